Source: an optimization exercise on an open RTL-to-GDS flow (aim: small area, a short achievable clock period and few clock cycles). Production flows keep margins and buffers that such runs may drop.
RTL that was checked went through simulation tests only; none was proved equivalent to the original.
The runs stand in the order in which they began. Some may have run side by side, so a run need not build on the results above it, and the first need not be the original design.
Some runs may be left out. An edit can pass the tests and still lose a function that they never use.
Only the layout flow was run in run 2; the RTL was not checked for function there.

--- design/flow/run.sh ---
#!/bin/bash
# synth_recipe.tcl (not shown) runs the flow's synth.tcl, then flattens the netlist and writes it again
# the make line also repeats each setting of config.mk as NAME=value (left out here)
make -C /OpenROAD-flow-scripts/flow DESIGN_CONFIG=/design/flow/config.mk WORK_HOME=/design/flow/orfs CLKGATE_MAP_FILE= SYNTH_SCRIPT=/design/flow/synth_recipe.tcl finish
--- design/flow/config.mk ---
export PLATFORM = sky130hd
export DESIGN_NAME = brainfuck
export DESIGN_NICKNAME = brainfuck
export VERILOG_FILES = /design/flow/design.v
export SDC_FILE = /design/flow/constraint.sdc
export NUM_CORES = 4
export LEC_CHECK = 0
export CAP_MARGIN = 20
export CORE_MARGIN = 2
export CORE_UTILIZATION = 45
export PLACE_DENSITY = 0.6
export SLEW_MARGIN = 20
--- design/flow/constraint.sdc ---
create_clock -name core_clock -period 10.0 [get_ports {clk}]
set_input_delay 2.0000 -clock core_clock [delete_from_list [all_inputs] [get_ports {clk}]]
set_output_delay 2.0000 -clock core_clock [all_outputs]
set_load 0.01 [all_outputs]
--- design/flow/design.v ---
module brainfuck(
  input clk,
  input rst,
  output [10:0] code_addr,
  input  [7:0]  code_data,
  output        out_valid,
  output [7:0]  out_data,
  input         out_ready,
  input         in_valid,
  input  [7:0]  in_data,
  output        in_ready,
  output        halted
);
wire [7:0] i, d;
reg [10:0] ptr;
reg [10:0] pc;
reg [3:0] state;
reg [3:0] depth;
wire print_program = 0;
wire print_code = 0;
assign halted = state == HALTED;
reg [7:0] reg_dat_di;
reg reg_dat_we;
wire reg_dat_wait = reg_dat_we && !out_ready;
assign out_valid = reg_dat_we;
assign out_data = reg_dat_di;
localparam WELCOME=0, PRINT_PROGRAM=1, STARTING = 2,
           EXECUTING = 3, SKIPPING_FORWARDS=4,
           SKIPPING_BACKWARDS = 5, WAITING_FOR_INPUT = 6,
           WAITING_FOR_OUTPUT = 7, HALTED = 8;
assign in_ready = state == WAITING_FOR_INPUT;
wire in_take = in_ready && in_valid;
wire [10:0] new_ptr = (state == EXECUTING && (i == "<")) ? ptr-11'd1 :
                     (state == EXECUTING && (i == ">")) ? ptr+11'd1 :
                     ptr;
wire [7:0] new_d = (state == WAITING_FOR_INPUT) ? in_data :
                   (state == EXECUTING && i == "+") ? d+8'd1 :
                   (state == EXECUTING && i == "-") ? d-8'd1 :
                   d;
wire [10:0] new_pc = (state == PRINT_PROGRAM || state == STARTING) ? pc :
                    (state == SKIPPING_BACKWARDS && (i != "[" || depth > 0)) ? pc-11'd1 :
                    (state == EXECUTING && i == "]" && d > 0) ? pc-1 :
                    pc+11'd1;
reg wait_for_send;
always @(posedge clk) begin
  if (rst) begin
    ptr <= 0;
    pc <= 0;
    state <= WELCOME;
    depth <= 0;
    reg_dat_we <= 0;
    wait_for_send <= 0;
  end else begin
  if (state == WELCOME) begin
    state <= PRINT_PROGRAM;
  end
  if (state == PRINT_PROGRAM) begin
    if (print_program) begin
      if (!wait_for_send) begin
        if (i == 8'hff) begin  
          pc <= 0;
          ptr <= 0;
          state <= STARTING;
        end else begin
          reg_dat_we <= 1;
          reg_dat_di <= i;
          wait_for_send <= 1;
          pc <= pc + 1;
        end
      end else if (!reg_dat_wait) begin
        reg_dat_we <= 0;
        wait_for_send <= 0;
      end
    end else begin
      state <= STARTING;
    end
  end
  if (state == STARTING) begin
    state  <= EXECUTING;
    if (print_code) begin
      reg_dat_we <= 1;
      reg_dat_di <= i;
      wait_for_send <= 1;
    end
  end
  if (state == HALTED && !reg_dat_wait) begin
    reg_dat_we <= 0;
    wait_for_send <= 0;
  end
  if ( state >= EXECUTING && state < HALTED) begin
    if (!wait_for_send) begin
      if (i != 8'hff && print_code) begin
        reg_dat_we <= 1;
        reg_dat_di <= i;
        wait_for_send <= 1;
      end
      if (state <= SKIPPING_BACKWARDS) begin
        pc <= new_pc;
        ptr <= new_ptr;
      end
      case (state)
      SKIPPING_FORWARDS:
        begin
          if (i == "[") depth <= depth + 1;
          else if (i == "]") begin
            if (depth == 0) state <= EXECUTING;
            else depth <= depth - 1;
          end
        end
      SKIPPING_BACKWARDS:
        begin
          if (i == "]") depth <= depth + 1;
          else if (i == "[") begin
            if (depth == 0) state <= EXECUTING;
            else depth <= depth -1;
          end
        end
      EXECUTING:
        begin
          if (i == 8'hff) begin
            state <= HALTED;
            ptr <= 0;
            pc <= 0;
          end else if (i == "[" && d == 0) begin
            depth <= 0;
            state <= SKIPPING_FORWARDS;
          end else if (i == "]" && d > 0) begin
            depth <= 0;
            state <= SKIPPING_BACKWARDS;
          end else if (i == ".") begin
            state <= WAITING_FOR_OUTPUT;
            reg_dat_we <= 1;
            reg_dat_di <= d;
            wait_for_send <= 1;
          end else if (i == ",") begin
            state <= WAITING_FOR_INPUT;
          end
        end
      WAITING_FOR_OUTPUT:
        if (!reg_dat_wait) begin
          state <= EXECUTING;
          reg_dat_we <= 0;
          wait_for_send <= 0;
        end
      WAITING_FOR_INPUT:
        if (in_valid) state <= EXECUTING;
      endcase
    end else if (!reg_dat_wait) begin
      reg_dat_we <= 0;
      wait_for_send <= 0;
    end
  end
  end
end
assign code_addr = new_pc;
rom code (.clk(clk), .code_data(code_data),
          .en(state >= PRINT_PROGRAM && state <= SKIPPING_BACKWARDS), .i(i));
ram data (.clk(clk), .rst(rst), .p_in(ptr), .d_in(new_d),
          .en((state >= STARTING && state <= SKIPPING_BACKWARDS) || in_take),
          .we((state >= EXECUTING && state <= SKIPPING_BACKWARDS) || in_take),
          .p_out(new_ptr), .d_out(d));
endmodule
module rom(
  input clk,
  input [7:0] code_data,
  input en,
  output reg [7:0] i
);
always @(posedge clk) if (en) begin
  i <= code_data;
end
endmodule
module ram #(
  parameter AW = 8
) (
  input clk,
  input rst,
  input [10:0] p_in,
  input [10:0] p_out,
  input en,
  input we,
  input [7:0] d_in,
  output reg [7:0] d_out
);
reg [8*(1<<AW)-1:0] mem;
genvar n;
generate for (n = 0; n < (1<<AW); n = n + 1) begin : tape_cell
  always @(posedge clk) begin
    if (rst) mem[8*n +: 8] <= 8'd0;
    else if (en && we && p_in[AW-1:0] == n) mem[8*n +: 8] <= d_in;
  end
end endgenerate
always @(posedge clk) if (en) begin
  d_out <= (we && p_in[AW-1:0] == p_out[AW-1:0]) ? d_in : mem[8*p_out[AW-1:0] +: 8];
end
endmodule
==> impl_metrics.ini, run 1 <==
[final_layout]
num-nets-final = 11069
syn2layout_area_growth_pct = 10.4
final_layout_size_suffix_gt1_frac = 0.0745
multiInputGateArea_um2 = 45500
mostFrequentLayoutCell = nor2_1
sequential_cell_area_um2 = 42300
final_cell_mix = nor2_1 (2,337), nand2_1 (2,078), dfxtp_1 (2,076), a211oi_1 (1,583), a21oi_1 (713)
n_fill_cell = 19188
post_layout_nonfiller_instances = 13901

[sta]
setup_repair_after_global_routing_missed_its_margin = false
timing.max_slew.rel_slack = 0.0898
maxClockFrequency_ghz = 0.141
finalHoldViolCount = 0
finalCriticalPeriod_ns = 7.07
post-route-period-util = 0.707
tightestPinTransition_ns = 1.37
slew_violations = 0
worst_clock_skew_ns = 0.0322
finalSetupViolations = 0
fin_tns_setup_ns = 0
fin_hold_ws_ns = 0.455

[place]
hpwl_um = 227000
finalWeightedCongestion = 0.975
dp.cells = 13484
placement.io_buffers = 41

[job]
timing.max_cap.violations = 0

[min_path]
hold_path.class = flop to flop

[critical_path]
crit_end_element = primary output
crit_start = data.d_out[4]$_DFFE_PN_
reg2reg_depth = 14
critical_path_class = flop to primary output
startpoint_type = flop
peak_fanout_along_the_critical_path = 8
cp.required_ns = 8.00
startpoint_of_the_worst_register_to_register_path = ptr[1]$_SDFFE_PP0P_
critPathCapture = code_addr[8]
crit-reg2reg-capture = data.d_out[7]$_DFFE_PN_
worst_ep_arrival_ns = 5.07
reg_to_reg_slack_setup_ns = 2.99

[detailed_routing]
avgViaCountPerCell = 6.28
detail_route.drc_violations = 0
drt_iter0_drc = 11754
wl_um = 376000
wl_per_cell_um = 27.0
dr.pass1.iters = 7
drt.antenna.violating_nets = 0
detailroute.via_count = 87349

[logic_synthesis]
postSynthAreaPerCell_um2 = 7.88
synth_nets = 11697
synth_enable_flop_cells = 24
netlist_instances = 11666
yosys_warnings = 3
synthArstFlopShare = 0
synth_seq_area_share = 0.460
ys_seq_elements = 2101
synthFlopType = dfxtp_1
post_synth_num_cell_types = 84
synth.cell_area_um2 = 91900

[clock_network]
cts_made_buffers = 220
clock_sinks = 2101
cts_root_buffer_type = clkbuf_16
clkLatencyLatePin_ns = 0.90
path_clk_slew_ns = 0.07
number_of_cells_upsized_or_downsized_after_cts = 0
cts-hold-fix-buffers = 0
tritoncts = yes
cts_max_level = 4
cts_setup_buffers = 0
cts.path.max_buffers = 3

[global_route]
maximum_number_of_pins_on_one_net_before_global_route_repair = 230
grt_pass1_wl_um = 545000
number_of_global_route_vias_before_repair = 79839
grt_overflow = 0
grt_use_total = 0.347
antenna_violations_before_repair = 22

[floorplan]
floorplan.initialDensity = 0.454
dieWidth_um = 456
die_h_um = 456
core.rowCount = 165
io-pin-count = 42
die_area_um2 = 208000
fp.coreArea_um2 = 203000

[outcome]
run_status = finished clean
==> how the worst min path moves through the flow <==
stage                     cells after the start                         from                           to
after floorplan                               0      data.d_out[2]$_DFFE_PN_      reg_dat_di[2]$_DFFE_PP_
after global placement                        2   data.mem[848]$_SDFFE_PP0P_   data.mem[848]$_SDFFE_PP0P_
after detailed placement                      2   data.mem[704]$_SDFFE_PP0P_   data.mem[704]$_SDFFE_PP0P_
after CTS                                     2  data.mem[1056]$_SDFFE_PP0P_  data.mem[1056]$_SDFFE_PP0P_
after global routing                          2  data.mem[1336]$_SDFFE_PP0P_  data.mem[1336]$_SDFFE_PP0P_
final                                         2    data.mem[72]$_SDFFE_PP0P_    data.mem[72]$_SDFFE_PP0P_
==> flip-flops by register name, indices dropped and copies added, names as in the netlist <==
name,count
data.mem,2048
pc,11
code.i,8
data.d_out,8
ptr,8
reg_dat_di,8
depth,4
state,4
reg_dat_we,1
wait_for_send,1
==> synth_stat cells (14+ instances only) <==
| master | count | area share |
|---|---|---|
| o22ai_1 | 63 | 0.0043 |
| nor4_1 | 37 | 0.0025 |
| buf_4 | 32 | 0.0026 |
| buf_2 | 180 | 0.0098 |
| nor2_1 | 2430 | 0.099 |
| a211oi_1 | 1583 | 0.13 |
| o221ai_1 | 28 | 0.0027 |
| a21oi_1 | 717 | 0.039 |
| buf_1 | 42 | 0.0017 |
| nand4_1 | 91 | 0.0062 |
| mux2i_1 | 223 | 0.024 |
| a221oi_1 | 15 | 0.0014 |
| o21ai_0 | 51 | 0.0028 |
| nand2_1 | 2081 | 0.085 |
| nand3_1 | 333 | 0.018 |
| mux4_2 | 63 | 0.015 |
| xor2_1 | 15 | 0.0014 |
| a311oi_1 | 56 | 0.0053 |
| clkbuf_1 | 885 | 0.036 |
| dfxtp_1 | 2077 | 0.45 |
| a31oi_1 | 141 | 0.0096 |
| xnor2_1 | 18 | 0.0017 |
| a22oi_1 | 51 | 0.0042 |
| nor3_1 | 41 | 0.0022 |
| edfxtp_1 | 24 | 0.0078 |
| and3_1 | 77 | 0.0052 |
| o211ai_1 | 14 | 0.0011 |
| a32oi_1 | 100 | 0.0095 |
==> metal layers <==
| layer | part of all wire | wire, um | track usage |
|---|---|---|---|
| met1 | 0.40 | 149000 | 0.456 |
| met2 | 0.42 | 159000 | 0.516 |
| met3 | 0.11 | 42000 | 0.0859 |
| met4 | 0.067 | 25100 | 0.202 |
| met5 | 0.00060 | 226 | 0 |
==> per-stage QoR <==
stage / area (um2) / util / setup slack (ns)
5_1_grt: 101000 / 0.501 / 2.71
6_report: 101000 / 0.501 / 2.93
2_1_floorplan: 91900 / - / 4.95
4_1_cts: 101000 / 0.500 / 3.01
3_5_place_dp: 93900 / 0.464 / 3.34
3_3_place_gp: 93700 / 0.463 / 2.82
==> cell families after synthesis <==
group / share of synthesized area
simple gates: 0.224
compound gates: 0.219
flops: 0.460
buf+inv: 0.0520
mux: 0.0402
xor+xnor: 0.00315
fa+ha+maj: 0.00150
==> worst max-delay path: stages, from the launching register on <==
cell	delay [ns]
edfxtp_1	0.71
or4_1	0.64
or4b_1	0.60
a31oi_2	0.53
and4_1	0.34
nand4_1	0.14
mux2_2	0.29
nor2_1	0.18
xor2_1	0.18
clkdlybuf4s50_1	0.55
==> area by class of cell <==
| cell class | instances | share of cell area |
|---|---|---|
| Antenna cell | 6 | 0.000148 |
| Clock buffer | 331 | 0.0644 |
| Clock inverter | 76 | 0.00858 |
| Inverter | 14 | 0.000518 |
| Multi-Input combinational cell | 8403 | 0.449 |
| Sequential cell | 2101 | 0.417 |
| Tap cell | 2672 | 0.0330 |
| Timing Repair Buffer | 298 | 0.0275 |
Testbench counts, summed over its fixed seeds: cycles 2,184,851.
Power of run 1 is not shown: the default activity estimate is doubtful for this run.
==> inputs of run 2 (changes only) <==
==> design/flow/design.v (replaced) <==
module brainfuck(
  input clk,
  input rst,
  output [10:0] code_addr,
  input  [7:0]  code_data,
  output        out_valid,
  output [7:0]  out_data,
  input         out_ready,
  input         in_valid,
  input  [7:0]  in_data,
  output        in_ready,
  output        halted
);
localparam W = 4;    
localparam [3:0] OFF_MAX = W;
localparam [3:0] OFF_MIN = -W;
reg [10:0] pc;         
reg [10:0] pc_e;       
reg        v_e;        
reg        e_plus, e_minus, e_left, e_right, e_dot, e_comma, e_open, e_close, e_end;
reg        pred_e;     
reg        skip;       
reg [3:0]  depth;      
reg        f1;         
reg        clrp;       
reg        halt_r;
reg        ov;
reg [7:0]  od;
reg        rst_q;      
reg        rec_ok;
reg [3:0]  roff;                
reg [3:0]  dl [0:2*W];          
reg        rep;                 
reg [10:0] stk_n [0:15];
reg [9:0]  ctag [0:1];
reg [10:0] ctgt [0:1];
reg        cval [0:1];
reg        sidx;
reg [7:0]  c0;
reg [7:0]  tn [1:255];
wire d_plus  = code_data == 8'h2B;
wire d_minus = code_data == 8'h2D;
wire d_right = code_data == 8'h3E;
wire d_left  = code_data == 8'h3C;
wire d_dot   = code_data == 8'h2E;
wire d_comma = code_data == 8'h2C;
wire d_open  = code_data == 8'h5B;
wire d_close = code_data == 8'h5D;
wire d_end   = code_data == 8'hFF;
wire nz = |c0;
wire ex = v_e & ~skip & ~halt_r;
wire sk = v_e & skip;
wire [10:0] stk0 = ~stk_n[0];
wire [10:0] stk1 = ~stk_n[1];
wire hit = cval[pc_e[0]] && ctag[pc_e[0]] == pc_e[10:1];
wire out_busy  = ov & ~out_ready;
wire stall     = ex & ((e_dot & out_busy) | (e_comma & ~in_valid) | (e_end & out_busy));
wire halt_now  = ex & e_end & ~out_busy;
wire simple     = rec_ok & roff == 4'd0;
wire push       = ex & e_open & nz;
wire enter_skip = ex & e_open & ~nz & ~hit;
wire hit_jump   = ex & e_open & ~nz & hit;
wire c_clr      = ex & e_close & clrp;
wire c_fall     = ex & e_close & ~clrp & ~nz;
wire c_rep      = ex & e_close & ~clrp & nz & simple;
wire c_taken    = ex & e_close & ~clrp & nz & ~simple;
wire pop        = c_clr | c_fall | c_rep;
wire redir_top  = c_taken & ~pred_e;
wire redir_seq  = ((c_clr | c_fall) & pred_e) | c_rep;
wire redirect   = hit_jump | redir_top | redir_seq;
wire [10:0] rtarget = hit_jump ? ctgt[pc_e[0]] : redir_top ? stk0 : pc_e + 11'd1;
wire apply   = rep & nz;
wire dot_go  = ex & e_dot & ~out_busy;
wire in_take = ex & e_comma & in_valid;
wire mv_r    = ex & e_right;
wire mv_l    = ex & e_left;
reg [3:0] dl_here;
integer m;
always @* begin
  dl_here = 4'd0;
  for (m = 0; m <= 2*W; m = m + 1)
    if (roff == OFF_MIN + m) dl_here = dl[m];
end
wire pred_ok   = ~skip & ~enter_skip & ~(ex & (e_plus | e_minus) & f1);
wire pred      = d_close & pred_ok;
wire [10:0] top_after = push ? pc : pop ? stk1 : stk0;
wire frozen    = halt_r | halt_now;
wire adv       = ~stall & ~redirect & ~frozen & ~apply;
always @(posedge clk) begin
  rst_q <= rst;
  if (rst) begin
    pc <= 11'd0;
    v_e <= 1'b0;
    pred_e <= 1'b0;
    skip <= 1'b0;
    depth <= 4'd0;
    f1 <= 1'b0;
    clrp <= 1'b0;
    halt_r <= 1'b0;
    ov <= 1'b0;
    rep <= 1'b0;
    rec_ok <= 1'b0;
    cval[0] <= 1'b0;
    cval[1] <= 1'b0;
  end else begin
    if (redirect) begin
      pc <= rtarget;
      v_e <= 1'b0;
    end else if (adv) begin
      pc <= pred ? top_after : pc + 11'd1;
      pc_e <= pc;
      v_e <= 1'b1;
      pred_e <= pred;
      e_plus <= d_plus;   e_minus <= d_minus;
      e_left <= d_left;   e_right <= d_right;
      e_dot <= d_dot;     e_comma <= d_comma;
      e_open <= d_open;   e_close <= d_close;
      e_end <= d_end;
    end
    if (ex & ~stall) begin
      f1 <= push;
      clrp <= (e_plus | e_minus) & f1;
    end
    if (push) begin
      rec_ok <= 1'b1;
      roff <= 4'd0;
    end else if (ex & rec_ok) begin
      if (e_dot | e_comma | e_open | e_close) rec_ok <= 1'b0;
      if (e_right) begin
        if (roff == OFF_MAX) rec_ok <= 1'b0;
        else roff <= roff + 4'd1;
      end
      if (e_left) begin
        if (roff == OFF_MIN) rec_ok <= 1'b0;
        else roff <= roff - 4'd1;
      end
      if (e_plus & dl_here == 4'd7) rec_ok <= 1'b0;
      if (e_minus & dl_here == 4'd8) rec_ok <= 1'b0;
    end
    if (c_rep) rep <= 1'b1;
    else if (rep & ~nz) rep <= 1'b0;
    if (enter_skip) begin
      skip <= 1'b1;
      depth <= 4'd0;
      sidx <= pc_e[0];
      ctag[pc_e[0]] <= pc_e[10:1];
      cval[pc_e[0]] <= 1'b0;
    end else if (sk) begin
      if (e_open) depth <= depth + 4'd1;
      else if (e_close) begin
        if (depth == 4'd0) begin
          skip <= 1'b0;
          ctgt[sidx] <= pc;
          cval[sidx] <= 1'b1;
        end else depth <= depth - 4'd1;
      end
    end
    if (halt_now) halt_r <= 1'b1;
    if (dot_go) begin
      ov <= 1'b1;
      od <= c0;
    end else if (out_ready) ov <= 1'b0;
  end
end
genvar j;
generate for (j = 0; j <= 2*W; j = j + 1) begin : rd
  localparam [3:0] OFF = j - W;
  wire here = roff == OFF;
  always @(posedge clk) begin
    if (push) dl[j] <= 4'd0;
    else if (ex & rec_ok & here & e_plus) dl[j] <= dl[j] + 4'd1;
    else if (ex & rec_ok & here & e_minus) dl[j] <= dl[j] - 4'd1;
  end
end endgenerate
wire s_push = push;
wire s_pop  = pop;
wire s_hold = ~push & ~pop;
always @(posedge clk) begin
  stk_n[0] <= ~(({11{s_hold}} & ~stk_n[0]) | ({11{s_push}} & pc) | ({11{s_pop}} & ~stk_n[1]));
end
genvar q;
generate for (q = 1; q < 16; q = q + 1) begin : sk_e
  wire [10:0] below;
  if (q == 15) begin : b0
    assign below = 11'd0;
  end else begin : bk
    assign below = ~stk_n[q + 1];
  end
  always @(posedge clk)
    stk_n[q] <= ~(({11{s_hold}} & ~stk_n[q]) | ({11{s_push}} & ~stk_n[q - 1]) | ({11{s_pop}} & below));
end endgenerate
wire [7:0] c0_add = (ex & e_plus) ? 8'd1 :
                    (ex & e_minus) ? 8'hFF :
                    {{4{dl[W][3]}}, dl[W]};
wire [7:0] c0_sum = c0 + c0_add;
always @(posedge clk) begin
  if (rst_q) c0 <= 8'd0;
  else if (mv_r) c0 <= ~tn[1];
  else if (mv_l) c0 <= ~tn[255];
  else if ((ex & (e_plus | e_minus)) | apply) c0 <= c0_sum;
  else if (in_take) c0 <= in_data;
  else if (c_clr) c0 <= 8'd0;
end
wire [7:0] t_r = {8{~rst_q & mv_r}};
wire [7:0] t_l = {8{~rst_q & mv_l}};
wire [7:0] t_h = {8{~rst_q & ~mv_r & ~mv_l}};
wire [7:0] t_hw = {8{~rst_q & ~mv_r & ~mv_l & ~apply}};
wire [7:0] t_a = {8{~rst_q & apply}};
genvar n;
generate for (n = 1; n < 256; n = n + 1) begin : tc
  wire [7:0] v = ~tn[n];
  wire [7:0] rn, ln;
  if (n == 255) begin : r0
    assign rn = c0;
  end else begin : rk
    assign rn = ~tn[n + 1];
  end
  if (n == 1) begin : l0
    assign ln = c0;
  end else begin : lk
    assign ln = ~tn[n - 1];
  end
  if (n <= W || n >= 256 - W) begin : win
    localparam integer IDX = (n <= W) ? W + n : W + n - 256;
    wire [7:0] vs = v + {{4{dl[IDX][3]}}, dl[IDX]};
    always @(posedge clk)
      tn[n] <= ~((t_hw & v) | (t_r & rn) | (t_l & ln) | (t_a & vs));
  end else begin : far
    always @(posedge clk)
      tn[n] <= ~((t_h & v) | (t_r & rn) | (t_l & ln));
  end
end endgenerate
assign code_addr = pc;
assign out_valid = ov;
assign out_data  = od;
assign in_ready  = ex & e_comma;
assign halted    = halt_r;
endmodule
--- a/design/flow/config.mk
+++ b/design/flow/config.mk
@@ -5,8 +5,11 @@
 export SDC_FILE = /design/flow/constraint.sdc
 export NUM_CORES = 4
 export LEC_CHECK = 0
+export ABC_AREA = 1
+export ABC_CLOCK_PERIOD_IN_PS = 3000
 export CAP_MARGIN = 20
 export CORE_MARGIN = 2
 export CORE_UTILIZATION = 45
 export PLACE_DENSITY = 0.6
-export SLEW_MARGIN = 20
+export SETUP_SLACK_MARGIN = 5
+export SLEW_MARGIN = 60
==> impl_metrics.ini, run 2 <==
[clock_network]
cts.path.max_buffers = 3
cts_made_buffers = 232
cts_max_level = 4
path_clk_slew_ns = 0.06
cts_setup_buffers = 0
tritoncts = yes
cts-hold-fix-buffers = 0
clock_sinks = 2363
number_of_cells_upsized_or_downsized_after_cts = 0
clkLatencyLatePin_ns = 0.87
cts_root_buffer_type = clkbuf_16

[logic_synthesis]
synth_seq_area_share = 0.541
synth_top_cell_area_share = 0.515
synth_most_common_cell = dfxtp_1
synth.cell_area_um2 = 88800
postSynthAreaPerCell_um2 = 8.55
ys_seq_elements = 2363
synthArstFlopShare = 0
post_synth_main_area_contributors = dfxtp_1 (52%), o22ai_1 (15%), nor2_1 (7.2%)
synth_nets = 10511
yosys_warnings = 4
synth_top_cells_by_count = dfxtp_1 (2,286), o22ai_1 (2,192), nor2_1 (1,713)
post_synth_num_cell_types = 47
synth_enable_flop_cells = 77
synthFlopType = dfxtp_1
netlist_instances = 10386
library_cell_occupying_the_most_area_in_the_post_synthesis_netlist = dfxtp_1

[global_route]
grt_overflow = 0
grt_use_total = 0.197
antenna_violations_before_repair = 1
grt_pass1_wl_um = 344000
number_of_global_route_vias_before_repair = 70462
maximum_number_of_pins_on_one_net_before_global_route_repair = 146

[floorplan]
dieWidth_um = 448
io-pin-count = 42
fp.coreArea_um2 = 197000
floorplan.initialDensity = 0.451
die_area_um2 = 201000
core.rowCount = 163
die_h_um = 448

[job]
timing.max_cap.violations = 0

[sta]
tightestPinTransition_ns = 0.587
finalHoldViolCount = 0
setup_repair_after_global_routing_missed_its_margin = false
post-route-period-util = 0.459
fin_hold_ws_ns = 0.453
maxClockFrequency_ghz = 0.218
timing.max_slew.rel_slack = 0.609
worst_clock_skew_ns = 0.0370
fin_tns_setup_ns = 0
finalSetupViolations = 0
finalCriticalPeriod_ns = 4.59
slew_violations = 0

[detailed_routing]
wl_um = 204000
dr.pass1.iters = 5
drt_iter0_drc = 5433
detailroute.via_count = 73519
wl_per_cell_um = 16.0
detail_route.drc_violations = 0
avgViaCountPerCell = 5.74
drt.antenna.violating_nets = 0

[critical_path]
worst_path_max_delay_cell = clkdlybuf4s50_1
startpoint_type = flop
worstPathBufferInverterCount = 3
cp.required_ns = 8.00
cpMostUsedCell = inv_2
crit_end_element = primary output
timing.critical_path.max_delay_family = buffers and inverters
peak_fanout_along_the_critical_path = 9
worst_ep_arrival_ns = 2.59
critPathMaxStageDelay_ns = 0.57
critical_path_class = flop to primary output
critical_path.cell_chain = inv_2 > nor3_4 > inv_2 > nor2_1 > clkdlybuf4s50_1

[final_layout]
final_cell_mix = dfxtp_1 (2,284), o22ai_1 (2,192), nor2_1 (1,704), a21oi_1 (946), inv_1 (917)
largest_register_ff_count = 2040
regMostFlops = tn
final_layout_size_suffix_gt1_frac = 0.0544
num-nets-final = 10094
post_layout_nonfiller_instances = 12803
final_core_utilization = 0.506
syn2layout_area_growth_pct = 12.1
mostFrequentLayoutCell = dfxtp_1
regs_by_ff_count = tn x2040, stk_n x176, dl x36

[place]
dp.cells = 12367
finalWeightedCongestion = 0.837
placement.io_buffers = 41
hpwl_um = 114000

[outcome]
run_status = finished clean

[min_path]
hold_path.class = flop to flop
==> run 2: cell type report <==
type | count | area, um2
timing repair buffer | 168 | 2900
inverter | 934 | 3560
fill | 18131 | 97200
clock buffer | 359 | 6980
clock inverter | 68 | 792
tap | 2640 | 3300
sequential | 2363 | 48100
antenna | 1 | 2.50
multi-input combinational | 6270 | 33900
==> run 2: logic make-up after synthesis <==
family | count (synthesis) | synth area share
AO/OA/AOI/OAI | 3910 | 0.263
XOR/XNOR | 57 | 0.00562
AND/OR/NAND/NOR | 2198 | 0.0964
flip-flops | 2363 | 0.541
buffers and inverters | 1753 | 0.0778
adder cells (fa/ha/maj) | 105 | 0.0164
==> run 2: stage by stage <==
step	setup WS, ns	cell area, um2
after floorplan	5.93	88800
after global placement	5.33	89900
after detailed placement	5.55	91500
after CTS	5.39	99300
after global routing	5.29	99600
final	5.41	99600
==> run 2: path summary, 6_finish.rpt <==
check | from | end | slack [ns] | cells after the start
setup reg to reg | halt_r$_SDFFE_PP0P_ | tn[202][6]$_DFF_P_ | 5.74 | 13
hold reg to reg | stk_n[15][6]$_DFF_P_ | stk_n[14][6]$_DFF_P_ | 0.45 | 2
setup / recovery | v_e$_SDFFE_PP0P_ | in_ready | 5.41 | 5
hold / removal | stk_n[15][6]$_DFF_P_ | stk_n[14][6]$_DFF_P_ | 0.45 | 2
==> run 2: worst min-delay path: stages, from the launching register on <==
cell     delay, ns
dfxtp_1       0.29
inv_1         0.06
a21oi_1       0.05
==> run 2: metal layers <==
| metal | up-vias | share of wire | wire (um) | track usage |
|---|---|---|---|---|
| met5 | - | 0 | 0 | 0 |
| met4 | 0 | 0.018 | 3630 | 0.0496 |
| met3 | 260 | 0.037 | 7510 | 0.0265 |
| met2 | 1185 | 0.47 | 96800 | 0.337 |
| met1 | 35658 | 0.47 | 96400 | 0.262 |
| li1 | 36416 | - | - | - |
Power of run 2 is not shown: the default activity estimate is doubtful for this run.
==> inputs of run 3 (changes only) <==
==> design/flow/design.v (replaced) <==
module brainfuck(
  input clk,
  input rst,
  output [10:0] code_addr,
  input  [7:0]  code_data,
  output        out_valid,
  output [7:0]  out_data,
  input         out_ready,
  input         in_valid,
  input  [7:0]  in_data,
  output        in_ready,
  output        halted
);
localparam W = 4;    
localparam [3:0] OFF_MAX = W;
localparam [3:0] OFF_MIN = -W;
reg [10:0] pc;         
reg [10:0] pc_e;       
reg        v_e;        
reg        e_plus, e_minus, e_left, e_right, e_dot, e_comma, e_open, e_close, e_end;
reg        pred_e;     
reg        e_fsk;      
reg        skip;       
reg [3:0]  depth;      
reg        f1;         
reg        clrp;       
reg        halt_r;
reg        ov;
reg [7:0]  od;
reg        rst_q;      
reg        inr;        
reg        sel_r, sel_l, sel_a;
reg        rec_ok;
reg [3:0]  roff;                
reg [7:0]  dl [0:2*W];          
reg        rep;                 
reg [7:0]  nrem;                
localparam SD = 8;
reg [10:0] stk_n [0:SD-1];
reg [3:0]  vcnt;       
reg        bscan;      
localparam CB = 2, CN = 1 << CB;
reg [10-CB:0] ctag [0:CN-1];
reg [10:0]    ctgt [0:CN-1];
reg [CN-1:0]  cval;
reg [CB-1:0]  sidx;
localparam RM = 256 - 2*W - 1;
reg [7:0]  c0;
reg [7:0]  cr [1:W];
reg [7:0]  cl [1:W];
reg [7:0]  rg [0:RM-1];
reg        rq;         
reg        par;        
reg        shl, shr;   
wire d_plus  = code_data == 8'h2B;
wire d_minus = code_data == 8'h2D;
wire d_right = code_data == 8'h3E;
wire d_left  = code_data == 8'h3C;
wire d_dot   = code_data == 8'h2E;
wire d_comma = code_data == 8'h2C;
wire d_open  = code_data == 8'h5B;
wire d_close = code_data == 8'h5D;
wire d_end   = code_data == 8'hFF;
wire nz = |c0;
wire ex = v_e & ~skip & ~bscan & ~halt_r;
wire bs = v_e & bscan;
wire v0 = vcnt != 4'd0;
wire v1 = vcnt[3:1] != 3'd0;
wire sk = v_e & skip;
wire [10:0] stk0 = ~stk_n[0];
wire [10:0] stk1 = ~stk_n[1];
wire hit = cval[pc_e[CB-1:0]] && ctag[pc_e[CB-1:0]] == pc_e[10:CB];
wire out_busy  = ov & ~out_ready;
wire stall     = ex & ((e_dot & out_busy) | (e_comma & ~in_valid) | (e_end & out_busy));
wire halt_now  = ex & e_end & ~out_busy;
wire unit_up    = dl[W] == 8'd1;
wire unit_dn    = dl[W] == 8'hFF;
wire simple     = rec_ok & roff == 4'd0 & (unit_up | unit_dn);
wire push       = ex & e_open & ~e_fsk & nz;
wire enter_skip = ex & e_open & ~e_fsk & ~nz & ~hit;
wire hit_jump   = ex & e_open & ~e_fsk & ~nz & hit;
wire c_clr      = ex & e_close & clrp;
wire c_fall     = ex & e_close & ~clrp & ~nz;
wire c_rep      = ex & e_close & ~clrp & nz & simple;
wire c_taken    = ex & e_close & ~clrp & nz & ~simple;
wire pop        = c_clr | c_fall | c_rep;
wire redir_top  = c_taken & ~pred_e & v0;
wire bs_start   = c_taken & ~pred_e & ~v0;
wire bs_found   = bs & e_open & depth == 4'd0;
wire redir_seq  = ((c_clr | c_fall) & pred_e) | c_rep;
wire redirect   = hit_jump | redir_top | redir_seq | bs_start | bs_found;
wire [10:0] pc_e1 = pc_e + 11'd1;
wire [10:0] rtarget = hit_jump ? ctgt[pc_e[CB-1:0]] : redir_top ? stk0 :
                      bs_start ? pc_e - 11'd1 : pc_e1;
wire apply   = sel_a;
wire rep_end = rep & nrem[7:1] == 7'd0;
wire dot_go  = ex & e_dot & ~out_busy;
wire in_take = inr & in_valid;
wire mv_r    = sel_r;
wire mv_l    = sel_l;
wire pred_ok   = ~skip & ~enter_skip & ~rep & ~bscan & ~(ex & (e_plus | e_minus) & f1);
wire [7:0] c0_add = (ex & e_plus) ? 8'd1 :
                    (ex & e_minus) ? 8'hFF :
                    dl[W];
wire [7:0] c0_sum = c0 + c0_add;
wire nz_next   = rst_q ? 1'b0 :
                 mv_r ? |cr[1] :
                 mv_l ? |cl[1] :
                 (ex & e_plus) ? ~&c0 :
                 (ex & e_minus) ? c0 != 8'd1 :
                 in_take ? |in_data :
                 c_clr ? 1'b0 : nz;
wire hit_f     = cval[pc[CB-1:0]] && ctag[pc[CB-1:0]] == pc[10:CB];
wire top_ok    = push | (pop ? v1 : v0);
wire pred      = d_close & pred_ok & nz_next & top_ok;
wire fjump     = d_open & pred_ok & hit_f & ~nz_next;
wire [10:0] top_after = push ? pc : pop ? stk1 : stk0;
wire frozen    = halt_r | halt_now;
wire adv       = ~stall & ~redirect & ~frozen & (~rep | rep_end);
wire skip_exit  = sk & e_close & depth == 4'd0;
wire skip_next  = enter_skip | (skip & ~skip_exit);
wire noex_next  = skip_next | bs_start | (bscan & ~bs_found);
wire mvr_next   = adv & d_right & ~noex_next;
wire mvl_next   = adv & d_left & ~noex_next;
wire apply_next = c_rep ? c0[0] : (rep & ~rep_end & nrem[1]);
wire q_new = rst ? 1'b0 : ((shl | shr) & ~mv_r & ~mv_l) ? ~rq : rq;
always @(posedge clk) begin
  rq  <= q_new;
  par <= (shl | shr) ? ~par : 1'b1;
  shl <= ~rst & (mvr_next | (~mvl_next & q_new));
  shr <= ~rst & (mvl_next | (~mvr_next & ~q_new));
  sel_r  <= ~rst & mvr_next;
  sel_l  <= ~rst & mvl_next;
  sel_a  <= ~rst & apply_next;
  if (rst | redirect) inr <= 1'b0;
  else if (adv) inr <= d_comma & ~noex_next;
end
always @(posedge clk) begin
  rst_q <= rst;
  if (rst) begin
    pc <= 11'd0;
    v_e <= 1'b0;
    pred_e <= 1'b0;
    skip <= 1'b0;
    depth <= 4'd0;
    f1 <= 1'b0;
    clrp <= 1'b0;
    halt_r <= 1'b0;
    ov <= 1'b0;
    rep <= 1'b0;
    rec_ok <= 1'b0;
    cval <= {CN{1'b0}};
    vcnt <= 4'd0;
    bscan <= 1'b0;
  end else begin
    if (redirect) begin
      pc <= rtarget;
      v_e <= 1'b0;
    end else if (adv) begin
      pc <= pred ? top_after : fjump ? ctgt[pc[CB-1:0]] : bscan ? pc - 11'd1 : pc + 11'd1;
      e_fsk <= fjump;
      pc_e <= pc;
      v_e <= 1'b1;
      pred_e <= pred;
      e_plus <= d_plus;   e_minus <= d_minus;
      e_left <= d_left;   e_right <= d_right;
      e_dot <= d_dot;     e_comma <= d_comma;
      e_open <= d_open;   e_close <= d_close;
      e_end <= d_end;
    end
    if (ex & ~stall) begin
      f1 <= push;
      clrp <= (e_plus | e_minus) & f1;
    end
    if (push) begin
      rec_ok <= 1'b1;
      roff <= 4'd0;
    end else if (ex & rec_ok) begin
      if (e_dot | e_comma | e_open | e_close) rec_ok <= 1'b0;
      if (e_right) begin
        if (roff == OFF_MAX) rec_ok <= 1'b0;
        else roff <= roff + 4'd1;
      end
      if (e_left) begin
        if (roff == OFF_MIN) rec_ok <= 1'b0;
        else roff <= roff - 4'd1;
      end
    end
    if (c_rep) begin
      rep <= 1'b1;
      nrem <= unit_dn ? c0 : 8'd0 - c0;
    end else if (rep) begin
      nrem <= nrem >> 1;
      if (rep_end) rep <= 1'b0;
    end
    if (enter_skip) begin
      skip <= 1'b1;
      depth <= 4'd0;
      sidx <= pc_e[CB-1:0];
      ctag[pc_e[CB-1:0]] <= pc_e[10:CB];
      cval[pc_e[CB-1:0]] <= 1'b0;
    end else if (sk) begin
      if (e_open) depth <= depth + 4'd1;
      else if (e_close) begin
        if (depth == 4'd0) begin
          skip <= 1'b0;
          ctgt[sidx] <= pc;
          cval[sidx] <= 1'b1;
        end else depth <= depth - 4'd1;
      end
    end
    if (bs_start) begin
      bscan <= 1'b1;
      depth <= 4'd0;
    end else if (bs) begin
      if (e_close) depth <= depth + 4'd1;
      else if (e_open) begin
        if (depth == 4'd0) bscan <= 1'b0;
        else depth <= depth - 4'd1;
      end
    end
    if (s_push) begin
      if (vcnt != SD) vcnt <= vcnt + 4'd1;
    end else if (s_pop) begin
      if (v0) vcnt <= vcnt - 4'd1;
    end
    if (halt_now) halt_r <= 1'b1;
    if (dot_go) begin
      ov <= 1'b1;
      od <= c0;
    end else if (out_ready) ov <= 1'b0;
  end
end
genvar j;
generate for (j = 0; j <= 2*W; j = j + 1) begin : rd
  localparam [3:0] OFF = j - W;
  wire here = roff == OFF;
  always @(posedge clk) begin
    if (push) dl[j] <= 8'd0;
    else if (rep) dl[j] <= dl[j] << 1;
    else if (ex & rec_ok & here & e_plus) dl[j] <= dl[j] + 8'd1;
    else if (ex & rec_ok & here & e_minus) dl[j] <= dl[j] - 8'd1;
  end
end endgenerate
wire s_push = push | bs_found;
wire s_pop  = pop;
wire s_hold = ~s_push & ~s_pop;
wire [10:0] push_val = bscan ? pc_e1 : pc;
always @(posedge clk) begin
  stk_n[0] <= ~(({11{s_hold}} & ~stk_n[0]) | ({11{s_push}} & push_val) | ({11{s_pop}} & ~stk_n[1]));
end
genvar q;
generate for (q = 1; q < SD; q = q + 1) begin : sk_e
  wire [10:0] below;
  if (q == SD - 1) begin : b0
    assign below = 11'd0;
  end else begin : bk
    assign below = ~stk_n[q + 1];
  end
  always @(posedge clk)
    stk_n[q] <= ~(({11{s_hold}} & ~stk_n[q]) | ({11{s_push}} & ~stk_n[q - 1]) | ({11{s_pop}} & below));
end endgenerate
wire [7:0] pm  = {8{par}};
wire [7:0] p5  = (rq ? rg[2] : rg[1]) ^ pm;    
wire [7:0] m5  = (rq ? rg[1] : rg[0]) ^ pm;    
always @(posedge clk) begin
  if (rst_q) c0 <= 8'd0;
  else if (mv_r) c0 <= cr[1];
  else if (mv_l) c0 <= cl[1];
  else if ((ex & (e_plus | e_minus)) | apply) c0 <= c0_sum;
  else if (in_take) c0 <= in_data;
  else if (c_clr) c0 <= 8'd0;
end
genvar n;
generate for (n = 1; n <= W; n = n + 1) begin : win
  wire [7:0] r_in = (n == W) ? p5 : cr[(n == W) ? n : n + 1];
  wire [7:0] r_lf = (n == 1) ? c0 : cr[(n == 1) ? n : n - 1];
  wire [7:0] l_in = (n == W) ? m5 : cl[(n == W) ? n : n + 1];
  wire [7:0] l_rt = (n == 1) ? c0 : cl[(n == 1) ? n : n - 1];
  always @(posedge clk) begin
    if (rst_q) begin
      cr[n] <= 8'd0;
      cl[n] <= 8'd0;
    end else if (mv_r) begin
      cr[n] <= r_in;
      cl[n] <= l_rt;
    end else if (mv_l) begin
      cr[n] <= r_lf;
      cl[n] <= l_in;
    end else if (apply) begin
      cr[n] <= cr[n] + dl[W + n];
      cl[n] <= cl[n] + dl[W - n];
    end
  end
end endgenerate
wire [7:0] r_l = {8{shl}};
wire [7:0] r_r = {8{shr}};
wire [7:0] to_m5 = cl[W] ^ ~pm;
wire [7:0] to_p5 = cr[W] ^ ~pm;
generate for (n = 0; n < RM; n = n + 1) begin : ring
  wire [7:0] nr = rg[(n + 1) % RM];
  wire [7:0] nl = rg[(n + RM - 1) % RM];
  if (n == 0) begin : j0
    always @(posedge clk)
      if (mv_r & ~rq) rg[n] <= to_m5;
      else rg[n] <= ~((r_l & nr) | (r_r & nl));
  end else if (n == 1) begin : j1
    always @(posedge clk)
      if (mv_r & rq) rg[n] <= to_m5;
      else if (mv_l & ~rq) rg[n] <= to_p5;
      else rg[n] <= ~((r_l & nr) | (r_r & nl));
  end else if (n == 2) begin : j2
    always @(posedge clk)
      if (mv_l & rq) rg[n] <= to_p5;
      else rg[n] <= ~((r_l & nr) | (r_r & nl));
  end else begin : jn
    always @(posedge clk)
      rg[n] <= ~((r_l & nr) | (r_r & nl));
  end
end endgenerate
assign code_addr = pc;
assign out_valid = ov;
assign out_data  = od;
assign in_ready  = inr;
assign halted    = halt_r;
endmodule
==> design/flow/flow/run.sh (new file) <==
#!/bin/bash
set -euo pipefail
bash standard.sh \
  "BUFFER_PORTS_ARGS=-buffer_cell sky130_fd_sc_hd__buf_4" \
  "SETUP_SLACK_MARGIN=6.4" \
  finish > standard_flow.log 2>&1
==> design/flow/standard.sh (new file) <==
#!/bin/bash
# synth_recipe.tcl (not shown) runs the flow's synth.tcl, then flattens the netlist and writes it again
# the make line also repeats each setting of config.mk as NAME=value (left out here)
make -C /OpenROAD-flow-scripts/flow DESIGN_CONFIG=/design/flow/config.mk WORK_HOME=/design/flow/orfs CLKGATE_MAP_FILE= SYNTH_SCRIPT=/design/flow/synth_recipe.tcl "${@:-finish}"
==> design/flow/config.mk (replaced) <==
export PLATFORM = sky130hd
export DESIGN_NAME = brainfuck
export DESIGN_NICKNAME = brainfuck
export VERILOG_FILES = /design/flow/design.v
export SDC_FILE = /design/flow/constraint.sdc
export NUM_CORES = 4
export LEC_CHECK = 0
export CAP_MARGIN = 20
export CELL_PAD_IN_SITES_DETAIL_PLACEMENT = 1
export CORE_MARGIN = 2
export CORE_UTILIZATION = 40
export PLACE_DENSITY = 0.5
export SLEW_MARGIN = 40
removed: design/flow/run.sh
==> impl_metrics.ini, run 3 <==
[logic_synthesis]
synth_top_cells_by_count = dfxtp_1 (2,254), a22oi_1 (1,986), clkbuf_1 (555)
synth_seq_area_share = 0.600
post_synth_main_area_contributors = dfxtp_1 (55%), a22oi_1 (18%), edfxtp_1 (4.5%)
netlist_instances = 7314
yosys_warnings = 6
ys_seq_elements = 2376
synth.cell_area_um2 = 81400
synthFlopType = dfxtp_1
library_cell_occupying_the_most_area_in_the_post_synthesis_netlist = dfxtp_1
postSynthAreaPerCell_um2 = 11.1
synth_top_cell_area_share = 0.555
synth_most_common_cell = dfxtp_1
synth_nets = 7492
synth_enable_flop_cells = 122
post_synth_num_cell_types = 91
synthArstFlopShare = 0

[clock_network]
clock_sinks = 2376
cts_made_buffers = 240
cts.path.max_buffers = 3
cts_root_buffer_type = clkbuf_16
path_clk_slew_ns = 0.07
tritoncts = yes
cts_max_level = 4
clkLatencyLatePin_ns = 0.88

[floorplan]
floorplan.initialDensity = 0.403
io-pin-count = 42
dieWidth_um = 455
fp.coreArea_um2 = 202000
die_area_um2 = 207000
die_h_um = 455
core.rowCount = 165

[critical_path]
reg_to_reg_slack_setup_ns = 6.50
crit-reg2reg-capture = pc[3]$_SDFFE_PP0P_
timing.critical_path.depth = 11
peak_fanout_along_the_critical_path = 4
startpoint_type = input pin
reg2reg_depth = 9
cp.required_ns = 10.75
startpoint_of_the_worst_register_to_register_path = dl[4][2]$_SDFFE_PP0P_
worst_path_max_delay_cell = or4_4
timing.critical_path.max_delay_family = simple AND/OR/NAND/NOR gates
worst_ep_arrival_ns = 4.38
critical_path.cell_chain = buf_4 > or4_4 > o21ai_4 > o311ai_4 > o211ai_1 > buf_4 > o41ai_4 > buf_6 > or4_4 > a21o_1 > o2111ai_1
critPathMaxStageDelay_ns = 0.52
critical_path_class = input pin to flop
crit_end_element = flop
worstPathBufferInverterCount = 3

[sta]
fin_tns_setup_ns = 0
finalSetupViolations = 0
fin_hold_ws_ns = 0.404
final_critical_path_setup_slack_ns = 6.37
slew_violations = 0
timing.max_slew.rel_slack = 0.451
finalHoldViolCount = 0
maxClockFrequency_ghz = 0.275
setup_repair_after_global_routing_missed_its_margin = false
post-route-period-util = 0.363
finalCriticalPeriod_ns = 3.63
tightestPinTransition_ns = 0.821
worst_clock_skew_ns = 0.0552

[global_route]
grt_overflow = 0
grt_use_total = 0.170
number_of_global_route_vias_before_repair = 57201
grt_pass1_wl_um = 298000
antenna_violations_before_repair = 2
maximum_number_of_pins_on_one_net_before_global_route_repair = 238

[place]
hpwl_um = 109000
finalWeightedCongestion = 0.853
dpl-instance-area_um2 = 83700
placement.io_buffers = 41
place_ws_ns = 5.03

[detailed_routing]
dr.pass1.iters = 6
detail_route.drc_violations = 0
wl_um = 181000
detailroute.via_count = 55930
avgViaCountPerCell = 5.61
drt.antenna.violating_nets = 0
drt_iter0_drc = 3796
wl_per_cell_um = 18.2

[min_path]
timing.hold.worst_endpoint = rg[15][6]$_DFF_P_
min_path_cells = 1
hold_path_startpoint = rg[14][6]$_DFF_P_
hold_path.class = flop to flop

[job]
timing.max_cap.violations = 0

[final_layout]
largest_register_ff_count = 1976
syn2layout_area_growth_pct = 14.3
regs_by_ff_count = rg x1976, stk_n x88, dl x72
final_cell_mix = dfxtp_1 (2,233), a22oi_1 (1,986), nor2_1 (441), a21oi_1 (258), clkbuf_16 (242)
mostFrequentLayoutCell = dfxtp_1
postLayoutCellArea_um2 = 93000
regMostFlops = rg
final_layout_size_suffix_gt1_frac = 0.0987
num-nets-final = 7258

[outcome]
run_status = finished clean
==> run 3: cell type report <==
type	count	area, um2
diodes	1	2.50
clock buffers	363	7130
well taps	2672	3340
inverters	98	373
clock inverters	87	1190
flip-flops and latches	2376	48900
fillers	20995	109000
multi-input cells	4212	30300
repair buffers	152	1810
==> run 3: worst reg2reg max path, cell delays in order, from the launching register on <==
cell and delay, ns:
dfxtp_1 0.51, and4_1 0.33, and4_1 0.31, o2111ai_2 0.32, and3_1 0.33, o31ai_4 0.56
nand2b_4 0.38, nor2_1 0.19, a32oi_1 0.29, o211ai_1 0.11
==> run 3: stage by stage <==
step	utilization	instances
after floorplan	-	7314
after global placement	0.412	9458
after detailed placement	0.414	9471
after CTS	0.457	9932
after global routing	0.460	9961
final	0.460	9961
==> run 3: worst max path at each step <==
stage / start / to / slack [ns]
finish: in_data[1] / pc[2]$_SDFFE_PP0P_ / 6.37
global route: bscan$_SDFFE_PP0P_ / dl[5][7]$_SDFFE_PP0P_ / 6.36
CTS: bscan$_SDFFE_PP0P_ / dl[3][7]$_SDFFE_PP0P_ / 6.30
detailed placement: in_data[0] / pc[8]$_SDFFE_PP0P_ / 5.03
global placement: in_valid / pc[10]$_SDFFE_PP0P_ / 5.07
floorplan: code_data[7] / pc[6]$_SDFFE_PP0P_ / 5.90
==> run 3: what timing repair did <==
action,CTS,global route
pin swaps,6,25
gates resized for setup,79,61
hold buffers,0,0
endpoints found under the setup margin,173,194
cloned,1,2
setup buffers,10,22
endpoints found under the hold margin,0,0
==> run 3: cells by family after synthesis <==
kind of cell	synth area share
compound gates	0.245
xor+xnor	0.0219
fa+ha+maj	0.0261
buf+inv	0.0343
flops	0.600
mux	0.0219
simple gates	0.0512
==> run 3: per-layer routing <==
metal	vias to the layer above	track usage	part of all wire
met5	-	0	0
met4	0	0.0539	0.026
met3	317	0.0288	0.032
met2	640	0.275	0.46
li1	27070	-	-
met1	27903	0.231	0.48
Testbench counts for the RTL of run 3, summed over its fixed seeds: cycles 316,232.
Power of run 3 is not shown: the default activity estimate is doubtful for this run.
==> inputs of run 4 (changes only) <==
--- a/design/flow/design.v
+++ b/design/flow/design.v
@@ -231,15 +231,24 @@
     end else if (out_ready) ov <= 1'b0;
   end
 end
+wire [2*W:0] here;
+reg  [7:0]   dl_cur;
+integer m;
+always @* begin
+  dl_cur = 8'd0;
+  for (m = 0; m <= 2*W; m = m + 1)
+    dl_cur = dl_cur | ({8{here[m]}} & dl[m]);
+end
+wire [7:0] dl_upd = dl_cur + {{7{e_minus}}, 1'b1};
+wire       rec_w  = ex & rec_ok & (e_plus | e_minus);
 genvar j;
 generate for (j = 0; j <= 2*W; j = j + 1) begin : rd
   localparam [3:0] OFF = j - W;
-  wire here = roff == OFF;
+  assign here[j] = roff == OFF;
   always @(posedge clk) begin
     if (push) dl[j] <= 8'd0;
     else if (rep) dl[j] <= dl[j] << 1;
-    else if (ex & rec_ok & here & e_plus) dl[j] <= dl[j] + 8'd1;
-    else if (ex & rec_ok & here & e_minus) dl[j] <= dl[j] - 8'd1;
+    else if (rec_w & here[j]) dl[j] <= dl_upd;
   end
 end endgenerate
 wire s_push = push | bs_found;
--- a/design/flow/config.mk
+++ b/design/flow/config.mk
@@ -9,5 +9,7 @@
 export CELL_PAD_IN_SITES_DETAIL_PLACEMENT = 1
 export CORE_MARGIN = 2
 export CORE_UTILIZATION = 40
+export CTS_CLUSTER_DIAMETER = 80
+export CTS_CLUSTER_SIZE = 24
 export PLACE_DENSITY = 0.5
 export SLEW_MARGIN = 40
==> impl_metrics.ini, run 4 <==
[outcome]
run_status = finished clean

[detailed_routing]
detailroute.via_count = 55097
wl_um = 184000
wl_per_cell_um = 19.4
drt_iter0_drc = 3918
drt.antenna.violating_nets = 0
detail_route.drc_violations = 0
dr.pass1.iters = 6
avgViaCountPerCell = 5.80

[critical_path]
worst_ep_arrival_ns = 4.53
reg2reg_depth = 11
critical_path_class = input pin to flop
cp.required_ns = 10.67
peak_fanout_along_the_critical_path = 5
startpoint_of_the_worst_register_to_register_path = c0[1]$_SDFFE_PP0P_
crit-reg2reg-capture = pc[1]$_SDFFE_PP0P_
startpoint_type = input pin
critPathCapture = pc[1]$_SDFFE_PP0P_
crit_start = in_data[6]
crit_end_element = flop
reg_to_reg_slack_setup_ns = 6.24

[final_layout]
final_core_utilization = 0.437
num-nets-final = 6920
largest_register_ff_count = 1976
final_layout_size_suffix_gt1_frac = 0.0766
syn2layout_area_growth_pct = 8.90
mostFrequentLayoutCell = dfxtp_1
final_cell_mix = dfxtp_1 (2,234), a22oi_1 (1,986), nor2_1 (407), nand2_1 (261), a21oi_1 (221)
regMostFlops = rg
insertedDiodeCount = 0
sequential_cell_area_um2 = 48800
post_layout_nonfiller_instances = 9507
n_fill_cell = 20999
multiInputGateArea_um2 = 29000
regs_by_ff_count = rg x1976, stk_n x88, dl x72

[place]
finalWeightedCongestion = 0.873
dp.cells = 9279
hpwl_um = 116000
placement.io_buffers = 41
place_ws_ns = 4.88

[sta]
worst_clock_skew_ns = 0.0290
setup_repair_after_global_routing_missed_its_margin = true
finalHoldViolCount = 0
finalCriticalPeriod_ns = 3.87
finalSetupViolations = 0
post-route-period-util = 0.387
timing.max_slew.rel_slack = 0.419
maxClockFrequency_ghz = 0.259
tightestPinTransition_ns = 0.867
fin_tns_setup_ns = 0
final_critical_path_setup_slack_ns = 6.13
slew_violations = 0

[logic_synthesis]
synthFlopType = dfxtp_1
synth.cell_area_um2 = 79900
synth_seq_area_share = 0.610
synth_top_cell_area_share = 0.564
ys_seq_elements = 2376
post_synth_main_area_contributors = dfxtp_1 (56%), a22oi_1 (19%), edfxtp_1 (4.6%)
postSynthAreaPerCell_um2 = 11.2
library_cell_occupying_the_most_area_in_the_post_synthesis_netlist = dfxtp_1
synth_top_cells_by_count = dfxtp_1 (2,254), a22oi_1 (1,986), clkbuf_1 (592)
synth_nets = 7264
yosys_warnings = 6
synthArstFlopShare = 0
post_synth_num_cell_types = 81
netlist_instances = 7138
synth_most_common_cell = dfxtp_1
synth_enable_flop_cells = 122

[clock_network]
tritoncts = yes
clkLatencyLatePin_ns = 0.79
path_clk_slew_ns = 0.09
clock_sinks = 2376
cts_made_buffers = 130
cts_max_level = 4
cts_root_buffer_type = clkbuf_16
cts-hold-fix-buffers = 0
cts.path.max_buffers = 3

[global_route]
grt_use_total = 0.175
antenna_violations_before_repair = 1
number_of_global_route_vias_before_repair = 55819
maximum_number_of_pins_on_one_net_before_global_route_repair = 220
grt_pass1_wl_um = 300000
grt_overflow = 0

[job]
timing.max_cap.violations = 0

[floorplan]
io-pin-count = 42
die_area_um2 = 203000
floorplan.initialDensity = 0.401
core.rowCount = 164
dieWidth_um = 451
fp.coreArea_um2 = 199000
die_h_um = 451

[min_path]
hold_path.class = flop to flop
-- run 4: changes by cell type after synthesis, sizes merged, moves of 20 or more --
cell	delta
clkbuf	+36
a21oi	-54
o211ai	-23
o21bai	-37
mux2i	-28
buf	-37
xnor2	-45
nor3	+24
ha	-45
a21o	-23
xor2	-26
nor2	-39
nand2	+20
-- run 4: layout make-up --
| cell class | instances | share of cell area |
|---|---|---|
| Multi-Input combinational cell | 4044 | 0.333 |
| Sequential cell | 2376 | 0.561 |
| Clock buffer | 147 | 0.0399 |
| Clock inverter | 42 | 0.00606 |
| Timing Repair Buffer | 151 | 0.0180 |
| Tap cell | 2656 | 0.0382 |
| Inverter | 91 | 0.00397 |
-- run 4: cells by family after synthesis --
logic type | synth area share
AO/OA/AOI/OAI | 0.246
XOR/XNOR | 0.0145
adder cells (fa/ha/maj) | 0.0177
buffers and inverters | 0.0340
flip-flops | 0.610
multiplexers | 0.0229
AND/OR/NAND/NOR | 0.0546
-- run 4: how the worst min path moves through the flow --
stage,slack [ns],depth (start not counted),endpoint,startpoint
after global placement,0.42,1,rg[213][2]$_DFF_P_,rg[212][2]$_DFF_P_
final,0.42,1,rg[145][5]$_DFF_P_,rg[144][5]$_DFF_P_
after global routing,0.44,1,rg[122][5]$_DFF_P_,rg[121][5]$_DFF_P_
after CTS,0.42,1,rg[145][5]$_DFF_P_,rg[144][5]$_DFF_P_
after detailed placement,0.43,1,rg[33][4]$_DFF_P_,rg[32][4]$_DFF_P_
after floorplan,0.41,1,rg[3][0]$_DFF_P_,rg[4][0]$_DFF_P_
-- run 4: what timing repair did --
action,CTS,global route
endpoints found under the setup margin,116,151
pin swaps,18,21
setup buffers,21,12
cloned,1,0
resized for setup,95,34
-- run 4: routing by layer --
metal	global-route usage	part of all wire	up-vias
li1	-	-	26303
met3	0.0265	0.034	251
met2	0.287	0.47	739
met1	0.239	0.47	27804
met4	0.0506	0.023	0
met5	0	0	-
-- run 4: stage by stage --
stage / hold WS, ns / instance area (um2)
2_1_floorplan: 0.415 / 80000
3_3_place_gp: 0.420 / 82000
3_5_place_dp: 0.425 / 82100
4_1_cts: 0.419 / 86600
5_1_grt: 0.438 / 87100
6_report: 0.421 / 87100
-- run 4: worst max-delay path, cell delays in order --
cell and delay (ns):
buf_8 0.10, nor4_4 0.27, nand2_2 0.17, a221o_1 0.35, a221o_2 0.44, a2111oi_4 0.50, buf_4 0.23, buf_6 0.13
mux2i_2 0.22, a211oi_2 0.10
Testbench counts for the RTL of run 4, summed over its fixed seeds: cycles 316,232.
Power of run 4 is not shown: the default activity estimate is doubtful for this run.
==> inputs of run 5 (changes only) <==
--- a/design/flow/design.v
+++ b/design/flow/design.v
@@ -29,7 +29,7 @@
 reg [7:0]  od;
 reg        rst_q;      
 reg        inr;        
-reg        sel_r, sel_l, sel_a;
+reg        sel_r, sel_l, sel_a, sel_hw;
 reg        rec_ok;
 reg [3:0]  roff;                
 reg [7:0]  dl [0:2*W];          
@@ -62,7 +62,8 @@
 wire d_close = code_data == 8'h5D;
 wire d_end   = code_data == 8'hFF;
 wire nz = |c0;
-wire ex = v_e & ~skip & ~bscan & ~halt_r;
+reg  x_e;
+wire ex = x_e;
 wire bs = v_e & bscan;
 wire v0 = vcnt != 4'd0;
 wire v1 = vcnt[3:1] != 3'd0;
@@ -132,6 +133,7 @@
   sel_r  <= ~rst & mvr_next;
   sel_l  <= ~rst & mvl_next;
   sel_a  <= ~rst & apply_next;
+  sel_hw <= ~rst & ~mvr_next & ~mvl_next & ~apply_next;
   if (rst | redirect) inr <= 1'b0;
   else if (adv) inr <= d_comma & ~noex_next;
 end
@@ -152,11 +154,14 @@
     cval <= {CN{1'b0}};
     vcnt <= 4'd0;
     bscan <= 1'b0;
+    x_e <= 1'b0;
   end else begin
     if (redirect) begin
       pc <= rtarget;
       v_e <= 1'b0;
+      x_e <= 1'b0;
     end else if (adv) begin
+      x_e <= ~noex_next;
       pc <= pred ? top_after : fjump ? ctgt[pc[CB-1:0]] : bscan ? pc - 11'd1 : pc + 11'd1;
       e_fsk <= fjump;
       pc_e <= pc;
@@ -224,7 +229,10 @@
     end else if (s_pop) begin
       if (v0) vcnt <= vcnt - 4'd1;
     end
-    if (halt_now) halt_r <= 1'b1;
+    if (halt_now) begin
+      halt_r <= 1'b1;
+      x_e <= 1'b0;
+    end
     if (dot_go) begin
       ov <= 1'b1;
       od <= c0;
@@ -286,20 +294,11 @@
   wire [7:0] r_lf = (n == 1) ? c0 : cr[(n == 1) ? n : n - 1];
   wire [7:0] l_in = (n == W) ? m5 : cl[(n == W) ? n : n + 1];
   wire [7:0] l_rt = (n == 1) ? c0 : cl[(n == 1) ? n : n - 1];
+  wire [7:0] r_sum = cr[n] + dl[W + n];
+  wire [7:0] l_sum = cl[n] + dl[W - n];
   always @(posedge clk) begin
-    if (rst_q) begin
-      cr[n] <= 8'd0;
-      cl[n] <= 8'd0;
-    end else if (mv_r) begin
-      cr[n] <= r_in;
-      cl[n] <= l_rt;
-    end else if (mv_l) begin
-      cr[n] <= r_lf;
-      cl[n] <= l_in;
-    end else if (apply) begin
-      cr[n] <= cr[n] + dl[W + n];
-      cl[n] <= cl[n] + dl[W - n];
-    end
+    cr[n] <= ({8{sel_r}} & r_in) | ({8{sel_l}} & r_lf) | ({8{sel_a}} & r_sum) | ({8{sel_hw}} & cr[n]);
+    cl[n] <= ({8{sel_r}} & l_rt) | ({8{sel_l}} & l_in) | ({8{sel_a}} & l_sum) | ({8{sel_hw}} & cl[n]);
   end
 end endgenerate
 wire [7:0] r_l = {8{shl}};
==> design/flow/flow/run.sh (replaced) <==
#!/bin/bash
set -euo pipefail
bash standard.sh \
  "BUFFER_PORTS_ARGS=-buffer_cell sky130_fd_sc_hd__buf_4" \
  "SETUP_SLACK_MARGIN=6.5" \
  finish > standard_flow.log 2>&1
==> impl_metrics.ini, run 5 <==
[outcome]
run_status = finished clean

[critical_path]
startpoint_of_the_worst_register_to_register_path = roff[1]$_SDFFCE_PP0P_
crit_start = in_data[0]
worst_path_max_delay_cell = or4_4
critPathMaxStageDelay_ns = 0.50
startpoint_type = input pin
crit_end_element = flop
worst_ep_arrival_ns = 4.28
critical_path_class = input pin to flop
peak_fanout_along_the_critical_path = 3
cp.required_ns = 10.72
critical_path.cell_chain = buf_8 > nor4_4 > a21oi_2 > or4_4 > a311oi_4 > nand4_1 > o31a_1 > a2111o_1 > a31oi_1

[sta]
finalSetupViolations = 0
timing.max_slew.rel_slack = 0.404
setup_repair_after_global_routing_missed_its_margin = true
finalHoldViolCount = 0
fin_hold_ws_ns = 0.429
worst_clock_skew_ns = 0.0304
finalCriticalPeriod_ns = 3.56
post-route-period-util = 0.356
slew_violations = 0
fin_tns_setup_ns = 0
tightestPinTransition_ns = 0.893
maxClockFrequency_ghz = 0.281

[global_route]
grt_use_total = 0.183
maximum_number_of_pins_on_one_net_before_global_route_repair = 231
grt_pass1_wl_um = 303000
grt_overflow = 0
number_of_global_route_vias_before_repair = 54124
antenna_violations_before_repair = 2

[clock_network]
tritoncts = yes
cts.path.max_buffers = 3
clock_sinks = 2378
cts_max_level = 4
clkLatencyLatePin_ns = 0.81
path_clk_slew_ns = 0.09
cts_root_buffer_type = clkbuf_16
cts_made_buffers = 132

[floorplan]
floorplan.initialDensity = 0.401
io-pin-count = 42
core.rowCount = 163
dieWidth_um = 448
fp.coreArea_um2 = 197000
die_area_um2 = 201000
die_h_um = 448

[final_layout]
final_layout_size_suffix_gt1_frac = 0.0876
multiInputGateArea_um2 = 28400
num-nets-final = 6805
final_cell_mix = dfxtp_1 (2,236), a22oi_1 (1,992), nor2_1 (365), a21oi_1 (220), nand2_1 (219)
mostFrequentLayoutCell = dfxtp_1
postLayoutCellArea_um2 = 87300
final_core_utilization = 0.443
largest_register_ff_count = 1976
n_fill_cell = 20464
sequential_cell_area_um2 = 48900
syn2layout_area_growth_pct = 10.5
regs_by_ff_count = rg x1976, stk_n x88, dl x72
regMostFlops = rg

[detailed_routing]
detailroute.via_count = 54159
avgViaCountPerCell = 5.78
wl_per_cell_um = 20.3
drt.antenna.violating_nets = 0
drt_iter0_drc = 4661
dr.pass1.iters = 6
detail_route.drc_violations = 0
wl_um = 190000

[logic_synthesis]
post_synth_main_area_contributors = dfxtp_1 (57%), a22oi_1 (19%), edfxtp_1 (4.6%)
library_cell_occupying_the_most_area_in_the_post_synthesis_netlist = dfxtp_1
post_synth_num_cell_types = 92
ys_seq_elements = 2378
synth_nets = 7077
synth_top_cells_by_count = dfxtp_1 (2,256), a22oi_1 (1,994), clkbuf_1 (566)
netlist_instances = 6951
synth_most_common_cell = dfxtp_1
yosys_warnings = 6
synth_seq_area_share = 0.618
synth.cell_area_um2 = 78900
postSynthAreaPerCell_um2 = 11.4
synthArstFlopShare = 0
synth_enable_flop_cells = 122
synthFlopType = dfxtp_1
synth_top_cell_area_share = 0.572

[place]
hpwl_um = 119000
placement.io_buffers = 41
dpl-instance-area_um2 = 81400
finalWeightedCongestion = 0.859

[min_path]
hold_path_startpoint = rg[4][5]$_DFF_P_
hold_path.class = flop to flop

[job]
timing.max_cap.violations = 0
## run 5: cell count changes in the layout (fill, tap and decap cells not counted), sizes merged, moves of 25 or more
cell / before / now
a222oi: 6 / 55
buf: 148 / 193
inv: 111 / 75
mux2i: 67 / 22
nand2: 264 / 223
nor2: 412 / 371
nor3: 68 / 41
o211ai: 44 / 8
o21ai: 100 / 146
o21bai: 3 / 28
## run 5: layout make-up
class / count / area share
tap: 2640 / 0.0379
sequential: 2378 / 0.560
timing repair inverter: 1 / 0.0000860
multi-input combinational: 3900 / 0.325
clock buffer: 150 / 0.0404
antenna: 1 / 0.0000287
inverter: 68 / 0.00324
timing repair buffer: 198 / 0.0260
clock inverter: 42 / 0.00720
## run 5: kinds of logic after synthesis
group	synth area share
adders and majority gates	0.0179
buffers and inverters	0.0323
and+or+nand+nor	0.0480
muxes	0.0151
DFF	0.618
xor gates and xnor gates	0.0165
AOI/OAI and AO/OA	0.252
## run 5: metrics by stage
step                worst slack (ns)  instances
floorplan                       6.02       6951
global placement                5.42       9085
detailed placement              5.30       9097
CTS                             6.32       9322
global route                    6.34       9378
finish                          6.44       9378
## run 5: what timing repair did
item                       in CTS  in global routing
gates cloned                    2                  3
buffers inserted               31                 48
pin swaps                       9                 50
hold buffers                    0                  0
gates resized for setup        92                114
setup endpoints to repair     293                142
## run 5: path summary, 6_finish.rpt
kind                                 to  slack (ns)  cells after the start
hold / removal         rg[5][5]$_DFF_P_        0.43                      1
setup reg to reg  dl[7][5]$_SDFFE_PP0P_        6.46                     17
hold reg to reg        rg[5][5]$_DFF_P_        0.43                      1
setup / recovery     pc[7]$_SDFFE_PP0P_        6.44                      9
## run 5: critical path, delay by kind of cell
family                 cells  cell delay (ns)
AO/OA/AOI/OAI              5             1.21
AND/OR/NAND/NOR            3             0.96
buffers and inverters      1             0.10
## run 5: metal layers
| metal | vias to the layer above | GRT usage | wire [um] |
|---|---|---|---|
| met5 | - | 0 | 0 |
| met2 | 640 | 0.303 | 89800 |
| met1 | 27381 | 0.253 | 90100 |
| met3 | 212 | 0.0247 | 6210 |
| li1 | 25926 | - | - |
| met4 | 0 | 0.0465 | 4030 |
Testbench counts for the RTL of run 5, summed over its fixed seeds: cycles 316,232.
Power of run 5 is not shown: the default activity estimate is doubtful for this run.
==> inputs of run 6 (changes only) <==
--- a/design/flow/design.v
+++ b/design/flow/design.v
@@ -99,7 +99,7 @@
 wire in_take = inr & in_valid;
 wire mv_r    = sel_r;
 wire mv_l    = sel_l;
-wire pred_ok   = ~skip & ~enter_skip & ~rep & ~bscan & ~(ex & (e_plus | e_minus) & f1);
+wire pred_ok   = ~skip & ~enter_skip & ~rep & ~bscan & ~inr & ~(ex & (e_plus | e_minus) & f1);
 wire [7:0] c0_add = (ex & e_plus) ? 8'd1 :
                     (ex & e_minus) ? 8'hFF :
                     dl[W];
@@ -109,7 +109,6 @@
                  mv_l ? |cl[1] :
                  (ex & e_plus) ? ~&c0 :
                  (ex & e_minus) ? c0 != 8'd1 :
-                 in_take ? |in_data :
                  c_clr ? 1'b0 : nz;
 wire hit_f     = cval[pc[CB-1:0]] && ctag[pc[CB-1:0]] == pc[10:CB];
 wire top_ok    = push | (pop ? v1 : v0);
==> impl_metrics.ini, run 6 <==
[logic_synthesis]
muxShareOfSynthArea = 0.0174
synth_nets = 7109
synthFlopType = dfxtp_1
ys_seq_elements = 2378
post_synth_num_cell_types = 84
synth_top_cells_by_count = dfxtp_1 (2,256), a22oi_1 (2,005), clkbuf_1 (561)
compound_gate_portion_of_the_synthesized_area = 0.246
netlist_instances = 6983
yosys_warnings = 6
synthArstFlopShare = 0
synth_top_family_by_area = compound AO/OA/AOI/OAI gates
postSynthAreaPerCell_um2 = 11.3
synthAdderAreaFrac = 0.0179
synth_enable_flop_cells = 122
synth_top_cell_area_share = 0.572
simple_logic_cell_fraction_of_the_synthesized_area = 0.0509
library_cell_occupying_the_most_area_in_the_post_synthesis_netlist = dfxtp_1
synth_seq_area_share = 0.618
synth.cell_area_um2 = 79000
synth-xor-area-share = 0.0170
synth_most_common_cell = dfxtp_1
post_synth_main_area_contributors = dfxtp_1 (57%), a22oi_1 (19%), edfxtp_1 (4.6%)

[final_layout]
final_cell_mix = dfxtp_1 (2,232), a22oi_1 (2,004), nor2_1 (370), nand2_1 (293), a21oi_1 (194)
num-nets-final = 6828
regMostFlops = rg
largest_register_ff_count = 1976
mostFrequentLayoutCell = dfxtp_1
final_layout_size_suffix_gt1_frac = 0.0875
final_core_utilization = 0.441
regs_by_ff_count = rg x1976, stk_n x88, dl x72
syn2layout_area_growth_pct = 10.1

[sta]
maxClockFrequency_ghz = 0.284
tightestPinTransition_ns = 0.882
post-route-period-util = 0.352
fin_tns_setup_ns = 0
finalCriticalPeriod_ns = 3.52
worst_clock_skew_ns = 0.0275
timing.max_slew.rel_slack = 0.412
slew_violations = 0
fin_hold_ws_ns = 0.423
finalHoldViolCount = 0
setup_repair_after_global_routing_missed_its_margin = true
finalSetupViolations = 0

[global_route]
grt_use_total = 0.178
number_of_global_route_vias_before_repair = 54733
grt_overflow = 0
grt_pass1_wl_um = 297000
antenna_violations_before_repair = 1
met2_usage = 0.291
globalRouteMet1Util = 0.241
maximum_number_of_pins_on_one_net_before_global_route_repair = 214
global_route.peak_usage_layer = met2
use_met3 = 0.0255

[critical_path]
timing.critical_path.max_delay_family = compound AO/OA/AOI/OAI gates
peak_fanout_along_the_critical_path = 12
reg_to_reg_slack_setup_ns = 6.48
crit-reg2reg-capture = pc[3]$_SDFFE_PP0N_
critPathMaxStageDelay_ns = 0.47
critical_path_class = flop to flop
critPathCapture = pc[3]$_SDFFE_PP0N_
crit_start = c0[0]$_SDFFE_PP0P_
worst_path_max_delay_cell = a2111oi_0
cp.required_ns = 10.75
worst_ep_arrival_ns = 4.27
reg2reg_depth = 13
timing.critical_path.depth = 13
crit_end_element = flop
startpoint_type = flop
critical_path.cell_chain = inv_1 > ha_2 > nor3b_4 > buf_4 > a21oi_2 > nand3_2 > nor3_4 > buf_4 > nor2_1 > a2111oi_0 > o211ai_1 > a311oi_1 > a211o_1
startpoint_of_the_worst_register_to_register_path = c0[0]$_SDFFE_PP0P_
worstPathBufferInverterCount = 3
cpMostUsedCell = buf_4

[floorplan]
die_area_um2 = 201000
die_h_um = 448
io-pin-count = 42
floorplan.initialDensity = 0.401
core.rowCount = 163
dieWidth_um = 448
fp.coreArea_um2 = 197000

[clock_network]
cts_made_buffers = 131
path_clk_slew_ns = 0.09
clkLatencyLatePin_ns = 0.81
cts_max_level = 4
cts_root_buffer_type = clkbuf_16
clock_sinks = 2378
tritoncts = yes
cts-hold-fix-buffers = 0
cts.path.max_buffers = 3

[detailed_routing]
avgViaCountPerCell = 5.75
detail_route.drc_violations = 0
wl_um = 183000
drt_iter0_drc = 4253
drt.antenna.violating_nets = 0
detailroute.via_count = 54087
dr.pass1.iters = 8
wl_per_cell_um = 19.4

[min_path]
hold_path.class = flop to flop

[place]
placement.io_buffers = 41
finalWeightedCongestion = 0.893
hpwl_um = 113000

[job]
timing.max_cap.violations = 0

[outcome]
run_status = finished clean
## run 6: what timing repair did
| action | CTS | global route |
|---|---|---|
| setup endpoints to repair | 212 | 125 |
| gates cloned | 3 | 1 |
| buffers inserted | 47 | 35 |
| resized for setup | 99 | 87 |
| pin swaps | 19 | 61 |
## run 6: metal layers
| layer | vias up | routed length, um | part of all wire |
|---|---|---|---|
| li1 | 25856 | - | - |
| met1 | 27249 | 85200 | 0.47 |
| met2 | 739 | 85900 | 0.47 |
| met3 | 243 | 6510 | 0.036 |
| met4 | 0 | 5330 | 0.029 |
| met5 | - | 0 | 0 |
## run 6: cell type report
type	count	area, um2
Fill cell	20559	110000
Sequential cell	2378	48900
Multi-Input combinational cell	3933	28300
Clock buffer	151	3520
Tap cell	2640	3300
Timing Repair Buffer	197	2060
Clock inverter	48	594
Inverter	60	251
Timing Repair inverter	1	8.76
Antenna cell	1	2.50
## run 6: stage by stage
step	setup WS [ns]	cell area [um2]	cells
6_report	6.48	86900	9409
3_5_place_dp	5.25	81300	9121
4_1_cts	6.44	86200	9370
3_3_place_gp	5.36	81100	9114
2_1_floorplan	6.08	79100	6983
5_1_grt	6.29	86900	9409
## run 6: worst min-delay path by stage
stage	startpoint	end	slack, ns	cells after the start
final	rg[240][5]$_DFF_P_	rg[241][5]$_DFF_P_	0.42	1
after global routing	rg[240][5]$_DFF_P_	rg[241][5]$_DFF_P_	0.43	1
after CTS	rg[240][5]$_DFF_P_	rg[241][5]$_DFF_P_	0.42	1
after detailed placement	rg[163][3]$_DFF_P_	rg[164][3]$_DFF_P_	0.43	1
after global placement	rg[68][3]$_DFF_P_	rg[69][3]$_DFF_P_	0.42	1
after floorplan	c0[7]$_SDFFE_PP0P_	od[7]$_DFFE_PP_	0.41	0
## run 6: cell families (layout without fill, tap and decap cells)
group	Yosys count	in the layout
other cells	0	1
xor+xnor	153	153
fa+ha+maj	106	106
mux	89	89
compound gates	2672	2672
flops	2378	2378
buf+inv	673	457
simple gates	912	913
Testbench counts for the RTL of run 6, summed over its fixed seeds: cycles 316,232.
Power of run 6 is not shown: the default activity estimate is doubtful for this run.
==> inputs of run 7 (changes only) <==
--- a/design/flow/config.mk
+++ b/design/flow/config.mk
@@ -9,7 +9,7 @@
 export CELL_PAD_IN_SITES_DETAIL_PLACEMENT = 1
 export CORE_MARGIN = 2
 export CORE_UTILIZATION = 40
-export CTS_CLUSTER_DIAMETER = 80
-export CTS_CLUSTER_SIZE = 24
+export CTS_CLUSTER_DIAMETER = 90
+export CTS_CLUSTER_SIZE = 28
 export PLACE_DENSITY = 0.5
 export SLEW_MARGIN = 40
==> impl_metrics.ini, run 7 <==
[outcome]
run_status = finished clean

[final_layout]
n_fill_cell = 20591
regs_by_ff_count = rg x1976, stk_n x88, dl x72
post_layout_nonfiller_instances = 9371
regMostFlops = rg
final_layout_size_suffix_gt1_frac = 0.0785
num-nets-final = 6800
final_cell_mix = dfxtp_1 (2,235), a22oi_1 (2,004), nor2_1 (377), nand2_1 (293), a21oi_1 (202)
syn2layout_area_growth_pct = 9.09
largest_register_ff_count = 1976
mostFrequentLayoutCell = dfxtp_1

[job]
timing.max_cap.violations = 0

[critical_path]
reg_to_reg_slack_setup_ns = 6.50
worstPathBufferInverterCount = 2
critical_path.cell_chain = inv_2 > ha_4 > and3_4 > a22o_1 > a221oi_2 > nand3_1 > a221o_1 > fa_2 > a21o_1 > a21oi_2 > o21bai_1 > a21oi_2 > xor2_4 > buf_12 > o21ai_1 > nand2_1 > a21oi_2
peak_fanout_along_the_critical_path = 9
startpoint_of_the_worst_register_to_register_path = roff[1]$_SDFFCE_PP0P_
cp.required_ns = 10.70
critical_path_class = flop to flop
worst_ep_arrival_ns = 4.21
crit_end_element = flop
startpoint_type = flop
cpMostUsedCell = a21oi_2
crit-reg2reg-capture = dl[7][6]$_SDFFE_PP0P_
reg2reg_depth = 17
worst_path_max_delay_cell = edfxtp_1
timing.critical_path.max_delay_family = compound AO/OA/AOI/OAI gates
critPathMaxStageDelay_ns = 0.42

[logic_synthesis]
synth.cell_area_um2 = 79000
synthArstFlopShare = 0
post_synth_main_area_contributors = dfxtp_1 (57%), a22oi_1 (19%), edfxtp_1 (4.6%)
netlist_instances = 6983
ys_seq_elements = 2378
library_cell_occupying_the_most_area_in_the_post_synthesis_netlist = dfxtp_1
synthFlopType = dfxtp_1
synth_enable_flop_cells = 122
synth_seq_area_share = 0.618
synth_top_cells_by_count = dfxtp_1 (2,256), a22oi_1 (2,005), clkbuf_1 (561)
synth_most_common_cell = dfxtp_1
synth_nets = 7109
yosys_warnings = 6
postSynthAreaPerCell_um2 = 11.3
synth_top_cell_area_share = 0.572
post_synth_num_cell_types = 84

[min_path]
min_path_cells = 1
timing.hold.worst_endpoint = rg[142][2]$_DFF_P_
hold_path.class = flop to flop
hold_path_startpoint = rg[141][2]$_DFF_P_

[sta]
setup_repair_after_global_routing_missed_its_margin = true
maxClockFrequency_ghz = 0.285
worst_clock_skew_ns = 0.0374
post-route-period-util = 0.350
final_critical_path_setup_slack_ns = 6.50
finalHoldViolCount = 0
finalSetupViolations = 0
fin_hold_ws_ns = 0.429
tightestPinTransition_ns = 0.907
slew_violations = 0
finalCriticalPeriod_ns = 3.50
timing.max_slew.rel_slack = 0.395
fin_tns_setup_ns = 0

[floorplan]
fp.coreArea_um2 = 197000
floorplan.initialDensity = 0.401
dieWidth_um = 448
die_area_um2 = 201000
io-pin-count = 42
core.rowCount = 163
die_h_um = 448

[place]
finalWeightedCongestion = 0.893
place_ws_ns = 5.25
hpwl_um = 113000
dp.cells = 9121
placement.io_buffers = 41

[global_route]
grt_pass1_wl_um = 295000
grt_use_total = 0.176
number_of_global_route_vias_before_repair = 54425
antenna_violations_before_repair = 1
grt_overflow = 0
maximum_number_of_pins_on_one_net_before_global_route_repair = 214

[clock_network]
clock_sinks = 2378
cts_max_level = 3
cts-hold-fix-buffers = 0
cts_made_buffers = 109
cts.path.max_buffers = 3
clkLatencyLatePin_ns = 0.79
cts_root_buffer_type = clkbuf_16
path_clk_slew_ns = 0.10
tritoncts = yes

[detailed_routing]
detailroute.via_count = 54151
dr.pass1.iters = 6
wl_per_cell_um = 19.5
drt_iter0_drc = 4291
detail_route.drc_violations = 0
drt.antenna.violating_nets = 0
wl_um = 183000
avgViaCountPerCell = 5.78
==> run 7: cell counts after synthesis <==
No cell type changed its count.
==> run 7: worst reg2reg max path, stage by stage (launching register included) <==
cell	delay, ns
edfxtp_1	0.42
inv_2	0.08
ha_4	0.17
and3_4	0.18
a22o_1	0.23
a221oi_2	0.18
nand3_1	0.10
a221o_1	0.32
fa_2	0.39
a21o_1	0.18
a21oi_2	0.16
o21bai_1	0.10
a21oi_2	0.25
xor2_4	0.11
buf_12	0.16
o21ai_1	0.14
nand2_1	0.09
a21oi_2	0.15
==> run 7: cell families after synthesis <==
kind of cell,Yosys count,share of synthesized area
AO/OA/AOI/OAI,2672,0.246
XOR/XNOR,153,0.0170
adder cells (fa/ha/maj),106,0.0179
buffers and inverters,673,0.0323
flip-flops,2378,0.618
multiplexers,89,0.0174
AND/OR/NAND/NOR,912,0.0509
==> run 7: per-stage QoR <==
stage                      util  instance area (um2)
after detailed placement  0.413                81300
after CTS                 0.435                85600
after floorplan               -                79100
after global routing      0.438                86100
final                     0.438                86100
after global placement    0.412                81100
==> run 7: area by class of cell <==
type	instances	area, um2	share of cell area
Timing Repair Buffer	189	2000	0.0232
Clock inverter	45	652	0.00757
Sequential cell	2378	48900	0.567
Timing Repair inverter	1	8.76	0.000102
Clock buffer	122	2880	0.0334
Inverter	60	249	0.00289
Antenna cell	1	2.50	0.0000291
Tap cell	2640	3300	0.0383
Multi-Input combinational cell	3935	28200	0.327
==> run 7: worst max path at each step <==
stage | slack [ns] | endpoint | from | depth (start not counted)
finish | 6.50 | dl[7][6]$_SDFFE_PP0P_ | roff[1]$_SDFFCE_PP0P_ | 17
global route | 6.29 | dl[8][6]$_SDFFE_PP0P_ | roff[0]$_SDFFCE_PP0P_ | 18
CTS | 6.45 | out_data[6] | od[6]$_DFFE_PP_ | 1
detailed placement | 5.25 | pc[4]$_SDFFE_PP0N_ | flop | 9
global placement | 5.36 | pc[4]$_SDFFE_PP0N_ | flop | 9
floorplan | 6.08 | ctgt[2][0]$_DFFE_PP_ | rst | 3
==> run 7: layer usage <==
layer	wire, um	share of wire	track usage	vias up
li1	-	-	-	25817
met5	0	0	0	-
met4	5530	0.030	0.0538	0
met3	6240	0.034	0.0240	258
met1	84900	0.47	0.240	27362
met2	85900	0.47	0.291	714
==> run 7: repair_timing <==
action,in CTS,in global routing
setup buffers,47,24
resized for setup,92,48
endpoints found under the setup margin,207,151
pin swaps,15,20
gates cloned,3,3
Power of run 7 is not shown: the default activity estimate is doubtful for this run.
==> inputs of run 8 (changes only) <==
--- a/design/flow/config.mk
+++ b/design/flow/config.mk
@@ -8,8 +8,8 @@
 export CAP_MARGIN = 20
 export CELL_PAD_IN_SITES_DETAIL_PLACEMENT = 1
 export CORE_MARGIN = 2
-export CORE_UTILIZATION = 40
-export CTS_CLUSTER_DIAMETER = 90
-export CTS_CLUSTER_SIZE = 28
-export PLACE_DENSITY = 0.5
+export CORE_UTILIZATION = 50
+export CTS_CLUSTER_DIAMETER = 80
+export CTS_CLUSTER_SIZE = 24
+export PLACE_DENSITY = 0.65
 export SLEW_MARGIN = 40
==> impl_metrics.ini, run 8 <==
[critical_path]
critical_path.cell_chain = inv_2 > ha_4 > and3_4 > a22o_1 > a221oi_2 > nand3_1 > a221o_1 > fa_2 > a21o_1 > a21oi_4 > buf_12 > xnor2_4 > buf_8 > nor2_4 > a21oi_2 > nor2_1 > a21oi_1 > nor2_1
cp.required_ns = 10.67
startpoint_type = flop
startpoint_of_the_worst_register_to_register_path = roff[1]$_SDFFCE_PP0P_
worstPathBufferInverterCount = 3
peak_fanout_along_the_critical_path = 6
timing.critical_path.max_delay_family = compound AO/OA/AOI/OAI gates
reg2reg_depth = 18
worst_path_max_delay_cell = edfxtp_1
reg_to_reg_slack_setup_ns = 6.07
critical_path_class = flop to flop
crit-reg2reg-capture = dl[2][4]$_SDFFE_PP0P_
crit_end_element = flop
critPathMaxStageDelay_ns = 0.46
cpMostUsedCell = nor2_1
worst_ep_arrival_ns = 4.60

[min_path]
hold_path.class = flop to flop
min_path_cells = 1
hold_path_startpoint = rg[26][6]$_DFF_P_
timing.hold.worst_endpoint = rg[27][6]$_DFF_P_

[logic_synthesis]
synthFlopType = dfxtp_1
yosys_warnings = 6
synthArstFlopShare = 0
ys_seq_elements = 2378
synth_nets = 7109
postSynthAreaPerCell_um2 = 11.3
post_synth_main_area_contributors = dfxtp_1 (57%), a22oi_1 (19%), edfxtp_1 (4.6%)
synth.cell_area_um2 = 79000
synth_top_cells_by_count = dfxtp_1 (2,256), a22oi_1 (2,005), clkbuf_1 (561)
library_cell_occupying_the_most_area_in_the_post_synthesis_netlist = dfxtp_1
synth_seq_area_share = 0.618
synth_most_common_cell = dfxtp_1
post_synth_num_cell_types = 84
netlist_instances = 6983
synth_enable_flop_cells = 122
synth_top_cell_area_share = 0.572

[final_layout]
final_cell_mix = dfxtp_1 (2,236), a22oi_1 (2,005), nor2_1 (365), nand2_1 (293), a21oi_1 (194)
mostFrequentLayoutCell = dfxtp_1
largest_register_ff_count = 1976
regMostFlops = rg
insertedDiodeCount = 0
final_layout_size_suffix_gt1_frac = 0.0776
regs_by_ff_count = rg x1976, stk_n x88, dl x72
num-nets-final = 6790
syn2layout_area_growth_pct = 8.09

[floorplan]
dieWidth_um = 401
core.rowCount = 145
fp.coreArea_um2 = 157000
io-pin-count = 42
die_area_um2 = 161000
die_h_um = 401
floorplan.initialDensity = 0.504

[sta]
timing.max_slew.rel_slack = 0.403
post-route-period-util = 0.393
finalHoldViolCount = 0
fin_tns_setup_ns = 0
maxClockFrequency_ghz = 0.254
worst_clock_skew_ns = 0.0656
finalCriticalPeriod_ns = 3.93
slew_violations = 0
finalSetupViolations = 0
setup_repair_after_global_routing_missed_its_margin = true
tightestPinTransition_ns = 0.888

[job]
timing.max_cap.violations = 0

[place]
finalWeightedCongestion = 0.920
placement.io_buffers = 41
hpwl_um = 112000

[detailed_routing]
detailroute.via_count = 55063
avgViaCountPerCell = 6.29
wl_um = 184000
detail_route.drc_violations = 0
drt.antenna.violating_nets = 0
dr.pass1.iters = 8
wl_per_cell_um = 20.9
drt_iter0_drc = 5491

[clock_network]
cts_max_level = 3
cts.path.max_buffers = 3
path_clk_slew_ns = 0.11
cts_root_buffer_type = clkbuf_16
clkLatencyLatePin_ns = 0.79
cts_made_buffers = 117
tritoncts = yes
clock_sinks = 2378

[global_route]
grt_pass1_wl_um = 294000
grt_use_total = 0.216
antenna_violations_before_repair = 2
grt_overflow = 0
number_of_global_route_vias_before_repair = 55331
maximum_number_of_pins_on_one_net_before_global_route_repair = 204

[outcome]
run_status = finished clean
run 8: changes by cell type in the layout (fill, tap and decap cells not counted), sizes merged:
cell and change:
diode -1, clkbuf +11, nor2 -1, inv -8, clkinv -10, bufbuf -1
buf -16, bufinv -2
run 8: cells by family (layout without fill, tap and decap cells):
group / count (synthesis) / after routing / share of synthesized area
compound gates: 2672 / 2672 / 0.246
flops: 2378 / 2378 / 0.618
simple gates: 912 / 913 / 0.0509
buf+inv: 673 / 391 / 0.0323
xor+xnor: 153 / 154 / 0.0170
fa+ha+maj: 106 / 106 / 0.0179
mux: 89 / 89 / 0.0174
run 8: repair_timing:
item | 4_1_cts | 5_1_grt
setup endpoints to repair | 226 | 148
setup buffers | 34 | 22
hold buffers | 0 | 0
gates resized for setup | 115 | 61
pin swaps | 49 | 46
gates cloned | 2 | 2
run 8: worst max path at each step:
stage | startpoint | cells past startpoint | to
6_report | roff[1]$_SDFFCE_PP0P_ | 18 | dl[2][4]$_SDFFE_PP0P_
5_1_grt | roff[0]$_SDFFCE_PP0P_ | 18 | dl[1][5]$_SDFFE_PP0P_
4_1_cts | roff[1]$_SDFFCE_PP0P_ | 18 | dl[7][4]$_SDFFE_PP0P_
3_5_place_dp | flop | 10 | pc[4]$_SDFFE_PP0N_
3_3_place_gp | flop | 10 | pc[4]$_SDFFE_PP0N_
2_1_floorplan | rst | 3 | ctgt[2][0]$_DFFE_PP_
run 8: worst register-to-register path: cells and delay by family (launching register included):
kind                       cells  cell delay, ns
DFF                            1            0.46
buffers and inverters          3            0.44
and+or+nand+nor                5            0.58
adders and majority gates      2            0.57
AOI/OAI and AO/OA              7            1.60
xor gates and xnor gates       1            0.15
run 8: layer usage:
layer | global-route usage | up-vias | share of wire
met5 | 0 | - | 0
met4 | 0.0559 | 0 | 0.026
met3 | 0.0313 | 358 | 0.054
met2 | 0.364 | 1328 | 0.48
met1 | 0.290 | 27645 | 0.44
li1 | - | 25732 | -
run 8: area by class of cell:
type | count | area, um2
Fill cell | 16058 | 71200
Sequential cell | 2378 | 48900
Multi-Input combinational cell | 3934 | 28300
Clock buffer | 132 | 3060
Tap cell | 2058 | 2570
Timing Repair Buffer | 173 | 1880
Clock inverter | 26 | 390
Inverter | 60 | 235
run 8: stage by stage:
step	instance area [um2]	hold WS, ns	worst slack, ns	utilization	cells
finish	85300	0.413	6.07	0.545	8761
global route	85300	0.437	5.95	0.545	8761
CTS	84800	0.396	6.38	0.541	8733
detailed placement	80600	0.425	5.46	0.515	8539
global placement	80300	0.422	5.68	0.513	8529
floorplan	79100	0.406	6.08	-	6983
Power of run 8 is not shown: the default activity estimate is doubtful for this run.
==> inputs of run 9 (changes only) <==
--- a/design/flow/design.v
+++ b/design/flow/design.v
@@ -61,7 +61,8 @@
 wire d_open  = code_data == 8'h5B;
 wire d_close = code_data == 8'h5D;
 wire d_end   = code_data == 8'hFF;
-wire nz = |c0;
+reg  f_nz, f_ff, f_one, f_r1, f_l1;
+wire nz = f_nz;
 reg  x_e;
 wire ex = x_e;
 wire bs = v_e & bscan;
@@ -105,10 +106,10 @@
                     dl[W];
 wire [7:0] c0_sum = c0 + c0_add;
 wire nz_next   = rst_q ? 1'b0 :
-                 mv_r ? |cr[1] :
-                 mv_l ? |cl[1] :
-                 (ex & e_plus) ? ~&c0 :
-                 (ex & e_minus) ? c0 != 8'd1 :
+                 mv_r ? f_r1 :
+                 mv_l ? f_l1 :
+                 (ex & e_plus) ? ~f_ff :
+                 (ex & e_minus) ? ~f_one :
                  c_clr ? 1'b0 : nz;
 wire hit_f     = cval[pc[CB-1:0]] && ctag[pc[CB-1:0]] == pc[10:CB];
 wire top_ok    = push | (pop ? v1 : v0);
@@ -279,13 +280,20 @@
 wire [7:0] pm  = {8{par}};
 wire [7:0] p5  = (rq ? rg[2] : rg[1]) ^ pm;    
 wire [7:0] m5  = (rq ? rg[1] : rg[0]) ^ pm;    
+wire [7:0] c0_d = rst_q ? 8'd0 :
+                  mv_r ? cr[1] :
+                  mv_l ? cl[1] :
+                  ((ex & (e_plus | e_minus)) | apply) ? c0_sum :
+                  in_take ? in_data :
+                  c_clr ? 8'd0 : c0;
+wire [7:0] cr1_d, cl1_d;
 always @(posedge clk) begin
-  if (rst_q) c0 <= 8'd0;
-  else if (mv_r) c0 <= cr[1];
-  else if (mv_l) c0 <= cl[1];
-  else if ((ex & (e_plus | e_minus)) | apply) c0 <= c0_sum;
-  else if (in_take) c0 <= in_data;
-  else if (c_clr) c0 <= 8'd0;
+  c0    <= c0_d;
+  f_nz  <= |c0_d;
+  f_ff  <= &c0_d;
+  f_one <= c0_d == 8'd1;
+  f_r1  <= |cr1_d;
+  f_l1  <= |cl1_d;
 end
 genvar n;
 generate for (n = 1; n <= W; n = n + 1) begin : win
@@ -295,9 +303,15 @@
   wire [7:0] l_rt = (n == 1) ? c0 : cl[(n == 1) ? n : n - 1];
   wire [7:0] r_sum = cr[n] + dl[W + n];
   wire [7:0] l_sum = cl[n] + dl[W - n];
+  wire [7:0] r_d = ({8{sel_r}} & r_in) | ({8{sel_l}} & r_lf) | ({8{sel_a}} & r_sum) | ({8{sel_hw}} & cr[n]);
+  wire [7:0] l_d = ({8{sel_r}} & l_rt) | ({8{sel_l}} & l_in) | ({8{sel_a}} & l_sum) | ({8{sel_hw}} & cl[n]);
   always @(posedge clk) begin
-    cr[n] <= ({8{sel_r}} & r_in) | ({8{sel_l}} & r_lf) | ({8{sel_a}} & r_sum) | ({8{sel_hw}} & cr[n]);
-    cl[n] <= ({8{sel_r}} & l_rt) | ({8{sel_l}} & l_in) | ({8{sel_a}} & l_sum) | ({8{sel_hw}} & cl[n]);
+    cr[n] <= r_d;
+    cl[n] <= l_d;
+  end
+  if (n == 1) begin : nb
+    assign cr1_d = r_d;
+    assign cl1_d = l_d;
   end
 end endgenerate
 wire [7:0] r_l = {8{shl}};
--- a/design/flow/config.mk
+++ b/design/flow/config.mk
@@ -8,8 +8,8 @@
 export CAP_MARGIN = 20
 export CELL_PAD_IN_SITES_DETAIL_PLACEMENT = 1
 export CORE_MARGIN = 2
-export CORE_UTILIZATION = 50
-export CTS_CLUSTER_DIAMETER = 80
-export CTS_CLUSTER_SIZE = 24
-export PLACE_DENSITY = 0.65
+export CORE_UTILIZATION = 40
+export CTS_CLUSTER_DIAMETER = 90
+export CTS_CLUSTER_SIZE = 28
+export PLACE_DENSITY = 0.5
 export SLEW_MARGIN = 40
==> impl_metrics.ini, run 9 <==
[logic_synthesis]
netlist_instances = 6855
synthFlopType = dfxtp_1
yosys_warnings = 6
synth_top_cells_by_count = dfxtp_1 (2,261), a22oi_1 (2,022), clkbuf_1 (546)
synth_top_cell_area_share = 0.575
ys_seq_elements = 2383
post_synth_main_area_contributors = dfxtp_1 (57%), a22oi_1 (19%), edfxtp_1 (4.7%)
post_synth_num_cell_types = 86
synthArstFlopShare = 0
synth.cell_area_um2 = 78800
synth_nets = 6979
synth_seq_area_share = 0.621
synth_most_common_cell = dfxtp_1
synth_enable_flop_cells = 122
postSynthAreaPerCell_um2 = 11.5
library_cell_occupying_the_most_area_in_the_post_synthesis_netlist = dfxtp_1

[sta]
post-route-period-util = 0.357
tightestPinTransition_ns = 0.850
slew_violations = 0
worst_clock_skew_ns = 0.0398
finalHoldViolCount = 0
finalCriticalPeriod_ns = 3.57
timing.max_slew.rel_slack = 0.433
finalSetupViolations = 0
final_critical_path_setup_slack_ns = 6.43
fin_tns_setup_ns = 0
setup_repair_after_global_routing_missed_its_margin = true
maxClockFrequency_ghz = 0.280

[clock_network]
cts_max_level = 3
path_clk_slew_ns = 0.10
clkLatencyLatePin_ns = 0.78
tritoncts = yes
cts_made_buffers = 110
cts.path.max_buffers = 3
cts_root_buffer_type = clkbuf_16
clock_sinks = 2383

[place]
hpwl_um = 111000
finalWeightedCongestion = 0.882
placement.io_buffers = 41
place_ws_ns = 5.31
dp.cells = 8987

[critical_path]
crit-reg2reg-capture = dl[7][7]$_SDFFE_PP0P_
cp.required_ns = 10.68
critical_path_class = flop to flop
startpoint_type = flop
critPathCapture = dl[7][7]$_SDFFE_PP0P_
worst_ep_arrival_ns = 4.25
reg2reg_depth = 14
critical_path.cell_chain = buf_6 > ha_4 > buf_8 > buf_4 > a222oi_1 > o21ai_0 > a21oi_1 > o21ai_0 > ha_1 > a21o_1 > a41oi_2 > xnor2_2 > nand2_2 > o22ai_1
crit_end_element = flop
worst_path_max_delay_cell = ha_1
peak_fanout_along_the_critical_path = 7
critPathMaxStageDelay_ns = 0.49
startpoint_of_the_worst_register_to_register_path = roff[1]$_SDFFCE_PP0P_
reg_to_reg_slack_setup_ns = 6.43
cpMostUsedCell = o21ai_0
crit_start = roff[1]$_SDFFCE_PP0P_

[floorplan]
dieWidth_um = 448
die_area_um2 = 201000
floorplan.initialDensity = 0.403
fp.coreArea_um2 = 195000
core.rowCount = 162
die_h_um = 448
io-pin-count = 42

[global_route]
grt_pass1_wl_um = 290000
grt_overflow = 0
number_of_global_route_vias_before_repair = 53368
antenna_violations_before_repair = 2
grt_use_total = 0.172
maximum_number_of_pins_on_one_net_before_global_route_repair = 224

[final_layout]
regMostFlops = rg
multiInputGateArea_um2 = 27800
n_fill_cell = 20477
final_core_utilization = 0.439
largest_register_ff_count = 1976
mostFrequentLayoutCell = dfxtp_1
final_cell_mix = dfxtp_1 (2,239), a22oi_1 (2,021), nor2_1 (367), a21oi_1 (197), nand2_1 (168)
regs_by_ff_count = rg x1976, stk_n x88, dl x72
final_layout_size_suffix_gt1_frac = 0.0756
num-nets-final = 6661
sequential_cell_area_um2 = 49000
post_layout_nonfiller_instances = 9227
syn2layout_area_growth_pct = 8.96

[detailed_routing]
drt.antenna.violating_nets = 0
avgViaCountPerCell = 5.80
wl_per_cell_um = 19.4
detailroute.via_count = 53524
drt_iter0_drc = 4327
dr.pass1.iters = 9
wl_um = 179000
detail_route.drc_violations = 0

[outcome]
run_status = finished clean

[job]
timing.max_cap.violations = 0

[min_path]
hold_path.class = flop to flop
## run 9: how the worst min path moves through the flow
stage / from / end / slack [ns] / depth (start not counted)
2_1_floorplan: rg[4][0]$_DFF_P_ / rg[3][0]$_DFF_P_ / 0.41 / 1
3_5_place_dp: rg[129][1]$_DFF_P_ / rg[130][1]$_DFF_P_ / 0.43 / 1
6_report: rg[115][3]$_DFF_P_ / rg[116][3]$_DFF_P_ / 0.43 / 1
3_3_place_gp: rg[85][7]$_DFF_P_ / rg[84][7]$_DFF_P_ / 0.42 / 1
4_1_cts: rg[115][3]$_DFF_P_ / rg[116][3]$_DFF_P_ / 0.43 / 1
5_1_grt: rg[115][3]$_DFF_P_ / rg[116][3]$_DFF_P_ / 0.44 / 1
## run 9: timing repair
| action | CTS | global route |
|---|---|---|
| buffers inserted | 29 | 23 |
| hold buffers | 0 | 0 |
| hold endpoints to repair | 0 | 0 |
| resized for setup | 57 | 43 |
| gates cloned | 3 | 2 |
| pin swaps | 19 | 12 |
| endpoints found under the setup margin | 206 | 104 |
## run 9: layout make-up
class | count | share of cell area
diodes | 2 | 0.0000583
clock buffers | 130 | 0.0347
clock inverters | 46 | 0.00864
inverters | 53 | 0.00239
multi-input cells | 3822 | 0.324
flip-flops and latches | 2383 | 0.571
well taps | 2624 | 0.0382
repair buffers | 167 | 0.0209
## run 9: kinds of logic (layout without fill, tap and decap cells)
| kind of cell | after synthesis | count (layout) | synth area share |
|---|---|---|---|
| muxes | 85 | 85 | 0.0176 |
| buffers and inverters | 653 | 396 | 0.0314 |
| adders and majority gates | 104 | 104 | 0.0177 |
| other | 0 | 2 | 0 |
| and+or+nand+nor | 755 | 757 | 0.0428 |
| DFF | 2383 | 2383 | 0.621 |
| xor gates and xnor gates | 157 | 158 | 0.0175 |
| AOI/OAI and AO/OA | 2718 | 2718 | 0.252 |
## run 9: per-stage QoR
step	hold WS (ns)	cell area [um2]
after detailed placement	0.426	81100
after global placement	0.424	80700
final	0.429	85800
after CTS	0.426	85300
after global routing	0.442	85800
after floorplan	0.415	78800
## run 9: routing by layer
layer,wire length [um],global-route usage
met1,85000,0.238
met2,83300,0.283
met3,5780,0.0218
met4,5190,0.0488
met5,0,0
## run 9: worst max-delay path: cells and delay by family, from the launching register on
| kind | cells | cell delay (ns) |
|---|---|---|
| simple gates | 1 | 0.19 |
| buf+inv | 3 | 0.44 |
| flops | 1 | 0.47 |
| fa+ha+maj | 2 | 0.66 |
| xor+xnor | 1 | 0.18 |
| compound gates | 7 | 1.53 |
Testbench counts for the RTL of run 9, summed over its fixed seeds: cycles 316,232.
Power of run 9 is not shown: the default activity estimate is doubtful for this run.
==> inputs of run 10 (changes only) <==
--- a/design/flow/design.v
+++ b/design/flow/design.v
@@ -32,6 +32,7 @@
 reg        sel_r, sel_l, sel_a, sel_hw;
 reg        rec_ok;
 reg [3:0]  roff;                
+reg [2*W:0] roh;                
 reg [7:0]  dl [0:2*W];          
 reg        rep;                 
 reg [7:0]  nrem;                
@@ -180,15 +181,22 @@
     if (push) begin
       rec_ok <= 1'b1;
       roff <= 4'd0;
+      roh <= {{W{1'b0}}, 1'b1, {W{1'b0}}};
     end else if (ex & rec_ok) begin
       if (e_dot | e_comma | e_open | e_close) rec_ok <= 1'b0;
       if (e_right) begin
         if (roff == OFF_MAX) rec_ok <= 1'b0;
-        else roff <= roff + 4'd1;
+        else begin
+          roff <= roff + 4'd1;
+          roh <= roh << 1;
+        end
       end
       if (e_left) begin
         if (roff == OFF_MIN) rec_ok <= 1'b0;
-        else roff <= roff - 4'd1;
+        else begin
+          roff <= roff - 4'd1;
+          roh <= roh >> 1;
+        end
       end
     end
     if (c_rep) begin
@@ -252,7 +260,7 @@
 genvar j;
 generate for (j = 0; j <= 2*W; j = j + 1) begin : rd
   localparam [3:0] OFF = j - W;
-  assign here[j] = roff == OFF;
+  assign here[j] = roh[j];
   always @(posedge clk) begin
     if (push) dl[j] <= 8'd0;
     else if (rep) dl[j] <= dl[j] << 1;
==> impl_metrics.ini, run 10 <==
[critical_path]
critical_path_class = input pin to flop
worstPathBufferInverterCount = 1
crit_end_element = flop
critical_path.cell_chain = buf_6 > or4bb_4 > a211oi_4 > nand4b_1 > or4_4 > a211oi_4 > a22o_1 > a22o_1 > nand2_1 > a311oi_1
crit-reg2reg-capture = pc[7]$_SDFFE_PP0N_
startpoint_type = input pin
timing.critical_path.max_delay_family = simple AND/OR/NAND/NOR gates
peak_fanout_along_the_critical_path = 3
worst_ep_arrival_ns = 4.38
crit_start = code_data[5]
reg_to_reg_slack_setup_ns = 6.43
reg2reg_depth = 10
cp.required_ns = 10.66
critPathMaxStageDelay_ns = 0.57
worst_path_max_delay_cell = or4bb_4

[global_route]
antenna_violations_before_repair = 2
maximum_number_of_pins_on_one_net_before_global_route_repair = 234
grt_pass1_wl_um = 287000
grt_use_total = 0.166
grt_overflow = 0
number_of_global_route_vias_before_repair = 53781

[final_layout]
final_layout_size_suffix_gt1_frac = 0.0683
regs_by_ff_count = rg x1976, stk_n x88, dl x72
final_cell_mix = dfxtp_1 (2,243), a22oi_1 (2,018), nor2_1 (341), nand2_1 (293), a21oi_1 (197)
mostFrequentLayoutCell = dfxtp_1
num-nets-final = 6732
n_fill_cell = 20591
syn2layout_area_growth_pct = 8.32
largest_register_ff_count = 1976
regMostFlops = rg

[min_path]
hold_path_startpoint = rg[10][4]$_DFF_P_
timing.hold.worst_endpoint = rg[11][4]$_DFF_P_
min_path_cells = 1
hold_path.class = flop to flop

[logic_synthesis]
library_cell_occupying_the_most_area_in_the_post_synthesis_netlist = dfxtp_1
synth_enable_flop_cells = 131
synthFlopType = dfxtp_1
ys_seq_elements = 2392
post_synth_num_cell_types = 77
netlist_instances = 6960
synth_seq_area_share = 0.621
yosys_warnings = 6
postSynthAreaPerCell_um2 = 11.4
synthArstFlopShare = 0
synth_nets = 7082
synth_top_cells_by_count = dfxtp_1 (2,261), a22oi_1 (2,018), clkbuf_1 (566)
synth.cell_area_um2 = 79200
post_synth_main_area_contributors = dfxtp_1 (57%), a22oi_1 (19%), edfxtp_1 (5.0%)
synth_most_common_cell = dfxtp_1
synth_top_cell_area_share = 0.571

[floorplan]
die_h_um = 449
fp.coreArea_um2 = 197000
dieWidth_um = 449
core.rowCount = 163
floorplan.initialDensity = 0.402
die_area_um2 = 202000
io-pin-count = 42

[detailed_routing]
wl_per_cell_um = 18.7
route.top_layer_used = met4
drt.antenna.violating_nets = 0
detailed_route_wire_length_on_metal_1_um = 84200
dr.pass1.iters = 9
detail_route.drc_violations = 0
detailroute.via_count = 53418
wl_um = 175000
wl_met3_um = 5560
avgViaCountPerCell = 5.73
route.met2.wl_um = 81400
drt_iter0_drc = 4078

[sta]
post-route-period-util = 0.372
finalCriticalPeriod_ns = 3.72
final_critical_path_setup_slack_ns = 6.28
finalHoldViolCount = 0
finalSetupViolations = 0
slew_violations = 0
tightestPinTransition_ns = 0.933
timing.max_slew.rel_slack = 0.378
maxClockFrequency_ghz = 0.269
setup_repair_after_global_routing_missed_its_margin = true
fin_tns_setup_ns = 0
worst_clock_skew_ns = 0.0315

[clock_network]
clkLatencyLatePin_ns = 0.80
cts_max_level = 3
cts-hold-fix-buffers = 0
clock_sinks = 2392
tritoncts = yes
cts_root_buffer_type = clkbuf_16
cts.path.max_buffers = 3
cts_made_buffers = 111
path_clk_slew_ns = 0.11

[place]
hpwl_um = 109000
placement.io_buffers = 41
finalWeightedCongestion = 0.854
place_ws_ns = 5.18

[outcome]
run_status = finished clean

[job]
timing.max_cap.violations = 0
==> run 10: cell type report <==
cell class	instances	area, um2	share of cell area
repair buffers	152	1490	0.0173
well taps	2640	3300	0.0385
multi-input cells	3893	27800	0.324
flip-flops and latches	2392	49200	0.574
clock inverters	53	791	0.00922
diodes	1	2.50	0.0000292
inverters	60	230	0.00268
clock buffers	125	2950	0.0344
==> run 10: cell families (layout without fill, tap and decap cells) <==
family / after synthesis / count (layout) / synth area share
compound gates: 2688 / 2688 / 0.248
buf+inv: 675 / 390 / 0.0322
mux: 90 / 90 / 0.0179
flops: 2392 / 2392 / 0.621
xor+xnor: 154 / 154 / 0.0170
fa+ha+maj: 102 / 102 / 0.0172
other cells: 0 / 1 / 0
simple gates: 859 / 859 / 0.0470
==> run 10: what timing repair did <==
action,4_1_cts,5_1_grt
resized for setup,51,25
pin swaps,6,13
endpoints found under the setup margin,79,51
buffers inserted,12,22
==> run 10: per-layer routing <==
layer | track usage | vias up
li1 | - | 25702
met1 | 0.231 | 26934
met2 | 0.274 | 610
met3 | 0.0199 | 172
met4 | 0.0444 | 0
met5 | 0 | -
==> run 10: per-stage QoR <==
stage / hold slack (ns) / std cells / utilization / instance area [um2]
2_1_floorplan: 0.415 / 6960 / - / 79300
3_3_place_gp: 0.422 / 9097 / 0.412 / 81200
3_5_place_dp: 0.426 / 9099 / 0.413 / 81400
4_1_cts: 0.428 / 9289 / 0.433 / 85400
5_1_grt: 0.449 / 9316 / 0.436 / 85800
6_report: 0.423 / 9316 / 0.436 / 85800
==> run 10: worst max-delay path by stage <==
stage | depth (start not counted) | endpoint | slack (ns)
finish | 10 | pc[7]$_SDFFE_PP0N_ | 6.28
global route | 11 | pc[3]$_SDFFE_PP0N_ | 6.22
floorplan | 9 | pc[7]$_SDFFE_PP0N_ | 5.70
CTS | 10 | pc[7]$_SDFFE_PP0N_ | 6.39
detailed placement | 9 | pc[7]$_SDFFE_PP0N_ | 5.18
global placement | 10 | pc[7]$_SDFFE_PP0N_ | 5.28
==> run 10: worst reg2reg max path, delay by kind of cell (launching register included) <==
| family | cells | cell delay (ns) |
|---|---|---|
| flip-flops | 1 | 0.53 |
| multiplexers | 1 | 0.62 |
| XOR/XNOR | 1 | 0.15 |
| buffers and inverters | 1 | 0.27 |
| AO/OA/AOI/OAI | 4 | 0.85 |
| AND/OR/NAND/NOR | 3 | 1.02 |
Testbench counts for the RTL of run 10, summed over its fixed seeds: cycles 316,232.
Power of run 10 is not shown: the default activity estimate is doubtful for this run.
==> inputs of run 11 (changes only) <==
--- a/design/flow/design.v
+++ b/design/flow/design.v
@@ -118,7 +118,18 @@
 wire fjump     = d_open & pred_ok & hit_f & ~nz_next;
 wire [10:0] top_after = push ? pc : pop ? stk1 : stk0;
 wire frozen    = halt_r | halt_now;
-wire adv       = ~stall & ~redirect & ~frozen & (~rep | rep_end);
+wire adv_r     = ~redirect & ~frozen & (~rep | rep_end);
+wire adv       = ~stall & adv_r;
+wire [10:0] pc_hold = redirect ? rtarget : pc;
+wire [10:0] pc_top  = adv_r ? top_after : pc_hold;
+wire [10:0] pc_ct   = adv_r ? ctgt[pc[CB-1:0]] : pc_hold;
+wire [10:0] pc_seq  = adv_r ? (bscan ? pc - 11'd1 : pc + 11'd1) : pc_hold;
+wire c_top = pred_ok & nz_next & top_ok;
+wire c_ct  = pred_ok & hit_f & ~nz_next;
+wire [10:0] pc_d = stall ? pc :
+                   (d_close & c_top) ? pc_top :
+                   (d_open & c_ct) ? pc_ct : pc_seq;
+always @(posedge clk) pc <= rst ? 11'd0 : pc_d;
 wire skip_exit  = sk & e_close & depth == 4'd0;
 wire skip_next  = enter_skip | (skip & ~skip_exit);
 wire noex_next  = skip_next | bs_start | (bscan & ~bs_found);
@@ -141,7 +152,6 @@
 always @(posedge clk) begin
   rst_q <= rst;
   if (rst) begin
-    pc <= 11'd0;
     v_e <= 1'b0;
     pred_e <= 1'b0;
     skip <= 1'b0;
@@ -158,12 +168,10 @@
     x_e <= 1'b0;
   end else begin
     if (redirect) begin
-      pc <= rtarget;
       v_e <= 1'b0;
       x_e <= 1'b0;
     end else if (adv) begin
       x_e <= ~noex_next;
-      pc <= pred ? top_after : fjump ? ctgt[pc[CB-1:0]] : bscan ? pc - 11'd1 : pc + 11'd1;
       e_fsk <= fjump;
       pc_e <= pc;
       v_e <= 1'b1;
==> impl_metrics.ini, run 11 <==
[global_route]
number_of_global_route_vias_before_repair = 53451
antenna_violations_before_repair = 1
grt_use_total = 0.176
grt_pass1_wl_um = 297000
grt_overflow = 0
maximum_number_of_pins_on_one_net_before_global_route_repair = 204

[critical_path]
critical_path.cell_chain = buf_6 > nand4bb_4 > or3b_4 > nor3_4 > o2111ai_4 > a2111oi_4 > buf_6 > mux2_4 > a211oi_2 > a211oi_2
crit_start = code_data[5]
worstPathBufferInverterCount = 2
startpoint_type = input pin
critical_path_class = input pin to flop
peak_fanout_along_the_critical_path = 7
critPathMaxStageDelay_ns = 0.41
crit_end_element = flop
worst_path_max_delay_cell = or3b_4
reg_to_reg_slack_setup_ns = 6.59
timing.critical_path.max_delay_family = simple AND/OR/NAND/NOR gates
cp.required_ns = 10.63
worst_ep_arrival_ns = 4.15

[floorplan]
core.rowCount = 163
fp.coreArea_um2 = 197000
dieWidth_um = 450
die_area_um2 = 202000
die_h_um = 450
floorplan.initialDensity = 0.403
io-pin-count = 42

[place]
finalWeightedCongestion = 0.868
hpwl_um = 116000
dpl-instance-area_um2 = 81800
placement.io_buffers = 41

[logic_synthesis]
synth_seq_area_share = 0.620
netlist_instances = 6924
postSynthAreaPerCell_um2 = 11.5
synth_enable_flop_cells = 131
synth_top_cell_area_share = 0.570
post_synth_main_area_contributors = dfxtp_1 (57%), a22oi_1 (19%), edfxtp_1 (5.0%)
synth_top_cells_by_count = dfxtp_1 (2,261), a22oi_1 (2,018), clkbuf_1 (564)
post_synth_num_cell_types = 84
synthArstFlopShare = 0
ys_seq_elements = 2392
synth_nets = 7046
synthFlopType = dfxtp_1
synth.cell_area_um2 = 79400
library_cell_occupying_the_most_area_in_the_post_synthesis_netlist = dfxtp_1
synth_most_common_cell = dfxtp_1
yosys_warnings = 6

[final_layout]
postLayoutCellArea_um2 = 86100
syn2layout_area_growth_pct = 8.49
num-nets-final = 6702
final_cell_mix = dfxtp_1 (2,242), a22oi_1 (2,017), nor2_1 (395), a21oi_1 (191), nand2_1 (142)
final_core_utilization = 0.437
final_layout_size_suffix_gt1_frac = 0.0705
largest_register_ff_count = 1976
mostFrequentLayoutCell = dfxtp_1
regs_by_ff_count = rg x1976, stk_n x88, dl x72
regMostFlops = rg

[clock_network]
cts_max_level = 3
clock_sinks = 2392
cts_root_buffer_type = clkbuf_16
path_clk_slew_ns = 0.11
clkLatencyLatePin_ns = 0.79
cts.path.max_buffers = 3
cts-hold-fix-buffers = 0
cts_made_buffers = 111
tritoncts = yes

[detailed_routing]
detailroute.via_count = 53907
detail_route.drc_violations = 0
route.met2.wl_um = 85800
wl_per_cell_um = 20.0
wl_met3_um = 6530
drt_iter0_drc = 4314
route.top_layer_used = met4
dr.pass1.iters = 8
drt.antenna.violating_nets = 0
wl_um = 186000
avgViaCountPerCell = 5.81
detailed_route_wire_length_on_metal_1_um = 88400

[sta]
tightestPinTransition_ns = 0.879
worst_clock_skew_ns = 0.0332
finalCriticalPeriod_ns = 3.52
slew_violations = 0
post-route-period-util = 0.352
setup_repair_after_global_routing_missed_its_margin = true
timing.max_slew.rel_slack = 0.414
finalHoldViolCount = 0
finalSetupViolations = 0
maxClockFrequency_ghz = 0.284
fin_tns_setup_ns = 0

[outcome]
run_status = finished clean

[min_path]
hold_path_startpoint = rg[185][7]$_DFF_P_
hold_path.class = flop to flop

[job]
timing.max_cap.violations = 0
[run 11: cells by family (layout without fill, tap and decap cells)]
group,count (synthesis),in the layout,share of synthesized area
multiplexers,118,118,0.0216
adder cells (fa/ha/maj),102,102,0.0172
AO/OA/AOI/OAI,2712,2712,0.249
AND/OR/NAND/NOR,768,769,0.0429
other,0,2,0
buffers and inverters,675,384,0.0321
XOR/XNOR,157,158,0.0173
flip-flops,2392,2392,0.620
[run 11: path summary, 6_finish.rpt]
check             depth (start not counted)                  to
setup / recovery                         10  pc[3]$_SDFFE_PP0N_
hold / removal                            1  rg[184][7]$_DFF_P_
setup reg to reg                          9  pc[3]$_SDFFE_PP0N_
hold reg to reg                           1  rg[184][7]$_DFF_P_
[run 11: per-layer routing]
layer  track usage  up-vias
met1         0.245    27155
met3        0.0199      229
met4        0.0540        0
met5             0        -
li1              -    25727
met2         0.285      796
[run 11: cell type report]
class / instances / area [um2]
antenna: 2 / 5.00
fill: 20626 / 111000
inverter: 58 / 218
timing repair buffer: 158 / 1710
multi-input combinational: 3859 / 28100
sequential: 2392 / 49300
clock buffer: 125 / 2950
clock inverter: 43 / 646
tap: 2640 / 3300
[run 11: repair_timing]
| action | CTS | global route |
|---|---|---|
| endpoints found under the setup margin | 76 | 185 |
| pin swaps | 5 | 9 |
| gates resized for setup | 30 | 40 |
| buffers inserted | 13 | 22 |
| gates cloned | 0 | 3 |
[run 11: through the flow]
stage / cells / worst slack (ns) / hold WS [ns]
final: 9277 / 6.48 / 0.431
after global placement: 9054 / 4.69 / 0.426
after floorplan: 6924 / 5.92 / 0.415
after CTS: 9246 / 6.44 / 0.434
after detailed placement: 9065 / 4.65 / 0.427
after global routing: 9276 / 6.42 / 0.450
Testbench counts for the RTL of run 11, summed over its fixed seeds: cycles 316,232.
Power of run 11 is not shown: the default activity estimate is doubtful for this run.

static timing again, ports no longer ideal:
No port has a modelled driver above. Below, the same layouts with a new extraction and two added sets of constraints.
Step 1: set_driving_cell puts a clkbuf_16 on clk and a buf_2 on each other input, an assumption about the parent block.
Step 2 moves the port delays by t, midway between the first and last clock arrival at a register: inputs arrive t later, outputs are due t later. That takes back most of the time a late clock gives input paths.
a / b / c = ideal / step 1 / step 2; a / b = the first two.
run	t (ns)	setup WS [ns]	hold WS [ns]	cell pins on the clock port's net
run 1	0.980	2.928 / 2.836 / 2.990	0.455 / 0.455 / 0.455	1
run 2	0.930	5.412 / 5.329 / 5.510	0.453 / 0.453 / 0.453	1
run 3	0.934	6.365 / 6.401 / 5.492	0.404 / 0.404 / 0.404	1
run 4	0.871	6.132 / 6.177 / 5.306	0.421 / 0.421 / 0.421	1
run 5	0.871	6.444 / 6.457 / 5.611	0.429 / 0.429 / 0.429	1
run 6	0.875	6.478 / 6.468 / 5.786	0.423 / 0.423 / 0.423	1
run 7	0.849	6.495 / 6.482 / 5.770	0.429 / 0.429 / 0.429	1
run 8	0.832	6.065 / 6.065 / 5.774	0.413 / 0.413 / 0.413	1
run 9	0.842	6.428 / 6.428 / 5.779	0.429 / 0.429 / 0.429	1
run 10	0.855	6.283 / 6.322 / 5.468	0.423 / 0.423 / 0.423	1
run 11	0.855	6.482 / 6.506 / 5.675	0.431 / 0.431 / 0.431	1
After both steps setup and hold are still met in every run listed. For run 3, which loses most, drivers alone change the setup slack by +0.036 ns; drivers and shift together by -0.873 ns.
